Context: an optimization exercise on an open-source flow, tuned for small area. The choices shown serve that exercise and are no tape-out recipe.
At most, simulation tests tie the RTL to the original design; equivalence was not proved.
The runs stand in the order in which they began. Some may have run side by side, so a run need not build on the results above it, and the first need not be the original design.
Not every run is shown, and edits may drop behaviour that the tests do not exercise.
The RTL of run 3 was laid out without a check of its function.
Power and IR drop assume default switching activity. The flow treats the clock pin as an ideal source, which a real chip does not have.

$ cat run.sh
#!/bin/bash
# synth_recipe.tcl (not shown) runs the flow's synth.tcl, then flattens the netlist and writes it again
# the make line also repeats each setting of config.mk as NAME=value (left out here)
make -C /OpenROAD-flow-scripts/flow DESIGN_CONFIG=/design/flow/config.mk WORK_HOME=/design/flow/orfs CLKGATE_MAP_FILE= SYNTH_SCRIPT=/design/flow/synth_recipe.tcl finish
$ cat config.mk
export PLATFORM = sky130hd
export DESIGN_NAME = alu
export DESIGN_NICKNAME = alu
export VERILOG_FILES = /design/flow/design.v
export SDC_FILE = /design/flow/constraint.sdc
export NUM_CORES = 4
export LEC_CHECK = 0
export CAP_MARGIN = 20
export CORE_MARGIN = 2
export CORE_UTILIZATION = 40
export PLACE_DENSITY = 0.6
export SLEW_MARGIN = 20
$ cat constraint.sdc
create_clock -name core_clock -period 10.0 [get_ports {clk}]
set_input_delay 2.0000 -clock core_clock [delete_from_list [all_inputs] [get_ports {clk}]]
set_output_delay 2.0000 -clock core_clock [all_outputs]
set_load 0.01 [all_outputs]
$ cat design.v
module alu(
    output[16 - 1:0] data_out,
	 output 							  valid_out,
	 output 							  cmd_out,
	 input [16 - 1:0] data_in,
	 input 							  valid_in,
	 input 							  cmd_in,
	 output 									 amm_read,
	 output[8 - 1:0] amm_address,
	 input [8 - 1:0] amm_readdata,
	 input 									 amm_waitrequest,
	 input[1:0] 							 amm_response,
	 input clk,
	 input rst_n
    );
	reg[2:0] state;
	reg[5:0] nof_operands; 				 
	reg[3:0] opcode; 						 
	reg[7:0] operand[0:63];				 
	reg error;								 
	reg[11:0] result;						 
	reg[5:0] last_index;					 
	reg[5:0] current_index;				 
	reg[5:0] nof;							 
	reg      first_indirect;			 
	reg[7:0] shiftop1, shiftop2;
	wire[1:0] mod = data_in[9:8];		 
	wire[7:0] operand_dir = data_in[7:0];
	wire[7:0] cur_address = operand[current_index];
	wire      bad_address = (cur_address > 'h0F && cur_address < 'h30) || (cur_address > 'h7F && cur_address < 'hA0);
	wire      payload_beat = valid_in && !cmd_in;
	always @(posedge clk) begin
		if(!rst_n) begin
			state <= 3'd0;
		end
		else begin
		case(state)
			3'd0: begin
						if(cmd_in == 1 && valid_in == 1) begin
							opcode <= data_in[11:8];
							nof_operands <= data_in[5:0];
							nof <= data_in[5:0];
							last_index <= 0;
							current_index <= 0;
							first_indirect <= 0;
							shiftop1 <= 0;
							shiftop2 <= 0;
							error <= 0;
							result <= (data_in[11:8] == 1) ? 12'hFFF : 12'h000;
							state <= 3'd1;
							if(data_in[5:0] == 0) begin
								error <= 1;
								state <= 3'd2;
							end
							if(data_in[5:0] != 1 && (data_in[11:8] == 4 || data_in[11:8] == 5 || data_in[11:8] == 6 || data_in[11:8] == 7)) begin
								error <= 1;
								state <= 3'd2;
							end
							if(data_in[5:0] != 2 && (data_in[11:8] == 8 || data_in[11:8] == 9))
								error <= 1;
						end
			end
			3'd1: begin
						if(payload_beat) begin
							if(mod == 2'b00) begin
								case(opcode)
									0: result <= result + operand_dir;
									1: result <= result & operand_dir;
									2:  result <= result | operand_dir;
									3: result <= result ^ operand_dir;
									4: result <= ~{4'b0, operand_dir};
									5: result <= operand_dir + 12'd1;
									6: result <= operand_dir - 12'd1;
									7: result <= ~{4'b0, operand_dir} + 12'd1;
									8, 9: begin
										if(nof == nof_operands) shiftop1 <= operand_dir;
										else shiftop2 <= operand_dir;
									end
									default: ;
								endcase
							end
							if(mod == 2'b01) begin
								operand[last_index] <= operand_dir;
								last_index <= last_index + 1;
								if(nof == nof_operands) first_indirect <= 1;
							end
							nof <= nof - 1;
							if(nof == 1) begin
								if(error || (last_index == 0 && mod != 2'b01))
									state <= 3'd2;
								else
									state <= 3'd4;
							end
						end
			end
			3'd4: begin
				if(bad_address) begin
					error <= 1;
					state <= 3'd2;
				end
				else if(amm_waitrequest == 0) begin
					if(amm_response != 2'b00) begin
						error <= 1;
						state <= 3'd2;
					end
					else begin
						current_index <= current_index + 1;
						case(opcode)
							0: result <= result + amm_readdata;
							1: result <= result & amm_readdata;
							2:  result <= result | amm_readdata;
							3: result <= result ^ amm_readdata;
							4: result <= ~{4'b0, amm_readdata};
							5: result <= amm_readdata + 12'd1;
							6: result <= amm_readdata - 12'd1;
							7: result <= ~{4'b0, amm_readdata} + 12'd1;
							8, 9: begin
								if(first_indirect && current_index == 0) shiftop1 <= amm_readdata;
								else shiftop2 <= amm_readdata;
							end
							default: ;
						endcase
						if(current_index + 1 == last_index)
							state <= 3'd2;
					end
				end
			end
			3'd2: state <= 3'd3;
			default: state <= 3'd0;
		endcase
		end
	end
	reg[16 - 1:0]  		reg_data_out;
	reg 							  		reg_valid_out;
	reg 							  		reg_cmd_out;
	reg[11:0]                     final_result;
	always @(*) begin
		final_result = result;
		if(opcode == 4 || opcode == 7)
			final_result = {4'b0, result[7:0]};
		if(opcode == 8)
			final_result = {4'b0, shiftop1} >> shiftop2;
		if(opcode == 9)
			final_result = {4'b0, shiftop1 << shiftop2};
		if(error == 1)
			final_result = 12'hBAD;
		reg_data_out = 0;
		reg_valid_out = 0;
		reg_cmd_out = 0;
		if(state == 3'd2) begin
			reg_data_out[4] = error;
			reg_data_out[3:0] = opcode;
			reg_valid_out = 1;
			reg_cmd_out = 1;
		end
		if(state == 3'd3) begin
			reg_data_out[11:0] = final_result;
			reg_valid_out = 1;
		end
	end
	assign data_out = reg_data_out;
	assign valid_out = reg_valid_out;
	assign cmd_out = reg_cmd_out;
	assign amm_address = cur_address;
	assign amm_read = (state == 3'd4) && !bad_address;
endmodule
==> results.txt, run 1 <==
- The run finished with no timing, DRC or antenna violations.
- The total track usage is 0.197.
- The die outline width is 262 microns.
- The worst endpoint required time is around 8.0 ns.
- Entering global routing, the biggest net connects 75 pins.
- The share of total power in the clock network is 0.398.
- For flop-to-flop paths, the worst setup slack is ~5.2 ns.
- The analysis attributes to cell leakage a power of around 0.0095 uW.
- The pre-antenna-repair detailed-routing pass consisted of 5 iterations.
- The remaining antenna violation count after routing is 0.
- The post-layout worst setup margin is between 2 and 3 ns.
- The worst register-to-register path has a depth of 10.
- In this run, the number of DRC markers left after iteration 0 of detailed routing was about 1700.
- During placement, the flow inserted port buffers numbering 49.
- The number of setup violations in the final report is 0.
- The initial antenna violation count came to 1.
- The TritonCTS clock tree is done.
- Based on the critical path, the design can be clocked at up to 140 MHz.
- The fraction of the core area covered by cells at the end of the flow is 0.453.
- Global routing finished with a remaining overflow of 0.
- Pin placement for this block handled 58 I/O pins.
- The worst setup path is of the flip-flop to output pin kind.
- Of the cells placed in the final design, the portion with a size suffix greater than 1 is 0.170.
- The number of buffers inserted by hold repair at cts is 0.
- The number of global-route vias before repair is between 15000 and 20000.
- Each instance of the synthesized netlist takes up on average between 15 and 20 sq um.
- The area added between synthesis and finish is 12.1%.
- The layout net count is 1825.
- The highest fanout seen on the critical path is 40.
- Measured against its own limit, the worst slew margin works out to 0.316.
- The clock latency on the worst-skew pair is roughly 0.64 ns.
- The flip-flop cell with the highest count after synthesis is edfxtp_1.
- The number of gates resized after CTS was 0.
- The number of enable flip-flop cells after synthesis is 570.
- Summed over all nets, the switching power comes to 1380 uW.
- For this run, asynchronously set or reset flops after synthesis account for 0.
- The hold-critical path depth is 2.
- The area share of the largest cell type after synthesis is 0.643.
- The total vias in the final route is 15700.
- The cell type with the largest total area after synthesis is edfxtp_1.
- The finished cells cover between 0.02 and 0.03 sq mm.
- The minimum clock period after layout is a little over 7 ns.
- The share of total power dissipated in combinational logic is 0.105.
- For this run, design rule violations remaining after detail routing come to 0.
- The clock skew after layout is around 0.034 ns.
- The number of buffers between clock root and the deepest sink is 3.
- The internal power of the cells totals between 4000 and 5000 uW.
- The gate count after technology mapping is around 1700.
- The endpoint of the lowest-slack register-to-register path is result[0]$_DFFE_PP_.
- The post-detailed-route via-to-cell ratio is 5.90.
- The global-route wire length before repair is about 100000 microns.
- The final hold violation count is 0.
- Adding up every negative setup slack in the final design gives 0 ns.
- Of the total power, the share spent switching nets is 0.247.
- Of the synthesized area, sequential elements account for 0.650.
- Setup repair after global routing left no endpoint under its margin.
- The initial utilization of the core area, before any placement, comes to 0.404.
- The worst hold path belongs to the class flip-flop to flip-flop.
- For this block, the routed nets add up to around 67000 microns of wire.
- The share of total power dissipated in sequential elements is 0.496.
- At the pin with the least slew margin, the transition time is 1.02 ns.
- The max-slew violation count came to 0.
- The worst voltage drop across the vdd grid is between 0.1 and 0.15 mV.
- The post-place instance area is 0.0279 sq mm.
- Post-CTS timing repair inserted 0 buffers for setup.
- The synthesized design contains between 500 and 600 register bits.
- The worst setup path is launched from a flip-flop.
- The number of distinct standard cells referenced by the synthesized netlist is 83.
- The floorplan has 94 rows.
- The pre-CTS worst setup slack is 3.41 ns.
- The post-route clock period utilization is 0.715.
- Across the run, the number of max-cap violations was 0.
- The final RePlAce weighted congestion is ~0.92.
- The detailed placer's ending HPWL is 42500 microns.
- Summing every instance area after synthesis gives 0.0266 sq mm.
- The area of the die is between 0.06 and 0.07 sq mm.
- The clock tree synthesis step divided the H-tree into 2 levels.
- After clock tree synthesis, the clock-pin slew on the worst setup and hold paths is 0.06 ns.
- The library cell used as clock root buffer is clkbuf_16.
- Ranked by total cell area, the synthesized netlist is headed by edfxtp_1, mux4_2, nor2_1.
- The die height is around 260 microns.
- The number of clock sinks is between 500 and 600.
- The worst hold path begins at current_index[1]$_DFFE_PP_.
- After detailed routing, the average wire length per cell comes to 25.3 microns.
- Buffers inserted during clock tree synthesis total 60.
- For this run, the number of Yosys warnings is 1.
- The type of element capturing the critical path is an output pin.
- The floorplan core area is between 0.06 and 0.07 sq mm.
- In this run the power density over the cells is approximately 190 mW/mm^2.
- For the worst setup path, the data arrival time is roughly 5.2 ns.
[layout by cell type (no fill, tap or decap), drive strengths merged, types with 6 or more instances in the layout]
cell type / instances
and3: 9
nand2: 93
inv: 47
edfxtp: 570
a31oi: 7
nor2: 154
or4: 10
nand3: 35
nor3: 31
a22oi: 7
or2: 6
a221oi: 11
o21ai: 58
nand2b: 20
mux4: 152
nor4: 16
clkbuf: 69
a21oi: 64
xnor2: 41
o221ai: 6
o21a: 6
ha: 44
o211ai: 6
o21bai: 7
mux2i: 30
clkdlybuf4s50: 41
xor2: 15
nand3b: 8
clkinv: 29
or3: 12
a211oi: 10
clkinvlp: 10
o22ai: 38
nand4: 9
dfxtp: 9
buf: 39
[state kept, by name, summed over array words and instances (netlist names), named ones only]
| name | flops |
|---|---|
| operand | 512 |
| result | 12 |
| shiftop1 | 8 |
| shiftop2 | 8 |
| current_index | 6 |
| last_index | 6 |
| nof | 6 |
| nof_operands | 6 |
| opcode | 4 |
| state | 3 |
| error | 1 |
| first_indirect | 1 |
[logic make-up after synthesis]
kind of cell / synth area share
fa+ha+maj: 0.0222
other cells: 0.000141
mux: 0.142
simple gates: 0.0741
compound gates: 0.0652
xor+xnor: 0.0184
buf+inv: 0.0280
flops: 0.650
[routing by layer]
| layer | global-route usage | part of all wire | up-vias |
|---|---|---|---|
| met4 | 0.0571 | 0.025 | 0 |
| met5 | 0 | 0 | - |
| li1 | - | - | 6844 |
| met2 | 0.307 | 0.47 | 663 |
| met1 | 0.286 | 0.43 | 8095 |
| met3 | 0.0326 | 0.070 | 108 |
[cells in the mapped netlist (5+ instances only)]
master / n
ha_1: 44
xor2_1: 15
a21oi_1: 64
a21o_1: 5
buf_1: 9
buf_4: 8
o221ai_1: 6
o21bai_1: 7
a31oi_1: 7
nor3_1: 30
nand2_1: 93
xnor2_1: 41
inv_1: 45
nor2_1: 154
dfxtp_1: 9
o21ai_0: 57
a211oi_1: 10
a21boi_0: 5
nand3_1: 35
or4_1: 10
edfxtp_1: 570
nor4_1: 15
and3_1: 9
buf_2: 11
or3_1: 12
clkbuf_1: 64
mux4_2: 152
nand2b_1: 20
o211ai_1: 6
a221oi_1: 11
o22ai_1: 38
mux2i_1: 29
nand3b_1: 8
buf_6: 12
o21a_1: 6
a22oi_1: 7
nand4_1: 9
[worst max-delay path by stage]
stage | from | end | slack, ns
after detailed placement | flip-flop | amm_read | 3.41
after global routing | flip-flop | amm_read | 2.39
final | flip-flop | amm_read | 2.85
after floorplan | flip-flop | amm_address[0] | 5.14
after global placement | flip-flop | amm_read | 3.40
after CTS | flip-flop | amm_read | 2.72
[through the flow]
step | hold slack [ns] | std cells | total power, uW
6_report | 0.594 | 2663 | 5580
2_1_floorplan | 0.515 | 1712 | 3190
3_3_place_gp | 0.565 | 2549 | 3390
5_1_grt | 0.646 | 2663 | 5760
4_1_cts | 0.597 | 2662 | 5610
3_5_place_dp | 0.579 | 2550 | 3400
[power groups by stage]
stage | logic (uW) | registers [uW] | clock network, uW
2_1_floorplan | 423 | 2770 | 0
5_1_grt | 631 | 2770 | 2360
3_5_place_dp | 584 | 2820 | 0
6_report | 587 | 2770 | 2220
3_3_place_gp | 575 | 2820 | 0
4_1_cts | 587 | 2770 | 2250
[critical path, stage by stage (launching register included)]
cell and delay (ns):
dfxtp_4 0.92, buf_4 0.71, mux4_2 0.60, a22oi_1 0.21, a311oi_1 0.12, nor4_1 0.45
nand2_1 0.18, mux2i_4 0.53, nor2_1 0.19, clkdlybuf4s50_1 0.54
[layout make-up]
class                           count  area (sq um)
Clock inverter                     43           418
Multi-Input combinational cell    979          8610
Timing Repair Buffer               80           699
Antenna cell                        1          2.50
Tap cell                          864          1080
Fill cell                        5693         36000
Inverter                           48           180
Sequential cell                   579         17300
Clock buffer                       69          1560
==> run 2: changes to the inputs <==
==> design.v (replaced) <==
module alu(
    output [15:0] data_out,
    output        valid_out,
    output        cmd_out,
    input  [15:0] data_in,
    input         valid_in,
    input         cmd_in,
    output        amm_read,
    output [7:0]  amm_address,
    input  [7:0]  amm_readdata,
    input         amm_waitrequest,
    input  [1:0]  amm_response,
    input clk,
    input rst_n
    );
    localparam S_IDLE = 3'd0, S_PAY = 3'd1, S_MEM = 3'd2, S_RH = 3'd3, S_RP = 3'd4;
    reg [2:0]  state;
    reg [3:0]  opcode;
    reg [5:0]  nof;           
    reg [5:0]  nshift;        
    reg        error;
    reg [11:0] result;
    reg        first_ind;     
    reg [7:0]  fifo [0:62];
    wire [3:0] hop = data_in[11:8];
    wire [5:0] hnof = data_in[5:0];
    wire [1:0] mod = data_in[9:8];
    wire [7:0] d = data_in[7:0];
    wire is_add  = opcode == 4'd0;
    wire is_and  = opcode == 4'd1;
    wire is_or   = opcode == 4'd2;
    wire is_xor  = opcode == 4'd3;
    wire is_not  = opcode == 4'd4;
    wire is_inc  = opcode == 4'd5;
    wire is_dec  = opcode == 4'd6;
    wire is_neg  = opcode == 4'd7;
    wire is_shr  = opcode == 4'd8;
    wire is_shl  = opcode == 4'd9;
    wire is_shift = is_shr | is_shl;
    wire is_unary = opcode[3:2] == 2'b01;
    wire [7:0] head = fifo[62];
    wire head_mark = head[7:5] == 3'b100;
    wire d_bad = (d > 8'h0F && d < 8'h30) || (d > 8'h7F && d < 8'hA0);
    wire in_mem = state == S_MEM;
    wire aligned = &nshift;
    wire reading = in_mem && aligned && !head_mark;
    wire rd_done = reading && !amm_waitrequest;
    wire rd_ok = rd_done && amm_response == 2'b00;
    wire payload_beat = state == S_PAY && valid_in && !cmd_in;
    wire ind_beat = payload_beat && mod == 2'b01;
    wire push = ind_beat && !error && !d_bad;
    wire shift = push || (in_mem && (!aligned || rd_ok));
    wire [7:0] opnd = in_mem ? amm_readdata : d;
    wire       apply = (payload_beat && mod == 2'b00) || rd_ok;
    wire       is_a = in_mem ? first_ind : (nof == 6'd2);
    wire [7:0] addend = is_neg ? ~opnd : opnd;
    wire [11:0] sum = result + {4'b0, addend};
    reg [11:0] init;
    always @(*) begin
        case (hop)
            4'd1, 4'd6: init = 12'hFFF;
            4'd4:       init = 12'h0FF;
            4'd5, 4'd7: init = 12'h001;
            default:    init = 12'h000;
        endcase
    end
    integer i;
    always @(posedge clk) begin
        if (shift) begin
            fifo[0] <= {d[7] | !push, d[6] & push, d[5] & push, d[4:0]};
            for (i = 1; i < 63; i = i + 1)
                fifo[i] <= fifo[i-1];
        end
    end
    always @(posedge clk) begin
        if (!rst_n) begin
            state <= S_IDLE;
        end else begin
            if (shift && !aligned) nshift <= nshift + 6'd1;
            case (state)
            S_IDLE: if (valid_in && cmd_in) begin
                opcode <= hop;
                nof <= hnof;
                nshift <= 6'd0;
                first_ind <= 1'b0;
                result <= init;
                error <= (hnof != 6'd2 && hop[3:1] == 3'b100);
                state <= S_PAY;
                if (hnof == 6'd0 || (hop[3:2] == 2'b01 && hnof != 6'd1)) begin
                    error <= 1'b1;
                    state <= S_RH;
                end
            end
            S_PAY: if (payload_beat) begin
                if (ind_beat && d_bad) error <= 1'b1;
                if (ind_beat && nof == 6'd2) first_ind <= 1'b1;
                if (mod[1] && is_unary) result <= 12'h000;
                nof <= nof - 6'd1;
                if (nof == 6'd1) state <= S_MEM;
            end
            S_MEM: begin
                if (in_mem && aligned && head_mark) state <= S_RH;
                if (rd_done) begin
                    if (amm_response != 2'b00) begin
                        error <= 1'b1;
                        state <= S_RH;
                    end else
                        first_ind <= 1'b0;
                end
            end
            S_RH: state <= S_RP;
            default: state <= S_IDLE;
            endcase
            if (apply) begin
                if (is_add | is_inc | is_dec | is_neg) result <= sum;
                if (is_and) result <= result & {4'b0, opnd};
                if (is_or)  result <= result | {4'b0, opnd};
                if (is_xor | is_not) result <= result ^ {4'b0, opnd};
                if (is_shift) begin
                    if (is_a) result[7:0] <= opnd;
                    else result[11:8] <= {|opnd[7:3], opnd[2:0]};
                end
            end
        end
    end
    wire [7:0] sh_a = result[7:0];
    wire [2:0] sh_b = result[10:8];
    wire [7:0] shr_v = sh_a >> sh_b;
    wire [7:0] shl_v = sh_a << sh_b;
    wire [7:0] sh_v = result[11] ? 8'h00 : (is_shr ? shr_v : shl_v);
    wire [11:0] final_result = error    ? 12'hBAD :
                               is_shift ? {4'b0, sh_v} :
                               {result[11:8] & {4{~is_neg}}, result[7:0]};
    wire is_rh = state == S_RH;
    assign valid_out = is_rh || state == S_RP;
    assign cmd_out = is_rh;
    assign data_out = {4'b0, final_result[11:5] & {7{~is_rh}},
                       is_rh ? {error, opcode} : final_result[4:0]};
    assign amm_address = head;
    assign amm_read = reading;
endmodule
==> results.txt, run 2 <==
- The slowest stage of the critical path is the nor4b_2 cell.
- The maximum clock frequency is 183 MHz (+31%).
- The sequential-to-total area share from yosys stat is 0.822 (+0.173).
- The die height is 225 microns (-14%).
- More flip-flops sit in one register than any other, and that register is fifo.
- The number of enable flip-flop cells after synthesis is 534 (-6.3%).
- The post-route non-filler standard cell count is 1780 (-33%).
- The switching power as a share of total power is 0.205 (-0.0413).
- The remaining antenna violation count after routing is 0 (unchanged).
- The flop-to-flop setup slack is 5.53 ns (+0.38 ns).
- The power density normalized to cell area is 206 mW/mm^2 (+10%).
- The headroom to the max-slew limit is 0.284 (-0.0315).
- Walking the worst path, the cells encountered are nor4b_2 > nand2_1 > a22oi_1 > a221oi_1 > o21ai_0 > clkdlybuf4s50_1.
- The number of setup violations in the final report is 0 (unchanged).
- The post-cts gate resize count is 0 (unchanged).
- The most common cell after layout, fill and taps aside is edfxtp_1.
- The setup TNS is 0 ns (unchanged).
- The startpoint identified for the worst register-to-register timing path is state[1]$_SDFFE_PN0P_.
- The number of buffers added on ports is 49 (unchanged).
- The number of buffers between clock root and the deepest sink is 3 (unchanged).
- The fraction of final layout cells with drive strength greater than 1 is 0.101 (-0.0692).
- The run finished with no timing, DRC or antenna violations.
- The number of buffers inserted by hold repair at cts is 0 (unchanged).
- The number of flip-flops in the largest register came to 504 (-1.6%).
- The worst endpoint required time is 8.00 ns (about the same).
- The I/O pin count is 58 (unchanged).
- The post-detailed-route via-to-cell ratio is 5.13 (-13%).
- The cell type with the largest total area after synthesis is edfxtp_1.
- The area share of the largest cell type after synthesis came to 0.819 (+0.176).
- The launching element type of the critical path is a flip-flop.
- The largest stage delay on the critical path is 0.86 ns (-0.06 ns).
- The area of the die is 0.0507 sq mm (-26%).
- In the layout the commonest cells are edfxtp_1, nand2_1, clkbuf_16, clkdlybuf4s50_1, a21oi_1.
- The detailed placer's ending HPWL is 17600 microns (-59%).
- The post-route DRC violation count is 0 (unchanged).
- The leakage component of the power came to 0.00676 uW (-28%).
- The number of clock sinks is 537 (-7.3%).
- The clock latency on the worst-skew pair is 0.57 ns (-0.07 ns).
- The start point of the critical path is opcode[0]$_DFFE_PP_.
- The DRC marker count from the first detailed-route iteration was 899 (-48%).
- The overall power is 4610 uW (-17%).
- The global-route wire length before repair is 48900 microns (-51%).
- The number of distinct standard cells referenced by the synthesized netlist is 84 (+1.2%).
- The share of total power in the clock network is 0.390 (-0.008).
- The TritonCTS clock tree is done.
- The area added between synthesis and finish is 14.3%.
- The buffers inserted during post-CTS setup optimization is 0 (unchanged).
- The number of cells on the worst reg-to-reg path came to 10 (unchanged).
- The share of synthesized flip-flops with an asynchronous set or reset is 0 (unchanged).
- The gate count after technology mapping is 1044 (-39%).
- The initial antenna violation count is 0 (-1).
- The worst path buffer plus inverter count is 1 (-1).
- The path class of the tightest hold or removal check is flip-flop to flip-flop.
- The worst-case hold slack came to 0.405 ns (-0.189 ns).
- The category of the critical setup timing path is flip-flop to output pin.
- The clock-pin slew on the worst setup and hold paths is 0.06 ns (about the same).
- The mean cell area of the mapped netlist was 18.8 sq um (+20%).
- The total vias in the final route was 9127 (-42%).
- The layout net count is 1181 (-35%).
- The maximum number of pins on one net before global-route repair is 222 (+200%).
- The startpoint identified for the worst hold timing path is fifo[15][6]$_DFFE_PN_.
- The highest fanout seen on the critical path is 15 (-63%).
- The fraction of power consumed by sequential logic was 0.558 (+0.062).
- After synthesis, the cell types taking the most area are edfxtp_1, ha_1, a21oi_1.
- The post-route clock period utilization came to 0.546 (-0.169).
- The commonest cells after synthesis are edfxtp_1, nand2_1, a21oi_1, nor2_1, o21ai_0.
- The power share of the combinational group is 0.052 (-0.053).
- The actual slew at the worst max-slew pin is 1.07 ns (+0.0540 ns).
- The flip-flop cell with the highest count after synthesis is edfxtp_1.
- The count of H-tree levels built during CTS came to 2 (unchanged).
- The hold-critical path depth is 0 (-2).
- The leftover overflow at the end of global routing came to 0 (unchanged).
- The detailed-router iteration count before antenna repair was 6 (+1).
- The number of buffers added by the clock tree synthesis step came to 50 (-17%).
- In the post-synthesis netlist, the cell with the most instances is edfxtp_1.
- The total wire length is 31100 microns (-54%).
- The routed wirelength normalized by instance count is 17.5 microns (-31%).
- In this run the clock root is driven by a clkbuf_16.
- The category of cells accounting for the largest share of critical-path delay is simple AND/OR/NAND/NOR gates.
- The type of element capturing the critical path is an output pin.
- The minimum clock period after layout came to 5.46 ns (-1.69 ns).
- The power dissipated by switching net loads is 947 uW (-31%).
- The final hold violation count was 0 (unchanged).
- The final RePlAce weighted congestion was 0.896 (-2.2%).
- The die outline width came to 225 microns (-14%).
- The site row count was 81 (-14%).
- The number of warnings reported in the yosys synthesis log is 2 (+1).
- The initial core utilization is 0.402 (-0.00181).
- The total track usage is 0.123 (-0.0744).
- The flip-flop and latch count after synthesis is 537 (-7.3%).
- The max-slew violation count came to 0 (unchanged).
- The data arrival time of the critical path came to 3.46 ns (-1.69 ns).
- The clock skew after layout was 0.0160 ns (-0.0178 ns).
- The internal power of the cells is 3660 uW (-13%).
- The worst voltage drop across the vdd grid is 0.154 mV (+8.9%).
- The max-capacitance violation count was 0 (unchanged).
- Setup repair after global routing left no endpoint under its margin.
- The diode insertion count for antenna repair is 0 (-1).
- The path length in cells of the critical path is 6 (-3).
- The post-synthesis cell area is 0.0196 sq mm (-26%).
- The floorplan core area came to 0.0486 sq mm (-26%).
- In the final layout, the registers with the most flip-flops are fifo x504, result x12.
- The number of global-route vias before repair is 8789 (-43%).
- The cell count after placement is 1689 (-34%).
==> run 2: kinds of logic (layout without fill, tap and decap cells) <==
logic type,Yosys count,count (layout),synth area share
other cells,1,4,0.000192
compound gates,174,174,0.0624
mux,28,28,0.0196
fa+ha+maj,30,30,0.0196
flops,537,537,0.822
simple gates,183,183,0.0502
xor+xnor,22,22,0.00984
buf+inv,69,180,0.0160
==> run 2: path summary, 6_finish.rpt <==
path / endpoint
setup / recovery: data_out[0]
hold / removal: fifo[16][6]$_DFFE_PN_
setup reg to reg: result[9]$_DFFE_PP_
hold reg to reg: fifo[16][6]$_DFFE_PN_
==> run 2: final cells by class <==
cell class | instances | area, sq um
clock buffers | 71 | 1370
clock inverters | 19 | 191
fillers | 4109 | 26300
inverters | 30 | 113
multi-input cells | 441 | 3200
flip-flops and latches | 537 | 16100
well taps | 622 | 778
repair buffers | 60 | 618
==> run 2: per-stage QoR <==
step | util | setup WS (ns) | area, sq um
final | 0.460 | 4.54 | 22400
after global placement | 0.427 | 4.38 | 20800
after CTS | 0.459 | 4.57 | 22300
after floorplan | - | 0.577 | 19600
after global routing | 0.460 | 4.36 | 22400
after detailed placement | 0.427 | 4.29 | 20800
==> run 2: power groups by stage <==
stage / Combinational [uW] / Clock, uW / Sequential [uW]
2_1_floorplan: 178 / 0 / 2620
4_1_cts: 239 / 1860 / 2570
5_1_grt: 267 / 1940 / 2580
3_5_place_dp: 238 / 0 / 2620
3_3_place_gp: 235 / 0 / 2620
6_report: 241 / 1800 / 2570
==> run 2: per-layer routing <==
metal,vias up,global-route usage,share of wire
met5,-,0,0
met4,0,0.0530,0.031
met3,72,0.0282,0.059
met2,260,0.180,0.44
met1,4547,0.176,0.47
li1,4248,-,-
==> run 3: changes to the inputs <==
--- a/design.v
+++ b/design.v
@@ -39,3 +39,2 @@
     wire is_shift = is_shr | is_shl;
-    wire is_unary = opcode[3:2] == 2'b01;
     wire [7:0] head = fifo[62];
@@ -44,3 +43,3 @@
     wire in_mem = state == S_MEM;
-    wire aligned = &nshift;
+    wire aligned = nshift == 6'b100000;
     wire reading = in_mem && aligned && !head_mark;
@@ -52,2 +51,3 @@
     wire shift = push || (in_mem && (!aligned || rd_ok));
+    wire sh_step = in_mem && aligned && head_mark && is_shift && !error && nof != 6'd0;
     wire [7:0] opnd = in_mem ? amm_readdata : d;
@@ -55,13 +55,18 @@
     wire       is_a = in_mem ? first_ind : (nof == 6'd2);
-    wire [7:0] addend = is_neg ? ~opnd : opnd;
-    wire [11:0] sum = result + {4'b0, addend};
-    reg [11:0] init;
-    always @(*) begin
-        case (hop)
-            4'd1, 4'd6: init = 12'hFFF;
-            4'd4:       init = 12'h0FF;
-            4'd5, 4'd7: init = 12'h001;
-            default:    init = 12'h000;
-        endcase
-    end
+    wire        inv = is_not | is_neg;
+    wire        addm = is_add | is_inc | is_dec | is_neg;
+    wire [11:0] aa = result | {12{is_dec}};
+    wire [11:0] bb = {4'b0, opnd ^ {8{inv}}};
+    wire [11:0] xx = aa ^ bb;
+    wire [11:0] gg = aa & bb;
+    wire [12:0] cc;
+    assign cc[0] = is_inc | is_neg;
+    genvar k;
+    generate for (k = 0; k < 12; k = k + 1) begin : g_add
+        assign cc[k+1] = addm & (gg[k] | (xx[k] & cc[k]));
+    end endgenerate
+    wire [11:0] lg = is_and ? gg : is_or ? (xx | gg) : xx;
+    wire [11:0] alu_out = lg ^ cc[11:0];
+    wire        upd = !opcode[3] || (is_shift && is_a);
+    wire [5:0] bsat = opnd[5:0] | {6{opnd[7] | opnd[6]}};
     integer i;
@@ -78,3 +83,4 @@
         end else begin
-            if (shift && !aligned) nshift <= nshift + 6'd1;
+            if (shift && !aligned) nshift <= {nshift[4:0], nshift[5] ^ nshift[4] ^ (nshift[4:0] == 5'd0)};
+            if (payload_beat || sh_step) nof <= nof - 6'd1;
             case (state)
@@ -85,3 +91,3 @@
                 first_ind <= 1'b0;
-                result <= init;
+                result <= {12{hop == 4'd1}};
                 error <= (hnof != 6'd2 && hop[3:1] == 3'b100);
@@ -96,4 +102,2 @@
                 if (ind_beat && nof == 6'd2) first_ind <= 1'b1;
-                if (mod[1] && is_unary) result <= 12'h000;
-                nof <= nof - 6'd1;
                 if (nof == 6'd1) state <= S_MEM;
@@ -101,3 +105,3 @@
             S_MEM: begin
-                if (in_mem && aligned && head_mark) state <= S_RH;
+                if (aligned && head_mark && !sh_step) state <= S_RH;
                 if (rd_done) begin
@@ -114,20 +118,10 @@
             if (apply) begin
-                if (is_add | is_inc | is_dec | is_neg) result <= sum;
-                if (is_and) result <= result & {4'b0, opnd};
-                if (is_or)  result <= result | {4'b0, opnd};
-                if (is_xor | is_not) result <= result ^ {4'b0, opnd};
-                if (is_shift) begin
-                    if (is_a) result[7:0] <= opnd;
-                    else result[11:8] <= {|opnd[7:3], opnd[2:0]};
-                end
+                if (upd) result <= alu_out;
+                if (is_shift && !is_a && (in_mem || nof == 6'd1)) nof <= bsat;
             end
+            if (sh_step)
+                result[7:0] <= is_shr ? {1'b0, result[7:1]} : {result[6:0], 1'b0};
         end
     end
-    wire [7:0] sh_a = result[7:0];
-    wire [2:0] sh_b = result[10:8];
-    wire [7:0] shr_v = sh_a >> sh_b;
-    wire [7:0] shl_v = sh_a << sh_b;
-    wire [7:0] sh_v = result[11] ? 8'h00 : (is_shr ? shr_v : shl_v);
-    wire [11:0] final_result = error    ? 12'hBAD :
-                               is_shift ? {4'b0, sh_v} :
+    wire [11:0] final_result = error ? 12'hBAD :
                                {result[11:8] & {4{~is_neg}}, result[7:0]};
--- a/config.mk
+++ b/config.mk
@@ -9,4 +9,7 @@
 export CORE_MARGIN = 2
-export CORE_UTILIZATION = 40
-export PLACE_DENSITY = 0.6
+export CORE_UTILIZATION = 55
+export CTS_BUF_LIST = sky130_fd_sc_hd__clkbuf_8
+export CTS_CLUSTER_DIAMETER = 60
+export CTS_CLUSTER_SIZE = 16
+export PLACE_DENSITY = 0.65
 export SLEW_MARGIN = 20
==> results.txt, run 3 <==
- The minimum clock period after layout is 4.86 ns (-0.605 ns).
- The setup TNS is 0 ns (unchanged).
- In this run the critical register-to-register path is launched from state[1]$_SDFFE_PN0P_.
- The die outline width is 189 microns (-16%).
- The diode insertion count for antenna repair is 0 (unchanged).
- The maximum number of pins on one net before global-route repair is 213 (-4.1%).
- The initial core utilization is 0.559 (+0.157).
- The share of synthesized flip-flops with an asynchronous set or reset is 0 (unchanged).
- The layout net count is 1068 (-9.6%).
- The I/O pin count is 58 (unchanged).
- The number of buffers added by the clock tree synthesis step is 41 (-18%).
- The leakage component of the power is 0.00625 uW (-7.5%).
- The area share of the largest cell type after synthesis came to 0.855 (+0.0361).
- The total track usage is 0.139 (+0.0169).
- The gate count after technology mapping was 944 (-9.6%).
- The number of buffers added on ports is 49 (unchanged).
- The clock skew after layout is 0.0228 ns (+0.00684 ns).
- The total vias in the final route is 7976 (-13%).
- Counting instances in the post-synthesis netlist gives the leading cell types as edfxtp_1, nand2_1, nor2_1, a21oi_1, inv_1.
- The global-route track usage on met2 is 0.190 (+0.0104).
- The worst voltage drop across the vdd grid is 0.135 mV (-12%).
- The max-slew violation count is 0 (unchanged).
- The sequential-to-total area share from yosys stat is 0.858 (+0.0362).
- The data arrival time of the critical path is 2.86 ns (-0.60 ns).
- The detailed-router iteration count before antenna repair came to 5 (-1).
- The routed wirelength normalized by instance count is 16.8 microns (-3.6%).
- The area added between synthesis and finish is 9.11%.
- The final RePlAce weighted congestion is 0.855 (-4.6%).
- The flip-flop cell with the highest count after synthesis is edfxtp_1.
- The class of the most critical hold timing path is flip-flop to flip-flop.
- The slowest stage of the critical path is the nor3b_2 cell.
- The number of clock sinks is 537 (unchanged).
- The number of buffers between clock root and the deepest sink is 3 (unchanged).
- The met1 track demand over resource is 0.225 (+0.0489).
- The post-route clock period utilization was 0.486 (-0.0605).
- The count of H-tree levels built during CTS is 2 (unchanged).
- The most common cell in the synthesized netlist is edfxtp_1.
- The mean cell area of the mapped netlist came to 19.9 sq um (+5.9%).
- The initial antenna violation count was 0 (unchanged).
- CTS placed an instance of clkbuf_8 at the clock tree root.
- The number of distinct standard cells referenced by the synthesized netlist came to 66 (-21%).
- The actual slew at the worst max-slew pin came to 1.09 ns (+0.0184 ns).
- The most common cell after layout, fill and taps aside is edfxtp_1.
- By area the synthesized netlist is led by edfxtp_1, ha_1, mux2i_1.
- The met3 usage in global routing came to 0.0281 (-0.0000373).
- The register with the most flip-flops in the final layout is fifo.
- The post-place instance area was 0.0197 sq mm (-5.0%).
- The highest fanout seen on the critical path came to 14 (-1).
- The leftover overflow at the end of global routing is 0 (unchanged).
- In this run the critical register-to-register path is captured at result[9]$_DFFE_PP_.
- The number of enable flip-flop cells after synthesis is 534 (unchanged).
- The most critical setup path has its endpoint at amm_read.
- The buffers inserted during post-CTS setup optimization is 0 (unchanged).
- The critical path in this run is classified as flip-flop to output pin.
- The total wire length came to 24800 microns (-20%).
- The post-detailed-route via-to-cell ratio is 5.42 (+5.7%).
- The flip-flop and latch count after synthesis is 537 (unchanged).
- The TritonCTS clock tree is done.
- Traced cell by cell, the critical path runs through nor3b_2 > nand4_1 > inv_1 > clkdlybuf4s50_1.
- The detailed placer's ending HPWL is 13700 microns (-22%).
- Setup repair after global routing left no endpoint under its margin.
- The final hold violation count is 0 (unchanged).
- The clock latency on the worst-skew pair is 0.57 ns (about the same).
- Leaving out fill and tap cells, the most frequent cells in the layout are edfxtp_1, clkdlybuf4s50_1, nand2_1, clkbuf_8, nor2_1.
- The area of all placed cells without fillers is 0.0205 sq mm (-8.5%).
- The flop-to-flop setup slack is 6.13 ns (+0.60 ns).
- The largest registers in the layout are fifo x504, result x12.
- The launching element type of the critical path is a flip-flop.
- The die height was 189 microns (-16%).
- STA classifies the critical path endpoint as an output pin.
- The hold-critical path depth is 0 (unchanged).
- The fraction of final layout cells with drive strength greater than 1 is 0.0743 (-0.0267).
- The number of buffers inserted by hold repair at cts is 0 (unchanged).
- The floorplan core area is 0.0335 sq mm (-31%).
- The number of global-route vias before repair came to 7474 (-15%).
- met1 is the most crowded layer.
- The post-synthesis cell area is 0.0188 sq mm (-4.2%).
- The post-cts gate resize count is 0 (unchanged).
- The number of flip-flops in the largest register is 504 (unchanged).
- The site row count is 67 (-17%).
- The power density normalized to cell area is 186 mW/mm^2 (-9.5%).
- The cell type with the largest total area after synthesis is edfxtp_1.
- The worst endpoint required time is 8.00 ns (about the same).
- The DRC marker count from the first detailed-route iteration came to 625 (-30%).
- The number of setup violations in the final report came to 0 (unchanged).
- The run finished with no timing, DRC or antenna violations.
- Tracing the worst setup path back leads to its startpoint at state[1]$_SDFFE_PN0P_.
- The remaining antenna violation count after routing came to 0 (unchanged).
- The worst-case hold slack is 0.416 ns (+0.0113 ns).
- The max-capacitance violation count came to 0 (unchanged).
- The global-route wire length before repair came to 39400 microns (-19%).
- The headroom to the max-slew limit is 0.274 (-0.0108).
- The area of the die is 0.0356 sq mm (-30%).
- The clock-pin slew on the worst setup and hold paths is 0.09 ns (+0.03 ns).
- The post-route DRC violation count is 0 (unchanged).
- The largest stage delay on the critical path is 0.78 ns (-0.08 ns).
- The number of warnings reported in the yosys synthesis log is 2 (unchanged).
- The maximum clock frequency is 206 MHz (+12%).
- The number of cells on the worst reg-to-reg path is 10 (unchanged).
## run 3: changes by cell type after synthesis, moves of 6 or more
cell / previous run / this run
nor3_1: 16 / 7
xor2_1: 8 / 14
and2_1: 2 / 8
o21ai_0: 33 / 16
nor2b_1: 8 / 1
a21oi_1: 45 / 29
clkbuf_1: 20 / 10
ha_1: 29 / 20
nand2_1: 55 / 43
xnor2_1: 14 / 6
mux4_2: 8 / 0
## run 3: layer usage
metal  vias up  wire (microns)
met1      3971           12500
met2       179           10600
met3        43            1130
met4         0             504
met5         -               0
li1       3783               -
## run 3: power breakdown
part | internal, uW | switching (uW) | total, uW
logic | 68.7 | 114 | 183
registers | 2530 | 27.1 | 2560
clock network | 442 | 629 | 1070
## run 3: worst min-delay path by stage
stage	from	end	slack (ns)
6_report	fifo[16][7]$_DFFE_PN_	fifo[17][7]$_DFFE_PN_	0.42
5_1_grt	fifo[1][2]$_DFFE_PN_	fifo[2][2]$_DFFE_PN_	0.42
4_1_cts	fifo[16][7]$_DFFE_PN_	fifo[17][7]$_DFFE_PN_	0.42
3_5_place_dp	fifo[9][0]$_DFFE_PN_	fifo[10][0]$_DFFE_PN_	0.40
3_3_place_gp	fifo[40][7]$_DFFE_PN_	fifo[41][7]$_DFFE_PN_	0.40
2_1_floorplan	fifo[9][0]$_DFFE_PN_	fifo[10][0]$_DFFE_PN_	0.40
## run 3: cell type report
cell class / count / area (sq um)
tap: 448 / 561
multi-input combinational: 353 / 2420
fill: 2383 / 13100
clock buffer: 42 / 578
sequential: 537 / 16100
clock inverter: 7 / 113
inverter: 29 / 109
timing repair buffer: 55 / 581
## run 3: stage by stage
stage,utilization,total power [uW],worst slack [ns],instances
floorplan,-,2760,0.474,947
global placement,0.589,2790,4.37,1421
detailed placement,0.589,2790,4.29,1421
CTS,0.609,3880,4.95,1470
global route,0.610,3980,4.90,1471
finish,0.610,3810,5.14,1471
## run 3: logic make-up after synthesis
group	synth area share
other	0.000200
xor gates and xnor gates	0.00934
and+or+nand+nor	0.0508
adders and majority gates	0.0133
DFF	0.858
muxes	0.0117
AOI/OAI and AO/OA	0.0424
buffers and inverters	0.0139
## run 3: worst max-delay path, delay by kind of cell, from the launching register on
family        cells  cell delay [ns]
flops             1             0.57
simple gates      2             1.07
buf+inv           2             0.65
==> run 4: changes to the inputs <==
--- a/design.v
+++ b/design.v
@@ -57,3 +57,3 @@
     wire        addm = is_add | is_inc | is_dec | is_neg;
-    wire [11:0] aa = result | {12{is_dec}};
+    wire [11:0] aa = result;
     wire [11:0] bb = {4'b0, opnd ^ {8{inv}}};
@@ -91,3 +91,3 @@
                 first_ind <= 1'b0;
-                result <= {12{hop == 4'd1}};
+                result <= {12{hop == 4'd1 || hop == 4'd6}};
                 error <= (hnof != 6'd2 && hop[3:1] == 3'b100);
@@ -103,2 +103,3 @@
                 if (nof == 6'd1) state <= S_MEM;
+                if (mod[1] && opcode[3:2] == 2'b01) result <= 12'h000;
             end
==> flow/run.sh (new file) <==
#!/bin/bash
# Standard layout, with the port buffers made from the smallest buffer cell
# and a clock tree without dummy loads.
set -e
cat >> config.mk <<'EOC'
export BUFFER_PORTS_ARGS = -buffer_cell sky130_fd_sc_hd__buf_1
export CTS_ARGS = -sink_clustering_enable -repair_clock_nets -dont_use_dummy_load -buf_list sky130_fd_sc_hd__clkbuf_16 -sink_clustering_size 30 -sink_clustering_max_diameter 100
EOC
bash standard.sh > standard.log 2>&1
==> standard.sh (new file) <==
#!/bin/bash
# synth_recipe.tcl (not shown) runs the flow's synth.tcl, then flattens the netlist and writes it again
# the make line also repeats each setting of config.mk as NAME=value (left out here)
make -C /OpenROAD-flow-scripts/flow DESIGN_CONFIG=/design/flow/config.mk WORK_HOME=/design/flow/orfs CLKGATE_MAP_FILE= SYNTH_SCRIPT=/design/flow/synth_recipe.tcl "${@:-finish}"
--- a/config.mk
+++ b/config.mk
@@ -10,6 +10,5 @@
 export CORE_UTILIZATION = 55
-export CTS_BUF_LIST = sky130_fd_sc_hd__clkbuf_8
-export CTS_CLUSTER_DIAMETER = 60
-export CTS_CLUSTER_SIZE = 16
 export PLACE_DENSITY = 0.65
 export SLEW_MARGIN = 20
+export BUFFER_PORTS_ARGS = -buffer_cell sky130_fd_sc_hd__buf_1
+export CTS_ARGS = -sink_clustering_enable -repair_clock_nets -dont_use_dummy_load -buf_list sky130_fd_sc_hd__clkbuf_16 -sink_clustering_size 30 -sink_clustering_max_diameter 100
removed: run.sh
==> results.txt, run 4 <==
- The total vias in the final route is 7950 (-0.33%).
- The worst setup path is launched from an input port.
- The library cells used most frequently in the layout, excluding fill and tap cells, are edfxtp_1, buf_1, nor2_1, nand2_1, inv_1.
- The cell type of the slowest stage on the worst timing path is nor3_2.
- The initial core utilization came to 0.559 (-0.000687).
- The maximum clock frequency is 213 MHz (+3.4%).
- The gate count after technology mapping came to 946 (+0.21%).
- The buffers inserted during post-CTS setup optimization is 0 (unchanged).
- The DRC marker count from the first detailed-route iteration is 697 (+12%).
- The number of setup violations in the final report came to 0 (unchanged).
- The root buffer cell chosen for the clock tree is clkbuf_16.
- The category of cells accounting for the largest share of critical-path delay is buffers and inverters.
- The fraction of the core area covered by cells at the end of the flow came to 0.598 (-0.0118).
- The headroom to the max-slew limit is 0.337 (+0.0630).
- The remaining antenna violation count after routing is 0 (unchanged).
- The clock-pin slew on the worst setup and hold paths is 0.11 ns (+0.02 ns).
- The area of the die is 0.0356 sq mm (+0.12%).
- The floorplan core area is 0.0336 sq mm (+0.25%).
- The layout net count is 1058 (-0.94%).
- The cell count after placement is 1429 (+0.56%).
- The die height is 189 microns (about the same).
- The post-route DRC violation count was 0 (unchanged).
- The number of distinct standard cells referenced by the synthesized netlist is 79 (+20%).
- The sequential-to-total area share from yosys stat came to 0.857 (-0.00109).
- The number of warnings reported in the yosys synthesis log is 2 (unchanged).
- The die outline width came to 189 microns (about the same).
- The number of buffers inserted by hold repair at cts is 0 (unchanged).
- Setup repair after global routing left no endpoint under its margin.
- The switching power as a share of total power is 0.208 (+0.00562).
- The post-synthesis cell area is 0.0188 sq mm (+0.13%).
- The post-cts gate resize count is 0 (unchanged).
- The most common cell after layout, fill and taps aside is edfxtp_1.
- The global-route wire length before repair is 40900 microns (+4.0%).
- The number of buffers added by the clock tree synthesis step is 22 (-46%).
- The number of global-route vias before repair is 7572 (+1.3%).
- The fraction of final layout cells with drive strength greater than 1 is 0.0597 (-0.0146).
- The clock skew after layout was 0.0691 ns (+0.0463 ns).
- The power share of the combinational group came to 0.069 (+0.021).
- The largest stage delay on the critical path is 0.63 ns (-0.15 ns).
- The worst endpoint required time is 10.16 ns (+2.16 ns).
- The pre-CTS worst setup slack is 4.38 ns (+0.0901 ns).
- The number of buffers between clock root and the deepest sink is 3 (unchanged).
- The number of clock sinks is 537 (unchanged).
- The class of the most critical hold timing path is flip-flop to flip-flop.
- The leftover overflow at the end of global routing is 0 (unchanged).
- The maximum number of pins on one net before global-route repair was 240 (+13%).
- The detailed-router iteration count before antenna repair was 5 (unchanged).
- The data arrival time of the critical path is 4.86 ns (+2.00 ns).
- The internal power of the cells is 3130 uW (+3.0%).
- The post-layout worst setup margin is 5.30 ns (+0.161 ns).
- The share of synthesized flip-flops with an asynchronous set or reset is 0 (unchanged).
- The number of buffers added on ports is 49 (unchanged).
- The minimum clock period after layout is 4.70 ns (-0.161 ns).
- The max-capacitance violation count is 0 (unchanged).
- In the post-synthesis netlist, the biggest area contributors are edfxtp_1, ha_1, mux2i_1.
- The initial antenna violation count came to 0 (unchanged).
- The count of H-tree levels built during CTS is 1 (-1).
- TritonCTS built the clock tree.
- Walking the worst path, the cells encountered are buf_1 > nor3b_4 > nand4b_1 > nor3_2 > a21oi_4 > clkinvlp_4 > buf_12 > buf_16.
- The largest registers in the layout are fifo x504, result x12.
- The most frequently used cell type in the post-synthesis netlist is edfxtp_1.
- The post-detailed-route via-to-cell ratio is 5.47 (+0.91%).
- The clock latency on the worst-skew pair came to 0.56 ns (about the same).
- The post-route clock period utilization came to 0.470 (-0.0161).
- The power density normalized to cell area is 197 mW/mm^2 (+5.5%).
- The worst path buffer plus inverter count is 4 (+2).
- The actual slew at the worst max-slew pin is 0.994 ns (-0.0954 ns).
- The detailed placer's ending HPWL is 14800 microns (+8.1%).
- The final RePlAce weighted congestion is 0.913 (+6.8%).
- The fraction of power consumed by sequential logic is 0.684 (+0.013).
- The setup path with the least slack is of type input port to flip-flop.
- The final hold violation count is 0 (unchanged).
- The I/O pin count is 58 (unchanged).
- The power dissipated by switching net loads was 821 uW (+6.6%).
- The leakage component of the power was 0.00607 uW (-3.0%).
- The total wire length is 25700 microns (+3.9%).
- The routed wirelength normalized by instance count is 17.7 microns (+5.2%).
- The highest fanout seen on the critical path was 158 (+144).
- The area share of the largest cell type after synthesis came to 0.854 (-0.00108).
- From synthesis to final layout, the design area changed by 7.14%.
- The max-slew violation count is 0 (unchanged).
- The site row count is 67 (unchanged).
- The flip-flop cell with the highest count after synthesis is edfxtp_1.
- The total track usage is 0.144 (+0.00485).
- The worst voltage drop across the vdd grid is 0.157 mV (+16%).
- The diode insertion count for antenna repair is 0 (unchanged).
- The flow ran to the end and the layout has no timing, DRC or antenna violations.
- The largest register by flop count is fifo.
- The flip-flop and latch count after synthesis is 537 (unchanged).
- The share of total power in the clock network was 0.247 (-0.034).
- The synthesized design spends more area on one cell type than any other, namely edfxtp_1.
- The number of enable flip-flop cells after synthesis is 534 (unchanged).
- The mean cell area of the mapped netlist is 19.8 sq um (about the same).
- The number of flip-flops in the largest register came to 504 (unchanged).
- The type of element capturing the critical path is a flip-flop.
- Counting instances in the post-synthesis netlist gives the leading cell types as edfxtp_1, nor2_1, nand2_1, inv_1, a21oi_1.
- The post-route non-filler standard cell count came to 1453 (-1.2%).
## run 4: stage by stage
stage               TNS, ns  instance area (sq um)  hold slack (ns)  total power, uW
floorplan           -314.50                  18800            0.400             3000
global placement          0                  19500            0.402             3010
detailed placement        0                  19500            0.405             3030
CTS                       0                  20100            0.336             4000
global route              0                  20100            0.337             4120
finish                    0                  20100            0.344             3960
## run 4: cells by family (layout without fill, tap and decap cells)
family,after synthesis,after routing,share of synthesized area
fa+ha+maj,20,20,0.0133
other cells,1,4,0.000200
buf+inv,55,111,0.0131
xor+xnor,16,16,0.00746
compound gates,118,118,0.0449
mux,21,21,0.0112
flops,537,537,0.857
simple gates,178,178,0.0525
## run 4: final cells by class
class                      instances  area, sq um
clock buffer                      22          551
fill                            2401        13500
inverter                          29          113
multi-input combinational        357         2470
sequential                       537        16100
tap                              448          561
timing repair buffer              60          325
## run 4: power groups by stage
stage          Combinational, uW  Clock, uW  Sequential, uW
2_1_floorplan                202          0            2800
3_3_place_gp                 260          0            2750
3_5_place_dp                 267          0            2760
4_1_cts                      267       1030            2710
5_1_grt                      304       1100            2720
6_report                     272        978            2710
## run 4: path summary, 6_finish.rpt
| check | start | endpoint | slack (ns) | depth (start not counted) |
|---|---|---|---|---|
| setup / recovery | valid_in | fifo[29][4]$_DFFE_PN_ | 5.30 | 8 |
| setup reg to reg | opcode[0]$_DFFE_PP_ | result[7]$_DFFE_PP_ | 6.09 | 12 |
| hold reg to reg | fifo[16][5]$_DFFE_PN_ | fifo[17][5]$_DFFE_PN_ | 0.34 | 0 |
| hold / removal | fifo[16][5]$_DFFE_PN_ | fifo[17][5]$_DFFE_PN_ | 0.34 | 0 |
## run 4: per-layer routing
| metal | up-vias | global-route usage | share of wire |
|---|---|---|---|
| met1 | 3978 | 0.231 | 0.50 |
| met5 | - | 0 | 0 |
| li1 | 3769 | - | - |
| met4 | 0 | 0.0382 | 0.022 |
| met3 | 36 | 0.0197 | 0.038 |
| met2 | 167 | 0.212 | 0.44 |
==> run 5: changes to the inputs <==
==> flow/run.sh (replaced) <==
#!/bin/bash
# Standard layout, with the port buffers made from the smallest buffer cell
# and a clock tree without dummy loads.
set -e
cat >> config.mk <<'EOC'
export BUFFER_PORTS_ARGS = -buffer_cell sky130_fd_sc_hd__buf_1
export CTS_ARGS = -sink_clustering_enable -repair_clock_nets -dont_use_dummy_load -buf_list sky130_fd_sc_hd__clkbuf_8 -sink_clustering_size 20 -sink_clustering_max_diameter 80
EOC
bash standard.sh > standard.log 2>&1
--- a/config.mk
+++ b/config.mk
@@ -13,2 +13,2 @@
 export BUFFER_PORTS_ARGS = -buffer_cell sky130_fd_sc_hd__buf_1
-export CTS_ARGS = -sink_clustering_enable -repair_clock_nets -dont_use_dummy_load -buf_list sky130_fd_sc_hd__clkbuf_16 -sink_clustering_size 30 -sink_clustering_max_diameter 100
+export CTS_ARGS = -sink_clustering_enable -repair_clock_nets -dont_use_dummy_load -buf_list sky130_fd_sc_hd__clkbuf_8 -sink_clustering_size 20 -sink_clustering_max_diameter 80
==> results.txt, run 5 <==
- The die outline width came to 189 microns (unchanged).
- The number of flip-flops in the largest register was 504 (unchanged).
- The share of synthesized flip-flops with an asynchronous set or reset is 0 (unchanged).
- In the final layout, the registers with the most flip-flops are fifo x504, result x12.
- The post-synthesis compound-gate area fraction is 0.0449 (unchanged).
- The headroom to the max-slew limit is 0.360 (+0.0230).
- The max-slew violation count is 0 (unchanged).
- The clock-pin slew on the worst setup and hold paths is 0.12 ns (about the same).
- The fraction of final layout cells with drive strength greater than 1 is 0.0680 (+0.00835).
- The routed wirelength normalized by instance count is 17.7 microns (about the same).
- The post-detailed-route via-to-cell ratio is 5.52 (+0.91%).
- In the synthesized netlist the dominant register cell turns out to be edfxtp_1.
- The portion of netlist area occupied by mux cells is 0.0112 (unchanged).
- The diode insertion count for antenna repair is 0 (unchanged).
- The total track usage is 0.145 (+0.00114).
- The number of enable flip-flop cells after synthesis was 534 (unchanged).
- The overall power came to 3830 uW (-3.2%).
- The leftover overflow at the end of global routing was 0 (unchanged).
- The run finished with no timing, DRC or antenna violations.
- The layout net count is 1067 (+0.85%).
- The number of warnings reported in the yosys synthesis log came to 2 (unchanged).
- The minimum clock period after layout is 4.60 ns (-0.0972 ns).
- The post-route non-filler standard cell count is 1462 (+0.62%).
- The most common cell after layout, fill and taps aside is edfxtp_1.
- The gate count after technology mapping is 946 (unchanged).
- The total vias in the final route is 8072 (+1.5%).
- The clock latency on the worst-skew pair is 0.60 ns (+0.04 ns).
- The post-route DRC violation count is 0 (unchanged).
- The area added between synthesis and finish is 6.48%.
- The clock skew after layout is 0.0632 ns (-0.00593 ns).
- The initial core utilization is 0.559 (unchanged).
- The highest fanout seen on the critical path is 159 (+0.63%).
- The count of H-tree levels built during CTS came to 1 (unchanged).
- The post-cts gate resize count is 0 (unchanged).
- The number of clock sinks is 537 (unchanged).
- The area share of xor/xnor cells in the synthesized design is 0.00746 (unchanged).
- The worst setup path is captured at a flip-flop.
- The class of the most critical hold timing path is flip-flop to flip-flop.
- The worst setup path is launched from an input port.
- The floorplan core area is 0.0336 sq mm (unchanged).
- The initial antenna violation count is 0 (unchanged).
- The remaining antenna violation count after routing is 0 (unchanged).
- The die height came to 189 microns (unchanged).
- By area the synthesized netlist is led by edfxtp_1, ha_1, mux2i_1.
- The power density normalized to cell area came to 192 mW/mm^2 (-2.6%).
- The leakage component of the power is 0.00602 uW (-0.79%).
- The combinational family with the most area after synthesis is simple AND/OR/NAND/NOR gates.
- The sequential-to-total area share from yosys stat is 0.857 (unchanged).
- The post-synthesis share of cell area spent on and, or, nand and nor gates is 0.0525 (unchanged).
- The arithmetic-cell share of the synthesized area counting full adders, half adders and majority gates is 0.0133 (unchanged).
- The detailed-router iteration count before antenna repair was 5 (unchanged).
- The actual slew at the worst max-slew pin is 0.959 ns (-0.0345 ns).
- The final RePlAce weighted congestion is 0.913 (unchanged).
- After synthesis, the most frequently instantiated cells are edfxtp_1, nor2_1, nand2_1, inv_1, a21oi_1.
- The number of distinct standard cells referenced by the synthesized netlist came to 79 (unchanged).
- The maximum clock frequency is 217 MHz (+2.1%).
- The number of buffers added on ports is 49 (unchanged).
- The DRC marker count from the first detailed-route iteration is 793 (+14%).
- The maximum number of pins on one net before global-route repair is 240 (unchanged).
- The final hold violation count came to 0 (unchanged).
- The post-route clock period utilization came to 0.460 (-0.00972).
- The number of setup violations in the final report was 0 (unchanged).
- The I/O pin count is 58 (unchanged).
- edfxtp_1 is the most common cell in the netlist.
- The flop-to-flop setup slack was 6.09 ns (about the same).
- The post-synthesis cell area is 0.0188 sq mm (unchanged).
- The max-capacitance violation count was 0 (unchanged).
- The number of global-route vias before repair was 7650 (+1.0%).
- The number of buffers added by the clock tree synthesis step is 31 (+41%).
- Setup repair after global routing left no endpoint under its margin.
- The root buffer cell chosen for the clock tree is clkbuf_8.
- The number of buffers inserted by hold repair at cts is 0 (unchanged).
- The setup TNS is 0 ns (unchanged).
- Leaving out fill and tap cells, the most frequent cells in the layout are edfxtp_1, buf_1, nor2_1, nand2_1, clkbuf_8.
- The cell type with the largest total area after synthesis is edfxtp_1.
- The worst voltage drop across the vdd grid is 0.150 mV (-4.4%).
- The data arrival time of the critical path came to 4.84 ns (-0.02 ns).
- The area of the die is 0.0356 sq mm (unchanged).
- The TritonCTS clock tree is done.
- The area share of the largest cell type after synthesis is 0.854 (unchanged).
- The number of buffers between clock root and the deepest sink came to 3 (unchanged).
- The cell count after placement is 1429 (unchanged).
- The worst-case hold slack came to 0.414 ns (+0.0704 ns).
- The site row count is 67 (unchanged).
- The mean cell area of the mapped netlist is 19.8 sq um (unchanged).
- The buffers inserted during post-CTS setup optimization is 0 (unchanged).
- The worst endpoint required time is 10.24 ns (+0.08 ns).
- The flip-flop and latch count after synthesis came to 537 (unchanged).
- fifo holds more flip-flops than any other register.
- The category of the critical setup timing path is input port to flip-flop.
- The global-route wire length before repair is 41200 microns (+0.71%).
- The detailed placer's ending HPWL came to 14800 microns (unchanged).
- The total wire length is 25900 microns (+0.54%).
- The number of fill cells in the layout was 2414 (+0.54%).
-- run 5: cell counts after synthesis --
No cell type changed its count.
-- run 5: layout make-up --
class	instances	area, sq um	area share
sequential	537	16100	0.805
multi-input combinational	357	2470	0.124
tap	448	561	0.0280
clock buffer	31	427	0.0213
timing repair buffer	60	325	0.0163
inverter	29	113	0.00563
-- run 5: worst max-delay path, stage by stage --
cell	delay, ns
buf_1	0.12
nor3b_4	0.35
nand4b_1	0.16
nor3_2	0.62
a21oi_4	0.13
clkinvlp_4	0.34
buf_12	0.40
buf_16	0.53
-- run 5: final timing paths --
| kind | startpoint | cells past startpoint | end |
|---|---|---|---|
| setup / recovery | valid_in | 8 | fifo[30][4]$_DFFE_PN_ |
| hold / removal | fifo[5][0]$_DFFE_PN_ | 0 | fifo[6][0]$_DFFE_PN_ |
| setup reg to reg | state[1]$_SDFFE_PN0P_ | 12 | result[7]$_DFFE_PP_ |
| hold reg to reg | fifo[5][0]$_DFFE_PN_ | 0 | fifo[6][0]$_DFFE_PN_ |
-- run 5: report_power, final --
group / internal (uW) / switching (uW) / total [uW]
clock network: 278 / 574 / 852
logic: 83.2 / 189 / 273
registers: 2650 / 50.9 / 2710
-- run 5: logic make-up after synthesis --
family,count (synthesis)
DFF,537
and+or+nand+nor,178
AOI/OAI and AO/OA,118
buffers and inverters,55
muxes,21
adders and majority gates,20
xor gates and xnor gates,16
other,1
-- run 5: through the flow --
step	area [sq um]	util	worst slack (ns)
global placement	19500	0.581	4.45
detailed placement	19500	0.581	4.38
global route	20000	0.595	5.19
finish	20000	0.595	5.40
floorplan	18800	-	-0.624
CTS	19900	0.593	5.05
-- run 5: metal layers --
layer | share of wire | track usage
met1 | 0.49 | 0.233
met3 | 0.047 | 0.0209
met2 | 0.44 | 0.210
met5 | 0 | 0
met4 | 0.022 | 0.0424
==> run 6: changes to the inputs <==
==> flow/run.sh (replaced) <==
#!/bin/bash
# Standard layout, with the port buffers made from the smallest buffer cell
# and a clock tree without dummy loads.
set -e
cat >> config.mk <<'EOC'
export BUFFER_PORTS_ARGS = -buffer_cell sky130_fd_sc_hd__buf_1
export CTS_ARGS = -sink_clustering_enable -repair_clock_nets -dont_use_dummy_load -buf_list sky130_fd_sc_hd__clkbuf_8 -sink_clustering_size 16 -sink_clustering_max_diameter 60
EOC
bash standard.sh > standard.log 2>&1
--- a/config.mk
+++ b/config.mk
@@ -13,2 +13,2 @@
 export BUFFER_PORTS_ARGS = -buffer_cell sky130_fd_sc_hd__buf_1
-export CTS_ARGS = -sink_clustering_enable -repair_clock_nets -dont_use_dummy_load -buf_list sky130_fd_sc_hd__clkbuf_8 -sink_clustering_size 20 -sink_clustering_max_diameter 80
+export CTS_ARGS = -sink_clustering_enable -repair_clock_nets -dont_use_dummy_load -buf_list sky130_fd_sc_hd__clkbuf_8 -sink_clustering_size 16 -sink_clustering_max_diameter 60
==> results.txt, run 6 <==
- STA classifies the critical path endpoint as a flip-flop.
- The power dissipated by switching net loads is 849 uW (+4.2%).
- The number of setup violations in the final report is 0 (unchanged).
- The mean cell area of the mapped netlist is 19.8 sq um (unchanged).
- The most used flip-flop cell after synthesis is edfxtp_1.
- The max-slew violation count was 0 (unchanged).
- The most common cell after layout, fill and taps aside is edfxtp_1.
- The I/O pin count is 58 (unchanged).
- The fraction of the core area covered by cells at the end of the flow is 0.599 (+0.00409).
- The share of synthesized flip-flops with an asynchronous set or reset came to 0 (unchanged).
- Compared with the post-synthesis result, the final layout area differs by 7.21%.
- In the synthesized netlist, the cells that appear most often are edfxtp_1, nor2_1, nand2_1, inv_1, a21oi_1.
- The fraction of final layout cells with drive strength greater than 1 is 0.0771 (+0.00910).
- The max-capacitance violation count is 0 (unchanged).
- The post-place instance area is 0.0195 sq mm (unchanged).
- The headroom to the max-slew limit is 0.349 (-0.0107).
- The initial core utilization is 0.559 (unchanged).
- The data arrival time of the critical path is 4.86 ns (+0.02 ns).
- Setup repair after global routing left no endpoint under its margin.
- The pre-CTS worst setup slack is 4.38 ns (unchanged).
- The die height was 189 microns (unchanged).
- The minimum clock period after layout is 4.67 ns (+0.0745 ns).
- The final hold violation count is 0 (unchanged).
- The number of flip-flops in the largest register is 504 (unchanged).
- The post-cts gate resize count is 0 (unchanged).
- The internal power of the cells is 3110 uW (+3.0%).
- The total wire length is 26300 microns (+1.4%).
- The power density normalized to cell area is 197 mW/mm^2 (+2.6%).
- The number of buffers added by the clock tree synthesis step is 41 (+32%).
- The total vias in the final route is 8104 (+0.40%).
- The count of H-tree levels built during CTS is 2 (+1).
- The flip-flop and latch count after synthesis was 537 (unchanged).
- The leftover overflow at the end of global routing is 0 (unchanged).
- The DRC marker count from the first detailed-route iteration was 704 (-11%).
- The number of clock sinks is 537 (unchanged).
- The actual slew at the worst max-slew pin was 0.976 ns (+0.0161 ns).
- In the final layout, the registers with the most flip-flops are fifo x504, result x12.
- The area share of the largest cell type after synthesis came to 0.854 (unchanged).
- The total track usage is 0.149 (+0.00324).
- The startpoint of the most critical hold path is fifo[40][5]$_DFFE_PN_.
- In this run the critical register-to-register path is launched from opcode[0]$_DFFE_PP_.
- The worst-case hold slack is 0.389 ns (-0.0253 ns).
- The remaining antenna violation count after routing was 0 (unchanged).
- The site row count is 67 (unchanged).
- The number of fill cells in the layout is 2409 (-0.21%).
- The maximum number of pins on one net before global-route repair is 240 (unchanged).
- The run finished with no timing, DRC or antenna violations.
- The die outline width is 189 microns (unchanged).
- The post-layout worst setup margin is 5.33 ns (-0.0745 ns).
- The number of buffers added on ports was 49 (unchanged).
- The TritonCTS clock tree is done.
- More flip-flops sit in one register than any other, and that register is fifo.
- The maximum clock frequency was 214 MHz (-1.6%).
- The sequential-to-total area share from yosys stat is 0.857 (unchanged).
- The floorplan core area is 0.0336 sq mm (unchanged).
- The post-route DRC violation count was 0 (unchanged).
- The worst endpoint required time is 10.18 ns (-0.06 ns).
- The category of the critical setup timing path is input port to flip-flop.
- In the layout the commonest cells are edfxtp_1, buf_1, nor2_1, nand2_1, clkbuf_8.
- The number of buffers between clock root and the deepest sink is 3 (unchanged).
- The path class of the tightest hold or removal check is flip-flop to flip-flop.
- The cell count after placement came to 1429 (unchanged).
- The buffers inserted during post-CTS setup optimization was 0 (unchanged).
- The post-synthesis cell area came to 0.0188 sq mm (unchanged).
- The global-route wire length before repair is 41700 microns (+1.1%).
- The post-route non-filler standard cell count is 1472 (+0.68%).
- The clock skew after layout was 0.0498 ns (-0.0134 ns).
- The clock latency on the worst-skew pair is 0.56 ns (-0.04 ns).
- The worst setup path is launched from an input port.
- The post-detailed-route via-to-cell ratio is 5.51 (-0.29%).
- The flop-to-flop setup slack came to 6.08 ns (about the same).
- The power share of the combinational group was 0.069 (-0.002).
- The share of total power in the clock network is 0.247 (+0.025).
- In this run the critical register-to-register path is captured at result[7]$_DFFE_PP_.
- The number of warnings reported in the yosys synthesis log is 2 (unchanged).
- The number of global-route vias before repair is 7705 (+0.72%).
- The detailed-router iteration count before antenna repair is 5 (unchanged).
- The clock-pin slew on the worst setup and hold paths is 0.09 ns (-0.03 ns).
- The number of cells on the worst reg-to-reg path is 12 (unchanged).
- The area of all placed cells without fillers is 0.0201 sq mm (+0.69%).
- The gate count after technology mapping came to 946 (unchanged).
- The post-route clock period utilization is 0.467 (+0.00745).
- Of all cell types, the one taking the most synthesized area is edfxtp_1.
- The tree is rooted in a clkbuf_8.
- The leakage component of the power is 0.00609 uW (+1.2%).
- The final RePlAce weighted congestion was 0.913 (unchanged).
- The number of buffers inserted by hold repair at cts was 0 (unchanged).
- The layout net count is 1077 (+0.94%).
- The fraction of power consumed by sequential logic was 0.684 (-0.022).
- The highest fanout seen on the critical path is 159 (unchanged).
- The number of enable flip-flop cells after synthesis came to 534 (unchanged).
- The hold-critical path depth is 0 (unchanged).
- The endpoint of the worst hold path is fifo[41][5]$_DFFE_PN_.
- The detailed placer's ending HPWL came to 14800 microns (unchanged).
- By area the synthesized netlist is led by edfxtp_1, ha_1, mux2i_1.
- The area of the die is 0.0356 sq mm (unchanged).
- The routed wirelength normalized by instance count came to 17.8 microns (+0.76%).
- The number of distinct standard cells referenced by the synthesized netlist is 79 (unchanged).
- The most frequently used cell type in the post-synthesis netlist is edfxtp_1.
- The diode insertion count for antenna repair was 0 (unchanged).
- The switching power as a share of total power came to 0.215 (+0.00199).
- The initial antenna violation count is 0 (unchanged).
- The worst voltage drop across the vdd grid is 0.135 mV (-10%).
## run 6: worst max-delay path by stage
stage	from	to	slack, ns	cells past startpoint
floorplan	data_in[7]	fifo[0][0]$_DFFE_PN_	-0.62	5
global placement	valid_in	fifo[61][4]$_DFFE_PN_	4.45	7
detailed placement	valid_in	fifo[62][4]$_DFFE_PN_	4.38	7
CTS	valid_in	fifo[40][5]$_DFFE_PN_	4.97	7
global route	valid_in	fifo[28][6]$_DFFE_PN_	5.09	8
finish	valid_in	fifo[47][4]$_DFFE_PN_	5.33	8
## run 6: final cells by class
type | instances | area (sq um) | share of cell area
repair buffers | 60 | 325 | 0.0162
inverters | 29 | 113 | 0.00559
well taps | 448 | 561 | 0.0278
flip-flops and latches | 537 | 16100 | 0.800
multi-input cells | 357 | 2470 | 0.123
clock buffers | 41 | 564 | 0.0280
## run 6: critical path: stages
cell        delay, ns
buf_1            0.13
nor3b_4          0.35
nand4b_1         0.16
nor3_2           0.63
a21oi_4          0.13
clkinvlp_4       0.34
buf_12           0.38
buf_16           0.50
## run 6: stage by stage
step	power [uW]	setup TNS [ns]
6_report	3960	0
5_1_grt	4130	0
4_1_cts	4010	0
3_5_place_dp	3030	0
3_3_place_gp	3010	0
2_1_floorplan	3000	-314.50
## run 6: power groups by stage
stage / Combinational (uW) / Clock (uW) / Sequential [uW]
CTS: 267 / 1030 / 2710
floorplan: 202 / 0 / 2800
global placement: 260 / 0 / 2750
global route: 304 / 1100 / 2720
finish: 272 / 978 / 2710
detailed placement: 267 / 0 / 2760
## run 6: kinds of logic after synthesis
group / Yosys count / synth area share
compound gates: 118 / 0.0449
xor+xnor: 16 / 0.00746
fa+ha+maj: 20 / 0.0133
buf+inv: 55 / 0.0131
flops: 537 / 0.857
mux: 21 / 0.0112
other cells: 1 / 0.000200
simple gates: 178 / 0.0525
## run 6: metal layers
metal | track usage | part of all wire | vias up
li1 | - | - | 3806
met1 | 0.234 | 0.49 | 4037
met2 | 0.211 | 0.44 | 210
met3 | 0.0276 | 0.050 | 51
met4 | 0.0499 | 0.024 | 0
met5 | 0 | 0 | -
==> run 7: changes to the inputs <==
--- a/design.v
+++ b/design.v
@@ -31,3 +31,2 @@
     wire is_or   = opcode == 4'd2;
-    wire is_xor  = opcode == 4'd3;
     wire is_not  = opcode == 4'd4;
@@ -55,2 +54,3 @@
     wire       is_a = in_mem ? first_ind : (nof == 6'd2);
+    wire       upd = !opcode[3] || (is_shift && is_a);   
     wire        inv = is_not | is_neg;
@@ -58,3 +58,3 @@
     wire [11:0] aa = result;
-    wire [11:0] bb = {4'b0, opnd ^ {8{inv}}};
+    wire [11:0] bb = {4'b0, (opnd ^ {8{inv}}) & {8{upd}}};
     wire [11:0] xx = aa ^ bb;
@@ -69,3 +69,2 @@
     wire [11:0] alu_out = lg ^ cc[11:0];
-    wire        upd = !opcode[3] || (is_shift && is_a);
     wire [5:0] bsat = opnd[5:0] | {6{opnd[7] | opnd[6]}};
@@ -119,3 +118,3 @@
             if (apply) begin
-                if (upd) result <= alu_out;
+                result <= alu_out;
                 if (is_shift && !is_a && (in_mem || nof == 6'd1)) nof <= bsat;
--- a/flow/run.sh
+++ b/flow/run.sh
@@ -1,4 +1,9 @@
 #!/bin/bash
-# Standard layout, with the port buffers made from the smallest buffer cell
-# and a clock tree without dummy loads.
+# The standard layout (standard.sh) with three changes:
+#  - synthesis maps the combinational logic with an area-oriented ABC script
+#    (flow/synth_area.tcl, flow/abc_area.script); registers are unchanged;
+#  - the port buffers use the smallest buffer cell;
+#  - the clock tree uses clkbuf_8 clusters of at most 16 sinks and no dummy
+#    loads.
+# make's output goes to standard.log; each tool's log is under orfs/logs.
 set -e
@@ -8,2 +13,4 @@
 EOC
-bash standard.sh > standard.log 2>&1
+sed "s|SYNTH_SCRIPT=[^ ]*|SYNTH_SCRIPT=$PWD/flow/synth_area.tcl|" standard.sh > standard_area.sh
+grep -q "SYNTH_SCRIPT=$PWD/flow/synth_area.tcl" standard_area.sh
+bash standard_area.sh > standard.log 2>&1
==> flow/abc_area.script (new file) <==
&get -n
&st
&dch -f
&nf -a -R 1000
&put
mfs2
&get -n
&st
&dch -f
&nf -a -R 1000
&put
topo
stime -c
==> flow/synth_area.tcl (new file) <==
# The standard flow's synthesis (synth_recipe.tcl in the work folder) with one change:
# Yosys's abc maps the combinational logic with the area-oriented script
# abc_area.script next to this file instead of ORFS's abc_speed.script.
# Registers are mapped before abc runs, so they are the same as in the
# standard synthesis.
set area_abc_script [file join [file dirname [file normalize [info script]]] abc_area.script]
proc abc {args} {
    global area_abc_script
    set i [lsearch -exact $args -script]
    if { $i >= 0 } {
        set args [lreplace $args $i [expr {$i + 1}] -script $area_abc_script]
    }
    yosys abc {*}$args
}
source [file join [file dirname [file dirname [file normalize [info script]]]] synth_recipe.tcl]
==> results.txt, run 7 <==
- The floorplan core area was 0.0325 sq mm (-3.5%).
- STA classifies the critical path startpoint as an input port.
- The data arrival time of the critical path is 5.67 ns (+0.81 ns).
- The final hold violation count came to 0 (unchanged).
- The worst-case hold slack is 0.357 ns (-0.0324 ns).
- The clock skew after layout is 0.0661 ns (+0.0163 ns).
- The flip-flop and latch count after synthesis was 537 (unchanged).
- The worst voltage drop across the vdd grid is 0.140 mV (+3.4%).
- The number of buffers inserted by hold repair at cts is 0 (unchanged).
- The routed wirelength normalized by instance count is 16.7 microns (-6.6%).
- The number of buffers added on ports is 49 (unchanged).
- The commonest cells after synthesis are edfxtp_1, nand2_1, nor2_1, a21oi_1, clkinv_1.
- The die outline width is 185 microns (-1.9%).
- The category of the critical setup timing path is input port to flip-flop.
- The clock-pin slew on the worst setup and hold paths is 0.09 ns (about the same).
- The number of warnings reported in the yosys synthesis log was 2 (unchanged).
- The flip-flop cell with the highest count after synthesis is edfxtp_1.
- The initial core utilization was 0.557 (-0.00182).
- The max-slew violation count is 0 (unchanged).
- The die height is 185 microns (-1.9%).
- In the layout the commonest cells are edfxtp_1, buf_1, nand2_1, nor2_1, clkbuf_8.
- The number of distinct standard cells referenced by the synthesized netlist is 40 (-49%).
- The number of enable flip-flop cells after synthesis is 534 (unchanged).
- The power density normalized to cell area came to 193 mW/mm^2 (-2.0%).
- The headroom to the max-slew limit is 0.259 (-0.0900).
- The share of synthesized flip-flops with an asynchronous set or reset is 0 (unchanged).
- The area share of the largest cell type after synthesis is 0.888 (+0.0335).
- The site row count is 66 (-1.5%).
- The count of H-tree levels built during CTS is 2 (unchanged).
- The most common cell in the synthesized netlist is edfxtp_1.
- The area of the die is 0.0343 sq mm (-3.7%).
- The diode insertion count for antenna repair was 0 (unchanged).
- The leakage component of the power is 0.00569 uW (-6.6%).
- The total vias in the final route came to 7484 (-7.7%).
- The clock latency on the worst-skew pair is 0.56 ns (about the same).
- The total wire length is 23400 microns (-11%).
- The flop-to-flop setup slack is 4.69 ns (-1.39 ns).
- The gate count after technology mapping came to 867 (-8.4%).
- The fraction of final layout cells with drive strength greater than 1 is 0.0539 (-0.0232).
- The actual slew at the worst max-slew pin is 1.10 ns (+0.120 ns).
- Setup repair after global routing left no endpoint under its margin.
- The maximum clock frequency was 183 MHz (-14%).
- Ranked by total cell area, the synthesized netlist is headed by edfxtp_1, ha_1, nand2_1.
- Clock tree synthesis selected as its root buffer the cell clkbuf_8.
- The type of element capturing the critical path is a flip-flop.
- The detailed placer's ending HPWL is 12900 microns (-13%).
- The number of clock sinks is 537 (unchanged).
- The post-cts gate resize count came to 0 (unchanged).
- The number of buffers added by the clock tree synthesis step is 41 (unchanged).
- The I/O pin count was 58 (unchanged).
- The total track usage is 0.139 (-0.00948).
- The overall power is 3750 uW (-5.2%).
- The run finished with no timing, DRC or antenna violations.
- From synthesis to final layout, the design area changed by 7.76%.
- The post-route DRC violation count is 0 (unchanged).
- The sequential-to-total area share from yosys stat is 0.891 (+0.0336).
- The highest fanout seen on the critical path was 5 (-97%).
- The remaining antenna violation count after routing is 0 (unchanged).
- The post-detailed-route via-to-cell ratio is 5.32 (-3.3%).
- The number of setup violations in the final report is 0 (unchanged).
- The post-route clock period utilization was 0.545 (+0.0778).
- The class of the most critical hold timing path is flip-flop to flip-flop.
- The synthesized design spends more area on one cell type than any other, namely edfxtp_1.
- The max-capacitance violation count was 0 (unchanged).
- The setup TNS is 0 ns (unchanged).
- The global-route wire length before repair is 37200 microns (-11%).
- The number of fill cells in the layout is 2327 (-3.4%).
- The maximum number of pins on one net before global-route repair was 241 (+0.42%).
- The DRC marker count from the first detailed-route iteration is 508 (-28%).
- In the final layout, the registers with the most flip-flops are fifo x504, result x12.
- The initial antenna violation count is 0 (unchanged).
- The minimum clock period after layout is 5.45 ns (+0.778 ns).
- The buffers inserted during post-CTS setup optimization came to 0 (unchanged).
- The worst endpoint required time was 10.22 ns (+0.04 ns).
- The most common cell after layout, fill and taps aside is edfxtp_1.
- The number of flip-flops in the largest register is 504 (unchanged).
- The register with the most flip-flops in the final layout is fifo.
- The detailed-router iteration count before antenna repair is 4 (-1).
- The layout net count was 1018 (-5.5%).
- The mean cell area of the mapped netlist is 20.8 sq um (+5.0%).
- The post-synthesis cell area came to 0.0181 sq mm (-3.8%).
- TritonCTS built the clock tree.
- The number of buffers between clock root and the deepest sink is 3 (unchanged).
- The leftover overflow at the end of global routing was 0 (unchanged).
- The number of global-route vias before repair is 7152 (-7.2%).
- The final RePlAce weighted congestion is 0.845 (-7.5%).
## run 7: stage by stage
step / utilization / setup slack [ns] / cell area (sq um) / std cells
after floorplan: - / 2.29 / 18100 / 870
after global placement: 0.582 / 4.10 / 18900 / 1364
after detailed placement: 0.582 / 4.05 / 18900 / 1364
after CTS: 0.599 / 4.58 / 19400 / 1405
after global routing: 0.600 / 4.10 / 19500 / 1406
final: 0.600 / 4.55 / 19500 / 1406
## run 7: cell type report
| type | count | area [sq um] | area share |
|---|---|---|---|
| Tap cell | 442 | 553 | 0.0284 |
| Clock buffer | 41 | 564 | 0.0290 |
| Timing Repair Buffer | 57 | 277 | 0.0142 |
| Inverter | 27 | 101 | 0.00521 |
| Sequential cell | 537 | 16100 | 0.827 |
| Multi-Input combinational cell | 302 | 1880 | 0.0965 |
## run 7: final timing paths
check	endpoint	depth (start not counted)	startpoint
setup reg to reg	result[11]$_DFFE_PP_	25	nof[3]$_DFFE_PP_
setup / recovery	result[11]$_DFFE_PP_	23	data_in[0]
hold / removal	fifo[32][4]$_DFFE_PN_	0	fifo[31][4]$_DFFE_PN_
hold reg to reg	fifo[32][4]$_DFFE_PN_	0	fifo[31][4]$_DFFE_PN_
## run 7: power breakdown
group	switching, uW	internal, uW
Combinational	123	43.2
Clock	597	369
Sequential	31.2	2590
## run 7: cell families (layout without fill, tap and decap cells)
| family | Yosys count | after routing | share of synthesized area |
|---|---|---|---|
| AND/OR/NAND/NOR | 147 | 147 | 0.0379 |
| XOR/XNOR | 14 | 14 | 0.00679 |
| multiplexers | 16 | 16 | 0.00886 |
| AO/OA/AOI/OAI | 100 | 100 | 0.0335 |
| buffers and inverters | 31 | 125 | 0.00727 |
| other | 1 | 4 | 0.000208 |
| adder cells (fa/ha/maj) | 21 | 21 | 0.0145 |
| flip-flops | 537 | 537 | 0.891 |
## run 7: layer usage
metal / share of wire / vias up / GRT usage / wire length (microns)
met4: 0.021 / 0 / 0.0460 / 499
met3: 0.045 / 43 / 0.0279 / 1060
met2: 0.43 / 173 / 0.197 / 10100
met1: 0.50 / 3729 / 0.219 / 11800
li1: - / 3539 / - / -
met5: 0 / - / 0 / 0
## run 7: worst max-delay path, cell delays in order
cell and delay (ns):
buf_1 0.13, mux2i_1 0.29, xor2_1 0.17, nand2_1 0.09
ha_1 0.36, a21o_1 0.22, a21oi_1 0.15, nor2_1 0.07
a22o_1 0.22, and2_0 0.16, o21ai_0 0.21, nor2_1 0.09
o21ai_0 0.27, nand2b_1 0.17, a21oi_1 0.09, nand2_1 0.12
nand2_1 0.09, a21oi_1 0.15, nor2_1 0.09, and3_1 0.25
nand2_1 0.11, xnor2_1 0.11, o21ai_0 0.08
==> run 8: changes to the inputs <==
--- a/flow/run.sh
+++ b/flow/run.sh
@@ -11,3 +11,3 @@
 export BUFFER_PORTS_ARGS = -buffer_cell sky130_fd_sc_hd__buf_1
-export CTS_ARGS = -sink_clustering_enable -repair_clock_nets -dont_use_dummy_load -buf_list sky130_fd_sc_hd__clkbuf_8 -sink_clustering_size 16 -sink_clustering_max_diameter 60
+export CTS_ARGS = -sink_clustering_enable -repair_clock_nets -dont_use_dummy_load -buf_list sky130_fd_sc_hd__clkbuf_8 -sink_clustering_size 20 -sink_clustering_max_diameter 50
 EOC
==> config.mk (replaced) <==
export PLATFORM = sky130hd
export DESIGN_NAME = alu
export DESIGN_NICKNAME = alu
export VERILOG_FILES = /design/flow/design.v
export SDC_FILE = /design/flow/constraint.sdc
export NUM_CORES = 4
export LEC_CHECK = 0
export CAP_MARGIN = 20
export CORE_MARGIN = 2
export CORE_UTILIZATION = 70
export PLACE_DENSITY = 0.8
export SLEW_MARGIN = 20
export BUFFER_PORTS_ARGS = -buffer_cell sky130_fd_sc_hd__buf_1
export CTS_ARGS = -sink_clustering_enable -repair_clock_nets -dont_use_dummy_load -buf_list sky130_fd_sc_hd__clkbuf_8 -sink_clustering_size 20 -sink_clustering_max_diameter 50
==> results.txt, run 8 <==
- The floorplan core area was 0.0253 sq mm (-22%).
- The number of buffers between clock root and the deepest sink is 3 (unchanged).
- Leaving out fill and tap cells, the most frequent cells in the layout are edfxtp_1, buf_1, nand2_1, nor2_1, clkbuf_8.
- The worst-case hold slack came to 0.379 ns (+0.0225 ns).
- The worst endpoint required time is 10.26 ns (+0.04 ns).
- The detailed placer's ending HPWL is 15900 microns (+23%).
- The setup TNS is 0 ns (unchanged).
- The maximum clock frequency is 183 MHz (-0.16%).
- The final hold violation count came to 0 (unchanged).
- In the synthesized netlist, the cells that appear most often are edfxtp_1, nand2_1, nor2_1, a21oi_1, clkinv_1.
- The max-capacitance violation count was 0 (unchanged).
- The post-route non-filler standard cell count is 1290 (-8.3%).
- The sequential standard cell area was 0.0161 sq mm (unchanged).
- The post-place instance area is 0.0188 sq mm (-0.68%).
- The number of buffers added by the clock tree synthesis step is 38 (-7.3%).
- The met1 track demand over resource came to 0.319 (+0.100).
- The cell count after placement is 1252 (-8.2%).
- The area of the die was 0.0271 sq mm (-21%).
- The gate count after technology mapping is 867 (unchanged).
- The share of synthesized flip-flops with an asynchronous set or reset was 0 (unchanged).
- The site row count is 58 (-12%).
- The buffers inserted during post-CTS setup optimization is 0 (unchanged).
- The flop-to-flop setup slack is 4.72 ns (+0.03 ns).
- The highest fanout seen on the critical path is 5 (unchanged).
- The number of flip-flops in the largest register came to 504 (unchanged).
- The number of enable flip-flop cells after synthesis is 534 (unchanged).
- The DRC marker count from the first detailed-route iteration is 980 (+93%).
- The largest registers in the layout are fifo x504, result x12.
- The run finished with no timing, DRC or antenna violations.
- The total track usage was 0.204 (+0.0651).
- The die height was 165 microns (-11%).
- The launching element type of the critical path is an input port.
- The mean cell area of the mapped netlist is 20.8 sq um (unchanged).
- The die outline width is 165 microns (-11%).
- The final RePlAce weighted congestion came to 0.872 (+3.2%).
- The post-detailed-route via-to-cell ratio came to 5.91 (+11%).
- Ranked by total cell area, the synthesized netlist is headed by edfxtp_1, ha_1, nand2_1.
- The worst voltage drop across the vdd grid came to 0.144 mV (+3.2%).
- The post-layout worst setup margin was 4.54 ns (-0.00859 ns).
- Ranked by flip-flop count, first place goes to fifo.
- In this run the worst hold path is classified as flip-flop to flip-flop.
- The startpoint of the most critical hold path is fifo[22][4]$_DFFE_PN_.
- The I/O pin count came to 58 (unchanged).
- The most frequently used cell type in the post-synthesis netlist is edfxtp_1.
- The global-route wire length before repair was 40900 microns (+9.9%).
- The post-synthesis cell area is 0.0181 sq mm (unchanged).
- The clock-pin slew on the worst setup and hold paths is 0.11 ns (+0.02 ns).
- The minimum clock period after layout is 5.46 ns (+0.00859 ns).
- The initial core utilization is 0.715 (+0.159).
- The met3 usage in global routing is 0.0382 (+0.0103).
- The global-route track usage on met2 is 0.305 (+0.108).
- The pre-CTS worst setup slack is 4.03 ns (-0.0166 ns).
- The library cell used as clock root buffer is clkbuf_8.
- The number of setup violations in the final report is 0 (unchanged).
- The area share of the largest cell type after synthesis is 0.888 (unchanged).
- The endpoint of the lowest-slack register-to-register path is result[11]$_DFFE_PP_.
- The remaining antenna violation count after routing came to 0 (unchanged).
- The detailed-router iteration count before antenna repair is 5 (+1).
- The TritonCTS clock tree is done.
- The layer flagged by global routing as most heavily used is met1.
- The type of element capturing the critical path is a flip-flop.
- The clock latency on the worst-skew pair was 0.56 ns (about the same).
- The leakage component of the power is 0.00566 uW (-0.53%).
- The fraction of final layout cells with drive strength greater than 1 came to 0.0500 (-0.00394).
- The initial antenna violation count is 2 (+2).
- The total vias in the final route is 7624 (+1.9%).
- The actual slew at the worst max-slew pin is 1.07 ns (-0.0265 ns).
- Setup repair after global routing left no endpoint under its margin.
- The number of buffers added on ports is 49 (unchanged).
- The number of buffers inserted by hold repair at cts was 0 (unchanged).
- The maximum number of pins on one net before global-route repair was 200 (-17%).
- The sequential-to-total area share from yosys stat is 0.891 (unchanged).
- The leftover overflow at the end of global routing is 0 (unchanged).
- The startpoint identified for the worst register-to-register timing path is nof[3]$_DFFE_PP_.
- The post-route DRC violation count is 0 (unchanged).
- The routed wirelength normalized by instance count is 20.6 microns (+23%).
- The category of the critical setup timing path is input port to flip-flop.
- The post-cts gate resize count came to 0 (unchanged).
- The diode insertion count for antenna repair came to 0 (unchanged).
- The area added between synthesis and finish is 6.68%.
- The headroom to the max-slew limit is 0.277 (+0.0179).
- The area of all placed cells without fillers was 0.0193 sq mm (-1.0%).
- The power density normalized to cell area is 193 mW/mm^2 (+0.38%).
- The hold-critical path depth is 0 (unchanged).
- The area of the multi-input gates came to 0.00188 sq mm (unchanged).
- The max-slew violation count came to 0 (unchanged).
- The flip-flop and latch count after synthesis was 537 (unchanged).
- The total wire length is 26500 microns (+13%).
- The number of warnings reported in the yosys synthesis log is 2 (unchanged).
- The number of clock sinks is 537 (unchanged).
- The most common cell after layout, fill and taps aside is edfxtp_1.
- The number of cells on the worst reg-to-reg path was 25 (unchanged).
- The number of distinct standard cells referenced by the synthesized netlist is 40 (unchanged).
- The count of H-tree levels built during CTS was 2 (unchanged).
- The largest total area in the synthesized netlist belongs to edfxtp_1.
- The flip-flop cell with the highest count after synthesis is edfxtp_1.
- The data arrival time of the critical path came to 5.72 ns (+0.05 ns).
- The number of fill cells in the layout was 1332 (-43%).
- The post-route clock period utilization is 0.546 (+0.000859).
- The layout net count is 1014 (-0.39%).
- The clock skew after layout came to 0.0555 ns (-0.0106 ns).
- The endpoint of the worst hold path is fifo[23][4]$_DFFE_PN_.
- The number of global-route vias before repair was 7383 (+3.2%).
run 8: layout make-up:
type | count | share of cell area
clock buffers | 38 | 0.0271
inverters | 27 | 0.00526
multi-input cells | 302 | 0.0975
flip-flops and latches | 537 | 0.835
well taps | 330 | 0.0214
repair buffers | 56 | 0.0136
run 8: worst max path at each step:
stage                               start              endpoint  slack [ns]  depth (start not counted)
floorplan           state[1]$_SDFFE_PN0P_   nshift[3]$_DFFE_PP_        2.29                          8
global placement               data_in[0]  result[11]$_DFFE_PP_        4.14                         23
detailed placement             data_in[0]  result[11]$_DFFE_PP_        4.03                         23
CTS                            data_in[0]  result[11]$_DFFE_PP_        4.60                         23
global route             nof[2]$_DFFE_PP_  result[11]$_DFFE_PP_        4.16                         25
finish                         data_in[0]  result[11]$_DFFE_PP_        4.54                         23
run 8: power breakdown:
| group | leakage, uW | internal, uW | switching (uW) | total (uW) |
|---|---|---|---|---|
| Sequential | 0.00453 | 2590 | 37.7 | 2620 |
| Combinational | 0.000851 | 42.4 | 125 | 168 |
| Clock | 0.000273 | 343 | 590 | 933 |
| Total | 0.00566 | 2970 | 753 | 3730 |
run 8: stage by stage:
stage / utilization / power [uW]
after floorplan: - / 2790
after global placement: 0.742 / 2830
after detailed placement: 0.742 / 2840
after CTS: 0.763 / 3760
after global routing: 0.763 / 3870
final: 0.763 / 3730
run 8: critical path: stages:
cell      delay (ns)
buf_1           0.16
mux2i_1         0.32
xor2_1          0.17
nand2_1         0.10
ha_1            0.38
a21o_1          0.17
a21oi_1         0.07
nor2_1          0.16
a22o_1          0.17
and2_0          0.15
o21ai_0         0.11
nor2_1          0.15
o21ai_0         0.11
nand2b_1        0.19
a21oi_1         0.20
nand2_1         0.10
nand2_1         0.10
a21oi_1         0.07
nor2_1          0.24
and3_1          0.25
nand2_1         0.10
xnor2_1         0.16
o21ai_0         0.09
run 8: cells by family (layout without fill, tap and decap cells):
family,Yosys count,count (layout),synth area share
buf+inv,31,121,0.00727
mux,16,16,0.00886
fa+ha+maj,21,21,0.0145
xor+xnor,14,14,0.00679
other cells,1,4,0.000208
compound gates,100,100,0.0335
flops,537,537,0.891
simple gates,147,147,0.0379
run 8: metal layers:
metal,wire length (microns),share of wire,vias up
met5,0,0,-
met4,593,0.022,0
met3,1720,0.065,49
met2,12300,0.46,293
met1,11900,0.45,3742
li1,-,-,3540
==> run 9: changes to the inputs <==
--- a/flow/run.sh
+++ b/flow/run.sh
@@ -11,3 +11,3 @@
 export BUFFER_PORTS_ARGS = -buffer_cell sky130_fd_sc_hd__buf_1
-export CTS_ARGS = -sink_clustering_enable -repair_clock_nets -dont_use_dummy_load -buf_list sky130_fd_sc_hd__clkbuf_8 -sink_clustering_size 20 -sink_clustering_max_diameter 50
+export CTS_ARGS = -sink_clustering_enable -repair_clock_nets -dont_use_dummy_load -buf_list sky130_fd_sc_hd__clkbuf_16 -sink_clustering_size 36 -sink_clustering_max_diameter 70
 EOC
--- a/config.mk
+++ b/config.mk
@@ -13,2 +13,2 @@
 export BUFFER_PORTS_ARGS = -buffer_cell sky130_fd_sc_hd__buf_1
-export CTS_ARGS = -sink_clustering_enable -repair_clock_nets -dont_use_dummy_load -buf_list sky130_fd_sc_hd__clkbuf_8 -sink_clustering_size 20 -sink_clustering_max_diameter 50
+export CTS_ARGS = -sink_clustering_enable -repair_clock_nets -dont_use_dummy_load -buf_list sky130_fd_sc_hd__clkbuf_16 -sink_clustering_size 36 -sink_clustering_max_diameter 70
==> results.txt, run 9 <==
- The TritonCTS clock tree is done.
- Leaving out fill and tap cells, the most frequent cell in the layout is edfxtp_1.
- The number of enable flip-flop cells after synthesis is 534 (unchanged).
- The number of buffers added by the clock tree synthesis step is 21 (-45%).
- The global-route wire length before repair is 44400 microns (+8.4%).
- Yosys instantiated no cell more often than edfxtp_1.
- The power share of the combinational group was 0.045 (about the same).
- The power density normalized to cell area came to 196 mW/mm^2 (+1.3%).
- The DRC marker count from the first detailed-route iteration is 1184 (+21%).
- The post-route clock period utilization is 0.550 (+0.00387).
- The fraction of final layout cells with drive strength greater than 1 is 0.0329 (-0.0171).
- The fraction of power consumed by sequential logic came to 0.697 (-0.008).
- The category of the critical setup timing path is input port to flip-flop.
- The highest fanout seen on the critical path is 5 (unchanged).
- The number of warnings reported in the yosys synthesis log is 2 (unchanged).
- The number of buffers between clock root and the deepest sink is 3 (unchanged).
- The switching power as a share of total power is 0.202 (about the same).
- The number of buffers added on ports is 49 (unchanged).
- The buffers inserted during post-CTS setup optimization is 0 (unchanged).
- The number of cells on the worst reg-to-reg path is 25 (unchanged).
- The fraction of the core area covered by cells at the end of the flow came to 0.763 (about the same).
- The number of clock sinks is 537 (unchanged).
- The worst endpoint required time is 10.22 ns (-0.04 ns).
- The hold-critical path depth is 0 (unchanged).
- The initial antenna violation count is 2 (unchanged).
- The share of total power in the clock network was 0.258 (+0.008).
- The max-capacitance violation count is 0 (unchanged).
- The layout net count is 997 (-1.7%).
- The leakage component of the power is 0.00564 uW (-0.26%).
- Ranked by flip-flop count, first place goes to fifo.
- The number of setup violations in the final report was 0 (unchanged).
- The flow ran to the end and the layout has no timing, DRC or antenna violations.
- The final hold violation count is 0 (unchanged).
- The detailed placer's ending HPWL came to 15900 microns (unchanged).
- The gate count after technology mapping is 867 (unchanged).
- The flip-flop and latch count after synthesis is 537 (unchanged).
- The floorplan core area is 0.0253 sq mm (unchanged).
- The area added between synthesis and finish is 6.69% (about the same).
- The total vias in the final route is 7739 (+1.5%).
- The largest registers in the layout are fifo x504, result x12.
- In the layout the commonest cells are edfxtp_1, buf_1, nand2_1, nor2_1, a21oi_1.
- The headroom to the max-slew limit is 0.273 (-0.00373).
- The worst setup path is launched from an input port.
- The initial core utilization is 0.715 (unchanged).
- The power dissipated by switching net loads was 763 uW (+1.3%).
- After synthesis, the cell types taking the most area are edfxtp_1, ha_1, nand2_1.
- The synthesized design spends more area on one cell type than any other, namely edfxtp_1.
- The I/O pin count is 58 (unchanged).
- The number of distinct standard cells referenced by the synthesized netlist is 40 (unchanged).
- The area share of the largest cell type after synthesis is 0.888 (unchanged).
- The clock skew after layout was 0.0709 ns (+0.0153 ns).
- The post-cts gate resize count is 0 (unchanged).
- The sequential-to-total area share from yosys stat is 0.891 (unchanged).
- The die height is 165 microns (unchanged).
- The clock-pin slew on the worst setup and hold paths is 0.12 ns (about the same).
- The maximum number of pins on one net before global-route repair is 200 (unchanged).
- The total wire length is 29300 microns (+11%).
- The clock latency on the worst-skew pair is 0.55 ns (about the same).
- The actual slew at the worst max-slew pin was 1.08 ns (+0.00552 ns).
- The max-slew violation count came to 0 (unchanged).
- The die outline width is 165 microns (unchanged).
- The count of H-tree levels built during CTS is 1 (-1).
- The total track usage was 0.225 (+0.0209).
- The worst hold path belongs to the class flip-flop to flip-flop.
- The mean cell area of the mapped netlist was 20.8 sq um (unchanged).
- The number of global-route vias before repair is 7372 (-0.15%).
- The share of synthesized flip-flops with an asynchronous set or reset is 0 (unchanged).
- The post-route DRC violation count is 0 (unchanged).
- The post-detailed-route via-to-cell ratio is 6.08 (+2.9%).
- The site row count is 58 (unchanged).
- The area of the die was 0.0271 sq mm (unchanged).
- The diode insertion count for antenna repair came to 0 (unchanged).
- The final RePlAce weighted congestion is 0.872 (unchanged).
- The internal power of the cells was 3010 uW (+1.3%).
- The commonest cells after synthesis are edfxtp_1, nand2_1, nor2_1, a21oi_1, clkinv_1.
- STA classifies the critical path endpoint as a flip-flop.
- The worst voltage drop across the vdd grid came to 0.155 mV (+7.6%).
- The post-route non-filler standard cell count is 1273 (-1.3%).
- The data arrival time of the critical path is 5.72 ns (about the same).
- The detailed-router iteration count before antenna repair is 5 (unchanged).
- The setup TNS is 0 ns (unchanged).
- The leftover overflow at the end of global routing is 0 (unchanged).
- Setup repair after global routing left no endpoint under its margin.
- The routed wirelength normalized by instance count was 23.0 microns (+12%).
- The cell count after placement was 1252 (unchanged).
- The post-synthesis cell area was 0.0181 sq mm (unchanged).
- The number of flip-flops in the largest register is 504 (unchanged).
- The number of fill cells in the layout is 1348 (+1.2%).
- The number of buffers inserted by hold repair at cts came to 0 (unchanged).
- The root buffer cell chosen for the clock tree is clkbuf_16.
- The maximum clock frequency came to 182 MHz (-0.70%).
- The remaining antenna violation count after routing is 0 (unchanged).
- For this run, the leading register cell type out of synthesis is edfxtp_1.
- The minimum clock period after layout is 5.50 ns (+0.0387 ns).
## run 9: cell counts after synthesis
No cell type changed its count.
## run 9: power by group through the flow
stage          Sequential (uW)  Clock, uW  Combinational [uW]
6_report                  2630        974                 171
5_1_grt                   2640       1070                 192
4_1_cts                   2630        999                 170
3_5_place_dp              2670          0                 169
3_3_place_gp              2670          0                 160
2_1_floorplan             2680          0                 118
## run 9: stage by stage
| stage | instance area [sq um] | setup WS (ns) | hold slack (ns) | total power, uW |
|---|---|---|---|---|
| final | 19300 | 4.50 | 0.379 | 3770 |
| after global routing | 19300 | 4.01 | 0.374 | 3900 |
| after CTS | 19300 | 4.56 | 0.376 | 3800 |
| after detailed placement | 18800 | 4.03 | 0.405 | 2840 |
| after global placement | 18800 | 4.14 | 0.402 | 2830 |
| after floorplan | 18100 | 2.29 | 0.400 | 2790 |
## run 9: worst paths after layout
path | start | to | slack, ns
hold / removal | fifo[15][2]$_DFFE_PN_ | fifo[16][2]$_DFFE_PN_ | 0.38
hold reg to reg | fifo[15][2]$_DFFE_PN_ | fifo[16][2]$_DFFE_PN_ | 0.38
setup reg to reg | nof[3]$_DFFE_PP_ | result[11]$_DFFE_PP_ | 4.57
setup / recovery | data_in[0] | result[11]$_DFFE_PP_ | 4.50
## run 9: layout make-up
cell class,count,area (sq um),area share
clock buffer,21,526,0.0273
inverter,27,101,0.00526
multi-input combinational,302,1880,0.0975
sequential,537,16100,0.835
tap,330,413,0.0214
timing repair buffer,56,262,0.0136
## run 9: critical path: stages
cell and delay, ns:
buf_1 0.16, mux2i_1 0.32, xor2_1 0.17, nand2_1 0.10
ha_1 0.38, a21o_1 0.17, a21oi_1 0.08, nor2_1 0.16
a22o_1 0.17, and2_0 0.15, o21ai_0 0.10, nor2_1 0.14
o21ai_0 0.11, nand2b_1 0.19, a21oi_1 0.20, nand2_1 0.10
nand2_1 0.10, a21oi_1 0.08, nor2_1 0.24, and3_1 0.25
nand2_1 0.10, xnor2_1 0.16, o21ai_0 0.09
## run 9: logic make-up (layout without fill, tap and decap cells)
logic type,Yosys count,after routing,share of synthesized area
AOI/OAI and AO/OA,100,100,0.0335
muxes,16,16,0.00886
buffers and inverters,31,104,0.00727
other,1,4,0.000208
adders and majority gates,21,21,0.0145
and+or+nand+nor,147,147,0.0379
DFF,537,537,0.891
xor gates and xnor gates,14,14,0.00679
## run 9: layer usage
| metal | vias to the layer above | share of wire | global-route usage |
|---|---|---|---|
| li1 | 3502 | - | - |
| met5 | - | 0 | 0 |
| met3 | 40 | 0.070 | 0.0284 |
| met4 | 0 | 0.019 | 0.0510 |
| met1 | 3851 | 0.42 | 0.348 |
| met2 | 346 | 0.49 | 0.357 |
==> run 10: changes to the inputs <==
==> flow/run.sh (replaced) <==
#!/bin/bash
# The standard layout (standard.sh) with these changes:
#  - synthesis maps all the combinational logic with an area-oriented ABC
#    script (flow/synth_area.tcl, flow/abc_area.script) and does not map
#    adders to half/full-adder cells first (ADDER_MAP_FILE empty); registers
#    are mapped before abc runs, so they are the standard synthesis's;
#  - the port buffers use the smallest buffer cell;
#  - the clock tree uses clkbuf_8 clusters of at most 20 sinks within 50 um
#    and no dummy loads.
# make's output goes to standard.log; each tool's log is under orfs/logs.
set -e
cat >> config.mk <<'EOC'
export ADDER_MAP_FILE =
export BUFFER_PORTS_ARGS = -buffer_cell sky130_fd_sc_hd__buf_1
export CTS_ARGS = -sink_clustering_enable -repair_clock_nets -dont_use_dummy_load -buf_list sky130_fd_sc_hd__clkbuf_8 -sink_clustering_size 20 -sink_clustering_max_diameter 50
EOC
sed "s|SYNTH_SCRIPT=[^ ]*|SYNTH_SCRIPT=$PWD/flow/synth_area.tcl|" standard.sh > standard_area.sh
grep -q "SYNTH_SCRIPT=$PWD/flow/synth_area.tcl" standard_area.sh
bash standard_area.sh > standard.log 2>&1
--- a/flow/abc_area.script
+++ b/flow/abc_area.script
@@ -2,2 +2,3 @@
 &st
+&syn2
 &dch -f
--- a/config.mk
+++ b/config.mk
@@ -12,3 +12,4 @@
 export SLEW_MARGIN = 20
+export ADDER_MAP_FILE =
 export BUFFER_PORTS_ARGS = -buffer_cell sky130_fd_sc_hd__buf_1
-export CTS_ARGS = -sink_clustering_enable -repair_clock_nets -dont_use_dummy_load -buf_list sky130_fd_sc_hd__clkbuf_16 -sink_clustering_size 36 -sink_clustering_max_diameter 70
+export CTS_ARGS = -sink_clustering_enable -repair_clock_nets -dont_use_dummy_load -buf_list sky130_fd_sc_hd__clkbuf_8 -sink_clustering_size 20 -sink_clustering_max_diameter 50
==> results.txt, run 10 <==
- The flow ran to the end and the layout has no timing, DRC or antenna violations.
- The worst endpoint required time is 10.29 ns (+0.07 ns).
- For this design, the slowest cell found on the critical path is or4_1.
- STA classifies the critical path endpoint as a flip-flop.
- The area of all placed cells without fillers is 0.0190 sq mm (-1.7%).
- The number of fill cells in the layout is 1352 (+0.30%).
- The total track usage is 0.184 (-0.0407).
- The buffers inserted during post-CTS setup optimization came to 0 (unchanged).
- After synthesis, the cell types taking the most area are edfxtp_1, a21oi_1, nor2_1.
- The worst path buffer plus inverter count is 1 (unchanged).
- The largest register by flop count is fifo.
- The sequential standard cell area came to 0.0161 sq mm (unchanged).
- The die height came to 163 microns (-0.77%).
- Walking the worst path, the cells encountered are buf_1 > mux2i_1 > xnor2_1 > nor2_1 > nand2_1 > a21oi_1 > nand2_1 > o21ai_0 > maj3_1 > nand2_1 > o21a_1 > o21ai_0 > nand2_1 > a21oi_1 > a21oi_1 > or4_1 > nand2_1 > nand4_1 > nor2_1 > nand2_1 > xnor2_1 > o21ai_0.
- The post-place instance area is 0.0184 sq mm (-1.8%).
- The setup TNS is 0 ns (unchanged).
- TritonCTS built the clock tree.
- The area added between synthesis and finish is 6.57%.
- The number of cells on the worst reg-to-reg path is 24 (-4.0%).
- The leftover overflow at the end of global routing was 0 (unchanged).
- The worst hold path begins at fifo[0][6]$_DFFE_PN_.
- The cell count after placement is 1223 (-2.3%).
- The number of distinct standard cells referenced by the synthesized netlist is 37 (-7.5%).
- The leakage component of the power is 0.00588 uW (+4.2%).
- The largest stage delay on the critical path is 0.52 ns (+0.14 ns).
- The launching element type of the critical path is an input port.
- The endpoint of the worst hold path is fifo[1][6]$_DFFE_PN_.
- The number of setup violations in the final report is 0 (unchanged).
- The clock-pin slew on the worst setup and hold paths is 0.10 ns (-0.02 ns).
- The maximum number of pins on one net before global-route repair is 242 (+21%).
- The gate count after technology mapping came to 841 (-3.0%).
- The max-capacitance violation count is 0 (unchanged).
- The power density normalized to cell area was 201 mW/mm^2 (+2.4%).
- The number of buffers inserted by hold repair at cts is 0 (unchanged).
- The category of the critical setup timing path is input port to flip-flop.
- The area of the die is 0.0267 sq mm (-1.5%).
- The post-route clock period utilization is 0.535 (-0.0147).
- By instance count, the cell type seen most on the critical path is nand2_1.
- The area of the multi-input gates was 0.00164 sq mm (-13%).
- The most common cell after layout, fill and taps aside is edfxtp_1.
- The library cells used most frequently in the layout, excluding fill and tap cells, are edfxtp_1, nor2_1, buf_1, a21oi_1, nand2_1.
- The layout net count was 965 (-3.2%).
- The post-detailed-route via-to-cell ratio was 5.84 (-4.0%).
- The I/O pin count is 58 (unchanged).
- The actual slew at the worst max-slew pin came to 1.07 ns (-0.00819 ns).
- The maximum clock frequency is 187 MHz (+2.8%).
- The number of warnings reported in the yosys synthesis log is 2 (unchanged).
- The total wire length is 24000 microns (-18%).
- The detailed-router iteration count before antenna repair is 5 (unchanged).
- The minimum clock period after layout is 5.35 ns (-0.147 ns).
- The clock latency on the worst-skew pair is 0.55 ns (about the same).
- In the synthesized netlist the dominant register cell turns out to be edfxtp_1.
- The most frequently used cell type in the post-synthesis netlist is edfxtp_1.
- The post-synthesis cell area is 0.0178 sq mm (-1.6%).
- The worst register-to-register path begins at nof[2]$_DFFE_PP_.
- The final hold violation count is 0 (unchanged).
- The flip-flop and latch count after synthesis is 537 (unchanged).
- The diode insertion count for antenna repair came to 0 (unchanged).
- The number of buffers added by the clock tree synthesis step is 39 (+86%).
- The number of flip-flops in the largest register is 504 (unchanged).
- The number of global-route vias before repair was 6862 (-6.9%).
- The flop-to-flop setup slack is 4.76 ns (+0.19 ns).
- The die outline width is 163 microns (-0.77%).
- The site row count is 58 (unchanged).
- Sorting the synthesized cells by how often they occur yields edfxtp_1, nor2_1, a21oi_1, nand2_1, o21ai_0.
- The hold-critical path depth came to 0 (unchanged).
- The post-route non-filler standard cell count is 1262 (-0.86%).
- The routed wirelength normalized by instance count was 19.0 microns (-18%).
- The remaining antenna violation count after routing was 0 (unchanged).
- Setup repair after global routing left no endpoint under its margin.
- In the final layout, the registers with the most flip-flops are fifo x504, result x12.
- The area share of the largest cell type after synthesis is 0.902 (+0.0142).
- The global-route wire length before repair is 37100 microns (-16%).
- The final RePlAce weighted congestion is 0.902 (+3.5%).
- The data arrival time of the critical path is 5.64 ns (-0.08 ns).
- The number of enable flip-flop cells after synthesis came to 534 (unchanged).
- The fraction of final layout cells with drive strength greater than 1 is 0.0472 (+0.0143).
- The number of buffers added on ports is 49 (unchanged).
- The category of cells accounting for the largest share of critical-path delay is simple AND/OR/NAND/NOR gates.
- The number of clock sinks is 537 (unchanged).
- The number of buffers between clock root and the deepest sink is 3 (unchanged).
- The clock skew after layout came to 0.0677 ns (-0.00313 ns).
- The post-cts gate resize count is 0 (unchanged).
- The endpoint identified for the worst register-to-register timing path is result[11]$_DFFE_PP_.
- The count of H-tree levels built during CTS is 2 (+1).
- The mean cell area of the mapped netlist is 21.1 sq um (+1.5%).
- The floorplan core area came to 0.0250 sq mm (-0.86%).
- CTS placed an instance of clkbuf_8 at the clock tree root.
- The largest total area in the synthesized netlist belongs to edfxtp_1.
- The DRC marker count from the first detailed-route iteration is 850 (-28%).
- The class of the most critical hold timing path is flip-flop to flip-flop.
- The headroom to the max-slew limit is 0.289 (+0.0156).
- The initial antenna violation count is 1 (-1).
- The detailed placer's ending HPWL is 13800 microns (-13%).
- The post-route DRC violation count was 0 (unchanged).
- The worst voltage drop across the vdd grid is 0.169 mV (+8.7%).
- The share of synthesized flip-flops with an asynchronous set or reset is 0 (unchanged).
- The initial core utilization came to 0.710 (-0.00512).
- The total vias in the final route is 7364 (-4.8%).
- The path length in cells of the critical path is 22 (-4.3%).
- The sequential-to-total area share from yosys stat came to 0.905 (+0.0142).
- The max-slew violation count is 0 (unchanged).
- The highest fanout seen on the critical path is 4 (-1).
## run 10: cell types whose count changed in the layout (fill, tap and decap cells not counted), sizes merged, moves of 8 or more
cell / delta
a21oi: +11
nor3: -9
ha: -21
nor2: +18
a31oi: -8
clkinv: -19
xnor2: +15
clkbuf: +18
## run 10: logic make-up after synthesis
kind of cell,count (synthesis),synth area share
flops,537,0.905
simple gates,152,0.0389
compound gates,100,0.0324
xor+xnor,23,0.0113
mux,14,0.00788
buf+inv,13,0.00359
fa+ha+maj,1,0.000563
other cells,1,0.000211
## run 10: worst max path at each step
stage,startpoint,to
6_report,data_in[0],result[11]$_DFFE_PP_
3_3_place_gp,data_in[0],result[11]$_DFFE_PP_
5_1_grt,data_in[0],result[11]$_DFFE_PP_
2_1_floorplan,data_in[7],fifo[0][0]$_DFFE_PN_
4_1_cts,data_in[0],result[11]$_DFFE_PP_
3_5_place_dp,data_in[0],result[11]$_DFFE_PP_
## run 10: layout make-up
| type | instances | share of cell area |
|---|---|---|
| Clock buffer | 39 | 0.0283 |
| Sequential cell | 537 | 0.849 |
| Timing Repair Buffer | 53 | 0.0117 |
| Multi-Input combinational cell | 294 | 0.0863 |
| Inverter | 9 | 0.00264 |
| Tap cell | 330 | 0.0218 |
## run 10: report_power, final
| group | internal [uW] | total (uW) | switching, uW |
|---|---|---|---|
| registers | 2630 | 2680 | 48.6 |
| clock network | 351 | 936 | 585 |
| logic | 44.2 | 181 | 137 |
| total | 3030 | 3800 | 771 |
## run 10: through the flow
stage,setup WS (ns),hold slack (ns),utilization,power (uW)
2_1_floorplan,0.851,0.400,-,2880
3_3_place_gp,4.25,0.402,0.735,2900
3_5_place_dp,4.09,0.405,0.735,2910
4_1_cts,4.70,0.367,0.757,3840
5_1_grt,4.36,0.368,0.757,3950
6_report,4.65,0.368,0.757,3800
## run 10: routing by layer
layer | global-route usage | routed length (microns) | share of wire | up-vias
li1 | - | - | - | 3432
met4 | 0.0499 | 473 | 0.020 | 0
met2 | 0.269 | 10800 | 0.45 | 256
met3 | 0.0361 | 1480 | 0.062 | 41
met1 | 0.296 | 11200 | 0.47 | 3635
met5 | 0 | 0 | 0 | -
==> run 11: changes to the inputs <==
--- a/flow/run.sh
+++ b/flow/run.sh
@@ -7,3 +7,3 @@
 #  - the port buffers use the smallest buffer cell;
-#  - the clock tree uses clkbuf_8 clusters of at most 20 sinks within 50 um
+#  - the clock tree uses clkbuf_8 clusters of at most 18 sinks within 50 um
 #    and no dummy loads.
@@ -14,3 +14,3 @@
 export BUFFER_PORTS_ARGS = -buffer_cell sky130_fd_sc_hd__buf_1
-export CTS_ARGS = -sink_clustering_enable -repair_clock_nets -dont_use_dummy_load -buf_list sky130_fd_sc_hd__clkbuf_8 -sink_clustering_size 20 -sink_clustering_max_diameter 50
+export CTS_ARGS = -sink_clustering_enable -repair_clock_nets -dont_use_dummy_load -buf_list sky130_fd_sc_hd__clkbuf_8 -sink_clustering_size 18 -sink_clustering_max_diameter 50
 EOC
--- a/flow/abc_area.script
+++ b/flow/abc_area.script
@@ -2,3 +2,3 @@
 &st
-&syn2
+&deepsyn -T 120
 &dch -f
--- a/config.mk
+++ b/config.mk
@@ -14,2 +14,2 @@
 export BUFFER_PORTS_ARGS = -buffer_cell sky130_fd_sc_hd__buf_1
-export CTS_ARGS = -sink_clustering_enable -repair_clock_nets -dont_use_dummy_load -buf_list sky130_fd_sc_hd__clkbuf_8 -sink_clustering_size 20 -sink_clustering_max_diameter 50
+export CTS_ARGS = -sink_clustering_enable -repair_clock_nets -dont_use_dummy_load -buf_list sky130_fd_sc_hd__clkbuf_8 -sink_clustering_size 18 -sink_clustering_max_diameter 50
==> results.txt, run 11 <==
- The sequential-to-total area share from yosys stat is 0.914 (+0.00855).
- The die height is 163 microns (-0.46%).
- The leakage component of the power is 0.00586 uW (-0.40%).
- The number of distinct standard cells referenced by the synthesized netlist was 45 (+22%).
- The count of H-tree levels built during CTS is 2 (unchanged).
- The DRC marker count from the first detailed-route iteration is 889 (+4.6%).
- In the synthesized netlist, the cells that appear most often are edfxtp_1, nand2_1, nor2_1, a21oi_1, o21ai_0.
- The TritonCTS clock tree is done.
- The mean cell area of the mapped netlist is 21.9 sq um (+3.6%).
- The top cell types in the final layout, fill and taps aside, are edfxtp_1, nand2_1, buf_1, nor2_1, clkbuf_8.
- The power share of the combinational group is 0.072 (+0.024).
- The number of buffers between clock root and the deepest sink is 3 (unchanged).
- The clock-pin slew on the worst setup and hold paths is 0.10 ns (about the same).
- The layout net count was 928 (-3.8%).
- The area share of the largest cell type after synthesis was 0.910 (+0.00852).
- The largest registers in the layout are fifo x504, result x12.
- The class of the most critical hold timing path is flip-flop to flip-flop.
- The worst voltage drop across the vdd grid is 0.153 mV (-9.3%).
- The initial core utilization is 0.706 (-0.00460).
- The final hold violation count came to 0 (unchanged).
- The remaining antenna violation count after routing came to 0 (unchanged).
- The number of flip-flops in the largest register came to 504 (unchanged).
- The library cell used most frequently in the layout, excluding fill and tap cells, is edfxtp_1.
- Traced cell by cell, the critical path runs through buf_1 > mux2i_1 > xnor2_1 > o21ai_0 > nor2_1 > xor2_1 > nand2_1 > nand2_1 > maj3_1 > nand2_1 > o21ai_0 > a31o_1 > nand2_1 > a21oi_1 > nand2_1 > nand2_1 > o211ai_1 > a21oi_1 > a21oi_1 > nor2_1 > and3_1 > nand2_1 > xor2_1 > o21ai_0.
- The power density normalized to cell area is 218 mW/mm^2 (+8.7%).
- Sorting the synthesized cells by area gives the leading types as edfxtp_1, nand2_1, nor2_1.
- The library cell used as clock root buffer is clkbuf_8.
- The minimum clock period after layout is 5.71 ns (+0.362 ns).
- The detailed-router iteration count before antenna repair came to 5 (unchanged).
- The I/O pin count came to 58 (unchanged).
- The final RePlAce weighted congestion is 0.900 (-0.23%).
- The largest stage delay on the critical path is 0.37 ns (-0.15 ns).
- The site row count came to 58 (unchanged).
- The floorplan core area is 0.0250 sq mm (-0.29%).
- The post-synthesis cell area is 0.0176 sq mm (-0.94%).
- The total track usage is 0.207 (+0.0223).
- The flip-flop and latch count after synthesis was 537 (unchanged).
- The fraction of power consumed by sequential logic is 0.699 (-0.007).
- The category of cells accounting for the largest share of critical-path delay is compound AO/OA/AOI/OAI gates.
- The most numerous cell on the critical path is nand2_1.
- From synthesis to final layout, the design area changed by 6.75%.
- The number of buffers added on ports was 49 (unchanged).
- The share of synthesized flip-flops with an asynchronous set or reset is 0 (unchanged).
- The most frequently used cell type in the post-synthesis netlist is edfxtp_1.
- The critical path is of the input port to flip-flop type.
- The total vias in the final route is 7309 (-0.75%).
- The cell type with the largest total area after synthesis is edfxtp_1.
- The worst endpoint required time is 10.23 ns (-0.06 ns).
- Setup repair after global routing left no endpoint under its margin.
- The actual slew at the worst max-slew pin is 1.05 ns (-0.0172 ns).
- The post-cts gate resize count is 0 (unchanged).
- The maximum number of pins on one net before global-route repair came to 190 (-21%).
- The post-detailed-route via-to-cell ratio is 5.96 (+2.2%).
- The number of enable flip-flop cells after synthesis was 534 (unchanged).
- The clock skew after layout is 0.0881 ns (+0.0204 ns).
- The routed wirelength normalized by instance count is 21.7 microns (+14%).
- The data arrival time of the critical path came to 5.95 ns (+0.31 ns).
- The number of warnings reported in the yosys synthesis log is 2 (unchanged).
- The max-capacitance violation count is 0 (unchanged).
- The area of the die is 0.0265 sq mm (-0.92%).
- The maximum clock frequency is 175 MHz (-6.3%).
- The number of buffers added by the clock tree synthesis step is 39 (unchanged).
- The initial antenna violation count is 1 (unchanged).
- The headroom to the max-slew limit came to 0.300 (+0.0115).
- The fraction of final layout cells with drive strength greater than 1 is 0.0503 (+0.00307).
- The number of buffers inserted by hold repair at cts is 0 (unchanged).
- The type of element capturing the critical path is a flip-flop.
- Among all flip-flop cells after synthesis, the most frequent one is edfxtp_1.
- The setup TNS came to 0 ns (unchanged).
- The worst setup path is launched from an input port.
- The number of global-route vias before repair is 7055 (+2.8%).
- The switching power as a share of total power is 0.220 (+0.0174).
- The max-slew violation count is 0 (unchanged).
- The run finished with no timing, DRC or antenna violations.
- The gate count after technology mapping is 804 (-4.4%).
- The internal power of the cells is 3200 uW (+5.6%).
- The power dissipated by switching net loads came to 903 uW (+17%).
- The post-route non-filler standard cell count is 1226 (-2.9%).
- The share of total power in the clock network is 0.229 (-0.017).
- The number of setup violations in the final report came to 0 (unchanged).
- The die outline width is 163 microns (-0.46%).
- The cell type of the slowest stage on the worst timing path is mux2i_1.
- The total wire length is 26600 microns (+11%).
- The worst path buffer plus inverter count is 1 (unchanged).
- The leftover overflow at the end of global routing is 0 (unchanged).
- The cell count after placement came to 1186 (-3.0%).
- The number of clock sinks is 537 (unchanged).
- The highest fanout seen on the critical path is 4 (unchanged).
- The post-route DRC violation count is 0 (unchanged).
- The detailed placer's ending HPWL is 15800 microns (+15%).
- The buffers inserted during post-CTS setup optimization was 0 (unchanged).
- The global-route wire length before repair came to 40700 microns (+9.8%).
- The largest register by flop count is fifo.
- The post-route clock period utilization is 0.571 (+0.0362).
- The clock latency on the worst-skew pair is 0.56 ns (about the same).
run 11: cell families after synthesis:
kind of cell    share of synthesized area
simple gates                       0.0366
compound gates                     0.0314
xor+xnor                          0.00895
mux                               0.00568
flops                               0.914
fa+ha+maj                        0.000568
other cells                      0.000213
buf+inv                           0.00298
run 11: final cells by class:
cell class	count	area, sq um
flip-flops and latches	537	16100
multi-input cells	260	1500
well taps	330	413
diodes	1	2.50
fillers	1315	6160
repair buffers	53	234
inverters	6	22.5
clock buffers	39	537
run 11: worst register-to-register path, delay by kind of cell (launching register included):
kind,cells,cell delay [ns]
AO/OA/AOI/OAI,8,1.51
multiplexers,1,0.47
XOR/XNOR,3,0.56
AND/OR/NAND/NOR,12,1.78
adder cells (fa/ha/maj),1,0.16
flip-flops,1,0.46
run 11: path summary, 6_finish.rpt:
path                         startpoint                     to  slack [ns]  cells after the start
setup reg to reg  state[2]$_SDFFE_PN0P_   result[11]$_DFFE_PP_        4.74                     25
hold / removal    fifo[26][6]$_DFFE_PN_  fifo[27][6]$_DFFE_PN_        0.37                      0
hold reg to reg   fifo[26][6]$_DFFE_PN_  fifo[27][6]$_DFFE_PN_        0.37                      0
setup / recovery             data_in[0]   result[11]$_DFFE_PP_        4.29                     24
run 11: layer usage:
| layer | vias up | GRT usage | share of wire |
|---|---|---|---|
| met5 | - | 0 | 0 |
| li1 | 3320 | - | - |
| met1 | 3624 | 0.305 | 0.43 |
| met4 | 0 | 0.0495 | 0.016 |
| met2 | 318 | 0.330 | 0.49 |
| met3 | 47 | 0.0430 | 0.071 |
run 11: per-stage QoR:
step	util	setup slack (ns)	hold slack, ns	power (uW)	area [sq um]
floorplan	-	2.62	0.400	3120	17600
global placement	0.731	3.95	0.401	3170	18300
detailed placement	0.731	3.86	0.405	3210	18300
CTS	0.753	4.39	0.369	4140	18800
global route	0.753	3.90	0.369	4270	18800
finish	0.753	4.29	0.371	4100	18800
run 11: power groups by stage:
stage | combinational (uW) | sequential (uW) | clock, uW
after floorplan | 205 | 2910 | 0
after global placement | 274 | 2890 | 0
after detailed placement | 297 | 2910 | 0
after CTS | 293 | 2870 | 975
after global routing | 325 | 2890 | 1060
final | 296 | 2860 | 940
==> run 12: changes to the inputs <==
--- a/flow/run.sh
+++ b/flow/run.sh
@@ -7,3 +7,3 @@
 #  - the port buffers use the smallest buffer cell;
-#  - the clock tree uses clkbuf_8 clusters of at most 18 sinks within 50 um
+#  - the clock tree uses clkbuf_8 clusters of at most 20 sinks within 60 um
 #    and no dummy loads.
@@ -14,3 +14,3 @@
 export BUFFER_PORTS_ARGS = -buffer_cell sky130_fd_sc_hd__buf_1
-export CTS_ARGS = -sink_clustering_enable -repair_clock_nets -dont_use_dummy_load -buf_list sky130_fd_sc_hd__clkbuf_8 -sink_clustering_size 18 -sink_clustering_max_diameter 50
+export CTS_ARGS = -sink_clustering_enable -repair_clock_nets -dont_use_dummy_load -buf_list sky130_fd_sc_hd__clkbuf_8 -sink_clustering_size 20 -sink_clustering_max_diameter 60
 EOC
--- a/config.mk
+++ b/config.mk
@@ -14,2 +14,2 @@
 export BUFFER_PORTS_ARGS = -buffer_cell sky130_fd_sc_hd__buf_1
-export CTS_ARGS = -sink_clustering_enable -repair_clock_nets -dont_use_dummy_load -buf_list sky130_fd_sc_hd__clkbuf_8 -sink_clustering_size 18 -sink_clustering_max_diameter 50
+export CTS_ARGS = -sink_clustering_enable -repair_clock_nets -dont_use_dummy_load -buf_list sky130_fd_sc_hd__clkbuf_8 -sink_clustering_size 20 -sink_clustering_max_diameter 60
==> results.txt, run 12 <==
- The flow ran to the end and the layout has no timing, DRC or antenna violations.
- The cell count after placement was 1183 (-0.25%).
- The clock-pin slew on the worst setup and hold paths came to 0.11 ns (about the same).
- The clock latency on the worst-skew pair was 0.61 ns (+0.05 ns).
- The post-detailed-route via-to-cell ratio is 5.91 (-0.84%).
- The number of buffers between clock root and the deepest sink came to 3 (unchanged).
- The flip-flop and latch count after synthesis is 537 (unchanged).
- The routed wirelength normalized by instance count was 20.8 microns (-4.1%).
- Setup repair after global routing left no endpoint under its margin.
- The maximum number of pins on one net before global-route repair is 218 (+15%).
- The actual slew at the worst max-slew pin is 1.07 ns (+0.0228 ns).
- The hold-critical path depth was 0 (unchanged).
- The max-slew violation count is 0 (unchanged).
- The startpoint of the most critical hold path is fifo[31][2]$_DFFE_PN_.
- By count the netlist is led by edfxtp_1, nand2_1, nor2_1, a21oi_1, o21ai_0.
- The worst-case hold slack was 0.383 ns (+0.0121 ns).
- The number of buffers added on ports came to 49 (unchanged).
- The area share of the largest cell type after synthesis is 0.909 (-0.00110).
- The flop-to-flop setup slack is 4.24 ns (-0.50 ns).
- The number of buffers added by the clock tree synthesis step is 31 (-21%).
- The number of warnings reported in the yosys synthesis log came to 2 (unchanged).
- The post-synthesis cell area is 0.0176 sq mm (+0.12%).
- The number of distinct standard cells referenced by the synthesized netlist was 46 (+2.2%).
- The max-capacitance violation count came to 0 (unchanged).
- The total track usage came to 0.192 (-0.0142).
- The endpoint of the lowest-slack register-to-register path is result[11]$_DFFE_PP_.
- The setup TNS is 0 ns (unchanged).
- The library cell used as clock root buffer is clkbuf_8.
- The number of buffers inserted by hold repair at cts was 0 (unchanged).
- In the layout the commonest cells are edfxtp_1, buf_1, nand2_1, nor2_1, clkbuf_8.
- The largest stage delay on the critical path is 0.34 ns (-0.03 ns).
- The die height is 163 microns (about the same).
- The count of H-tree levels built during CTS is 1 (-1).
- The global-route wire length before repair was 38600 microns (-5.3%).
- The buffers inserted during post-CTS setup optimization is 0 (unchanged).
- The cell type of the slowest stage on the worst timing path is xnor2_1.
- The highest fanout seen on the critical path came to 4 (unchanged).
- The total wire length is 25200 microns (-5.0%).
- The clock skew after layout is 0.0385 ns (-0.0496 ns).
- The number of clock sinks was 537 (unchanged).
- fifo holds more flip-flops than any other register.
- The post-route clock period utilization is 0.622 (+0.0503).
- The diode insertion count for antenna repair was 0 (-1).
- The final hold violation count is 0 (unchanged).
- The leftover overflow at the end of global routing came to 0 (unchanged).
- The fraction of power consumed by sequential logic is 0.716 (+0.017).
- The maximum clock frequency is 161 MHz (-8.1%).
- The endpoint of the worst hold path is fifo[32][2]$_DFFE_PN_.
- The launching element type of the critical path is an input port.
- The site row count is 58 (unchanged).
- The fraction of final layout cells with drive strength greater than 1 is 0.0407 (-0.00956).
- The share of total power in the clock network is 0.216 (-0.013).
- The startpoint of the most critical register-to-register path is state[2]$_SDFFE_PN0P_.
- The number of fill cells in the layout is 1318 (+0.23%).
- The die outline width is 163 microns (about the same).
- The number of flip-flops in the largest register is 504 (unchanged).
- The initial antenna violation count was 0 (-1).
- The DRC marker count from the first detailed-route iteration is 937 (+5.4%).
- The min-delay analysis places its worst path in the category flip-flop to flip-flop.
- The library cell used most frequently in the layout, excluding fill and tap cells, is edfxtp_1.
- The floorplan core area came to 0.0250 sq mm (unchanged).
- The detailed-router iteration count before antenna repair is 5 (unchanged).
- The leakage component of the power is 0.00578 uW (-1.2%).
- The minimum clock period after layout is 6.22 ns (+0.503 ns).
- The category of the critical setup timing path is input port to flip-flop.
- The switching power as a share of total power is 0.215 (-0.00478).
- The mean cell area of the mapped netlist is 22.0 sq um (+0.25%).
- The post-cts gate resize count came to 0 (unchanged).
- By area the synthesized netlist is led by edfxtp_1, nand2_1, nor2_1.
- The worst voltage drop across the vdd grid is 0.180 mV (+18%).
- The power dissipated by switching net loads is 845 uW (-6.4%).
- The number of enable flip-flop cells after synthesis is 534 (unchanged).
- The type of element capturing the critical path is a flip-flop.
- The most used flip-flop cell after synthesis is edfxtp_1.
- The share of synthesized flip-flops with an asynchronous set or reset came to 0 (unchanged).
- The post-route non-filler standard cell count is 1214 (-0.98%).
- The most numerous cell type found on the critical path is nand2_1.
- The remaining antenna violation count after routing is 0 (unchanged).
- TritonCTS built the clock tree.
- The sequential-to-total area share from yosys stat was 0.913 (-0.00110).
- The area of the die came to 0.0265 sq mm (+0.12%).
- The data arrival time of the critical path came to 6.55 ns (+0.60 ns).
- The layout net count is 917 (-1.2%).
- The power density normalized to cell area came to 210 mW/mm^2 (-3.8%).
- The final RePlAce weighted congestion is 0.857 (-4.8%).
- The total vias in the final route was 7177 (-1.8%).
- The number of global-route vias before repair came to 6955 (-1.4%).
- The I/O pin count is 58 (unchanged).
- The detailed placer's ending HPWL is 14900 microns (-5.8%).
- The internal power of the cells is 3080 uW (-3.8%).
- The gate count after technology mapping was 803 (-0.12%).
- The cell type with the largest total area after synthesis is edfxtp_1.
- The power share of the combinational group came to 0.069 (-0.003).
- The number of cells on the worst reg-to-reg path came to 28 (+12%).
- The worst endpoint required time is 10.33 ns (+0.10 ns).
- The initial core utilization is 0.707 (+0.000852).
- Relative to the synthesized area, the layout overhead comes to 6.05%.
- In the final layout, the registers with the most flip-flops are fifo x504, result x12.
- The most frequently used cell type in the post-synthesis netlist is edfxtp_1.
- The number of setup violations in the final report is 0 (unchanged).
- The headroom to the max-slew limit is 0.285 (-0.0152).
- The post-route DRC violation count came to 0 (unchanged).
- The worst path buffer plus inverter count came to 1 (unchanged).
- The category of cells accounting for the largest share of critical-path delay is compound AO/OA/AOI/OAI gates.
[run 12: logic make-up (layout without fill, tap and decap cells)]
logic type / after synthesis / count (layout) / share of synthesized area
AOI/OAI and AO/OA: 86 / 86 / 0.0323
xor gates and xnor gates: 16 / 16 / 0.00795
buffers and inverters: 11 / 89 / 0.00319
DFF: 537 / 537 / 0.913
muxes: 9 / 9 / 0.00511
other: 1 / 4 / 0.000213
and+or+nand+nor: 143 / 143 / 0.0387
[run 12: through the flow]
stage                util  worst slack [ns]  instance area, sq um  power [uW]
floorplan               -              2.63                 17700        3050
global placement    0.732              3.59                 18300        3090
detailed placement  0.732              3.26                 18300        3130
CTS                 0.749              3.89                 18700        3960
global route        0.749              3.51                 18700        4070
finish              0.749              3.78                 18700        3920
[run 12: worst max-delay path by stage]
stage / from / endpoint / slack (ns) / cells after the start
final: data_in[0] / result[11]$_DFFE_PP_ / 3.78 / 27
after global routing: data_in[0] / result[11]$_DFFE_PP_ / 3.51 / 27
after floorplan: cmd_in / nshift[0]$_DFFE_PP_ / 2.63 / 6
after global placement: data_in[0] / result[11]$_DFFE_PP_ / 3.59 / 27
after CTS: data_in[0] / result[11]$_DFFE_PP_ / 3.89 / 27
after detailed placement: data_in[0] / result[11]$_DFFE_PP_ / 3.26 / 27
[run 12: final cells by class]
| type | count | area [sq um] | area share |
|---|---|---|---|
| Sequential cell | 537 | 16100 | 0.860 |
| Multi-Input combinational cell | 258 | 1520 | 0.0812 |
| Clock buffer | 31 | 427 | 0.0228 |
| Tap cell | 330 | 413 | 0.0221 |
| Timing Repair Buffer | 51 | 225 | 0.0120 |
| Inverter | 7 | 26.3 | 0.00140 |
[run 12: power by group through the flow]
stage | logic (uW) | registers [uW] | clock network, uW
2_1_floorplan | 189 | 2860 | 0
3_3_place_gp | 253 | 2840 | 0
3_5_place_dp | 272 | 2860 | 0
4_1_cts | 269 | 2810 | 877
5_1_grt | 298 | 2820 | 951
6_report | 270 | 2810 | 846
[run 12: layer usage]
metal | part of all wire | up-vias | GRT usage
li1 | - | 3297 | -
met1 | 0.45 | 3600 | 0.298
met2 | 0.48 | 226 | 0.294
met3 | 0.054 | 54 | 0.0359
met4 | 0.020 | 0 | 0.0499
met5 | 0 | - | 0

==> what the ideal ports hide <==
The flow's constraints put no driver on any port. The routed layouts listed below were extracted and timed again, unchanged, in two steps.
Step 1 assumes that a clkbuf_16 drives the clock port and a buf_2 every other input.
Step 2 times the ports against the registers' clock, not the clock port: input delays grow and output delays shrink by t, the midpoint of the rising clock arrivals with the driver on.
Slacks: ideal / step 1 / step 2; pairs: ideal / step 1.
| run | shift t [ns] | setup slack, ns | hold WS [ns] |
|---|---|---|---|
| run 1 | 0.690 | 2.847 / 2.782 / 3.471 | 0.594 / 0.594 / 0.594 |
| run 2 | 0.613 | 4.536 / 4.480 / 4.089 | 0.405 / 0.405 / 0.405 |
| run 3 | 0.607 | 5.142 / 5.096 / 4.828 | 0.416 / 0.416 / 0.416 |
| run 4 | 0.572 | 5.303 / 5.332 / 4.760 | 0.344 / 0.344 / 0.344 |
| run 5 | 0.621 | 5.400 / 5.425 / 4.804 | 0.414 / 0.414 / 0.414 |
| run 6 | 0.589 | 5.325 / 5.352 / 4.763 | 0.389 / 0.389 / 0.389 |
| run 7 | 0.576 | 4.547 / 4.576 / 4.000 | 0.357 / 0.357 / 0.357 |
| run 8 | 0.581 | 4.539 / 4.564 / 3.983 | 0.379 / 0.379 / 0.379 |
| run 9 | 0.573 | 4.500 / 4.533 / 3.960 | 0.379 / 0.379 / 0.379 |
| run 10 | 0.574 | 4.647 / 4.669 / 4.095 | 0.368 / 0.368 / 0.368 |
| run 11 | 0.564 | 4.285 / 4.305 / 3.741 | 0.371 / 0.371 / 0.371 |
| run 12 | 0.633 | 3.783 / 3.799 / 3.166 | 0.383 / 0.383 / 0.383 |
After both steps every run listed still meets setup and hold. For run 12, which loses most, drivers alone change the setup slack by +0.016 ns; drivers and shift together by -0.617 ns.
